From an optimization exercise on the open Yosys and OpenROAD flow, aimed at small area and a short achievable clock period; shortcuts taken in it are not production practice. Function was checked by simulation only, so behaviour that the tests miss may differ from the original. Order is by start time. A run may have started before the one above it ended, and the first run may already hold edits. Some runs may be left out. An edit can pass the tests and still lose a function that they never use. Power and IR drop assume default switching activity.

File: constraint.sdc
create_clock -name core_clock -period 15.0 [get_ports {clk}]
set_input_delay 3.0000 -clock core_clock [delete_from_list [all_inputs] [get_ports {clk}]]
set_output_delay 3.0000 -clock core_clock [all_outputs]
set_load 0.01 [all_outputs]
File: config.mk
export PLATFORM = sky130hd
export DESIGN_NAME = rv64_core
export DESIGN_NICKNAME = rv64_core
export VERILOG_FILES = /design/flow/design.v
export SDC_FILE = /design/flow/constraint.sdc
export NUM_CORES = 4
export LEC_CHECK = 0
export CAP_MARGIN = 20
export CORE_MARGIN = 2
export CORE_UTILIZATION = 40
export SLEW_MARGIN = 20
File: run.sh
#!/bin/bash
# synth_recipe.tcl (not shown) runs the flow's synth.tcl, then flattens the netlist and writes it again
# the make line also repeats each setting of config.mk as NAME=value (left out here)
make -C /OpenROAD-flow-scripts/flow DESIGN_CONFIG=/design/flow/config.mk WORK_HOME=/design/flow/orfs CLKGATE_MAP_FILE= SYNTH_SCRIPT=/design/flow/synth_recipe.tcl finish
File: design.v
module alu(
    input  logic [63:0] a,
    input  logic [63:0] b,
    input  logic [3:0]  alu_op,
    output logic [63:0] result
);
    localparam ALU_ADD     = 4'b0000;
    localparam ALU_SUB     = 4'b0001;
    localparam ALU_SH1ADD  = 4'b0010;
    localparam ALU_SH2ADD  = 4'b0011;
    localparam ALU_SH3ADD  = 4'b0100;
    always_comb begin
        case(alu_op)
            ALU_ADD:     result = a + b;
            ALU_SUB:     result = a - b;
            ALU_SH1ADD:  result = a + (b << 1);
            ALU_SH2ADD:  result = a + (b << 2);
            ALU_SH3ADD:  result = a + (b << 3);
            default:     result = 0;
        endcase
    end
endmodule
module control(
    input  logic [6:0] opcode,
    input  logic [2:0] funct3,
    input  logic [6:0] funct7,
    output logic       mem_read,
    output logic       mem_write,
    output logic [3:0] alu_op
);
    localparam ALU_ADD     = 4'b0000;
    localparam ALU_SUB     = 4'b0001;
    localparam ALU_SH1ADD  = 4'b0010;
    localparam ALU_SH2ADD  = 4'b0011;
    localparam ALU_SH3ADD  = 4'b0100;
    always_comb begin
        mem_read  = 0;
        mem_write = 0;
        alu_op    = ALU_ADD;
        case (opcode)
            7'b0000011: mem_read = 1;         
            7'b0100011: mem_write = 1;        
            7'b0110011: begin                  
                case ({funct7, funct3})
                    10'b0000000000: alu_op = ALU_ADD;
                    10'b0100000000: alu_op = ALU_SUB;
                    10'b0010000010: alu_op = ALU_SH1ADD;
                    10'b0010000100: alu_op = ALU_SH2ADD;
                    10'b0010000110: alu_op = ALU_SH3ADD;
                    default: alu_op = ALU_ADD;
                endcase
            end
        endcase
    end
endmodule
module regfile(
    input  logic        clk,
    input  logic        we,
    input  logic [4:0]  ra1, ra2, wa,
    input  logic [63:0] wd,
    output logic [63:0] rd1, rd2
);
    logic [63:0] regs[31:0];
    assign rd1 = (ra1 == 5'd0) ? 64'd0 : regs[ra1];
    assign rd2 = (ra2 == 5'd0) ? 64'd0 : regs[ra2];
    always_ff @(posedge clk) begin
        if (we && wa != 0)
            regs[wa] <= wd;
    end
endmodule
module rv64_core (
    input  logic        clk,
    input  logic        reset,
    output logic [63:0] imem_addr,
    input  logic [31:0] imem_rdata,
    output logic        dmem_we,
    output logic [63:0] dmem_addr,
    output logic [63:0] dmem_wdata,
    input  logic [63:0] dmem_rdata
);
    logic [63:0] pc;
    always_ff @(posedge clk or posedge reset) begin
        if (reset) begin
            pc <= 64'h80000000;  
        end else begin
            pc <= pc + 4;  
        end
    end
    assign imem_addr = pc;
    logic [6:0] opcode;
    logic [2:0] funct3;
    logic [6:0] funct7;
    logic [4:0] rd_addr;
    logic [4:0] rs1_addr;
    logic [4:0] rs2_addr;
    assign opcode   = imem_rdata[6:0];
    assign funct3   = imem_rdata[14:12];
    assign funct7   = imem_rdata[31:25];
    assign rd_addr  = imem_rdata[11:7];
    assign rs1_addr = imem_rdata[19:15];
    assign rs2_addr = imem_rdata[24:20];
    logic       mem_read_ctrl;
    logic       mem_write_ctrl;
    logic [3:0] alu_op_ctrl;
    logic       reg_wr_en;
    assign reg_wr_en = (opcode == 7'b0110011) || mem_read_ctrl;
    control control_unit (
        .opcode(opcode),
        .funct3(funct3),
        .funct7(funct7),
        .mem_read(mem_read_ctrl),
        .mem_write(mem_write_ctrl),
        .alu_op(alu_op_ctrl)
    );
    logic [63:0] rs1_data;
    logic [63:0] rs2_data;
    logic [63:0] alu_result;
    logic [63:0] wb_data;
    assign wb_data = mem_read_ctrl ? dmem_rdata : alu_result;
    regfile reg_file (
        .clk(clk),
        .we(reg_wr_en),
        .ra1(rs1_addr),
        .ra2(rs2_addr),
        .wa(rd_addr),
        .wd(wb_data),     
        .rd1(rs1_data),
        .rd2(rs2_data)
    );
    alu alu_unit (
        .a(rs1_data),
        .b(rs2_data),
        .alu_op(alu_op_ctrl),
        .result(alu_result)
    );
    assign dmem_we    = mem_write_ctrl;
    assign dmem_addr  = alu_result;  
    assign dmem_wdata = rs2_data;    
endmodule
==> flow_summary_export.csv, run 1 <==
group,metric,value,unit
timing,finalSetupViolCount,0,
synthesis,yosys_register_bits,2107,
timing,rsz0062_at_grt,"no",
route,wl_met2,206,mm
global_route,grt-ovfl-total,0,
floorplanning,start_util,0.402,
power,powerDensity,138,nW/um^2
route,via_per_inst,6.69,
route,drtAntennaViolNets,0,
final_layout,synthToLayoutAreaGrowth,14.1,%
synthesis,synth-seq-area-share,0.545,
final_layout,final_cell_mix,"edfxtp_1 (2045), mux4_2 (1015), buf_4 (398)",
global_route,gr-usage-all-layers,0.299,
clock_tree,cts_buffer_depth,4,
global_route,grt_max_degree,100,
final_layout,final_common_cell,"edfxtp_1",
run_status,status,"finished clean",
timing,finalSetupTns,0,ns
final_layout,drive_gt1_frac,0.237,
global_route,grt_pass1_vias,78600,
hold_path,min_to,"pc[63]",
place,place.detailed.hpwl,303,mm
synthesis,async_flop_share,0.0294,
global_route,grt_pass1_wl,618,mm
hold_path,hold_depth,1,
floorplanning,rows,197,
final_layout,final_nets,8447,
clock_tree,cts_tree,"done",
timing,fin_crit,14.59,ns
clock_tree,cts_buffers,215,
timing,period_share,0.972,
critical_path,critPathKind,"in -> out",
hold_path,hp-class,"reg -> reg",
power,power,18.1,mW
route,wire_per_inst,37.2,um
hold_path,hp-start,"pc[63]",
critical_path,required,12.00,ns
critical_path,crit_arrival,11.59,ns
route,dr.max_layer_used,"met5",
floorplanning,dieWidth,541,um
timing,hold_viol_final,0,
critical_path,r2r_slack,6.66,ns
floorplanning,io_pins,291,
clock_tree,ctsHtreeMaxLevel,4,
place,portBuffers,288,
clock_tree,cts_resized,0,
critical_path,crit_path_max_fanout,67,
synthesis,synth-edff-count,2045,
timing,report.final.slew_viol_count,0,
route,drt_pass1_iterations,6,
synthesis,ys.flop_type,"edfxtp_1",
route,drt-total-wl,449,mm
critical_path,rr_worst_depth,28,
synthesis,syn_inst,7598,
timing,skew,0.0730,ns
route,drc,0,
synthesis,synth.distinct_cells,113,
clock_tree,post_cts_buffers,0,
critical_path,startpoint,"imem_rdata[15]",
timing,tightestPinTransition,1.18,ns
timing,max_freq,0.0686,GHz
clock_tree,clkSlewWorstSetupHoldPaths,0.06,ns
synthesis,synth_area_per_cell,15.2,sq um
timing,maxSlewHeadroom,0.206,
critical_path,worstSetupEndpointType,"output pin",
clock_tree,clock_latency,0.92,ns
power,ir_worst_vdd,0.115,mV
place,gp_congestion,1.01,
power,p_leak,44.8,nW
critical_path,setup.worst_path.start_class,"input port",
floorplanning,fp.dieH,541,um
critical_path,reg2reg_from,"reg_file.regs[25][8]",
job,drv_cap,0,
clock_tree,cts_root_buffer,"clkbuf_16",
global_route,antenna_found_initial,30,
route,met3_length,54.0,mm
place,placed_cells,11700,
clock_tree,cts_hold_buf,0,
floorplanning,die_area,293000,sq um
critical_path,r2r-end,"reg_file.regs[15][60]",
clock_tree,cts.sinks,2107,
final_layout,instances_no_fill,12100,
synthesis,syn-cell-area,116000,sq um
synthesis,yosysWarnings,4,
route,drt_iter0_markers,12200,
floorplanning,core_region_area,288000,sq um
route,vias,80700,
route,wl_met1,169,mm
through the flow:
stage          setup slack, ns  hold WS, ns   util  area [sq um]
6_report                 0.415        0.464  0.458        132000
5_1_grt                0.00242        0.480  0.458        132000
3_5_place_dp             0.568        0.459  0.434        125000
2_1_floorplan             2.10        0.504      -        116000
3_3_place_gp             0.586        0.460  0.434        125000
4_1_cts                  0.561        0.469  0.458        132000
how the worst max path moves through the flow:
stage,endpoint,cells past startpoint
after floorplan,dmem_addr[62],27
after global placement,dmem_addr[62],30
after detailed placement,dmem_addr[62],31
after CTS,dmem_addr[62],31
after global routing,dmem_addr[62],31
final,dmem_addr[55],20
sequential cells by signal (all words and copies together) (netlist names):
name / count
reg_file.regs: 2045
pc: 62
per-layer routing:
metal	track usage	vias to the layer above
li1	-	32200
met1	0.399	42100
met2	0.471	5579
met3	0.0725	896
met4	0.119	4
met5	0	-
synthesized netlist by cell type (all sizes together) (36+ instances only):
master | number | share of area
mux2 | 44 | 0.0043
a21oi | 387 | 0.017
o21a | 36 | 0.0023
xnor2 | 230 | 0.018
clkbuf | 220 | 0.0071
nor3 | 65 | 0.0029
nand4 | 91 | 0.0050
and3 | 59 | 0.0032
nand2b | 47 | 0.0025
a22oi | 157 | 0.010
a31oi | 48 | 0.0028
a211oi | 49 | 0.0032
o21ai | 239 | 0.010
mux2i | 349 | 0.030
o21bai | 37 | 0.0024
inv | 123 | 0.0040
nor2 | 446 | 0.015
ha | 234 | 0.025
edfxtp | 2045 | 0.53
a21o | 144 | 0.0094
nor2b | 46 | 0.0025
mux4 | 1015 | 0.20
nand2 | 374 | 0.012
xor2 | 116 | 0.0088
dfrtp | 61 | 0.013
and2 | 48 | 0.0026
o22ai | 58 | 0.0031
buf | 255 | 0.015
nand3 | 121 | 0.0053
final cells by class:
type / instances / area [sq um]
diodes: 5 / 12.5
flip-flops and latches: 2107 / 63000
well taps: 3781 / 4730
clock inverters: 123 / 1260
fillers: 24800 / 156000
clock buffers: 263 / 5670
repair buffers: 709 / 6360
inverters: 124 / 467
multi-input cells: 4954 / 50400
kinds of logic (layout without fill, tap and decap cells):
| group | count (synthesis) | count (layout) | synth area share |
|---|---|---|---|
| flops | 2107 | 2107 | 0.545 |
| compound gates | 1455 | 1455 | 0.0836 |
| simple gates | 1432 | 1432 | 0.0597 |
| mux | 1408 | 1408 | 0.232 |
| buf+inv | 599 | 1219 | 0.0257 |
| xor+xnor | 346 | 346 | 0.0263 |
| fa+ha+maj | 250 | 250 | 0.0271 |
| other cells | 1 | 68 | 0.0000325 |
where the power goes:
group	total [mW]	switching, mW	internal, mW
sequential	7.53	0.0276	7.50
combinational	5.19	3.55	1.64
clock	5.41	2.33	3.09
critical path, stage by stage:
cell and delay (ns):
buf_8 0.59, buf_12 0.41, mux4_2 0.61, mux4_2 0.49
mux2i_1 0.77, nor2_1 0.36, ha_1 0.49, and2_1 0.20
o21ai_0 0.39, a311oi_1 0.41, a32o_1 0.41, a31oi_1 0.13
a2111o_1 0.51, a211oi_1 0.47, o21ai_1 0.42, mux2i_1 0.44
o22ai_1 0.12, nor3_1 0.37, nand2_1 0.19, clkdlybuf4s50_1 0.53
==> inputs of run 2 (changes only) <==
==> design.v (replaced) <==
module alu(
    input  logic [63:0] a,
    input  logic [63:0] b,
    input  logic        sub,
    input  logic [1:0]  sh,
    output logic [63:0] result
);
    logic [63:0] bop;
    logic [64:0] sum;
    always_comb begin
        case (sh)
            2'd0:    bop = b;
            2'd1:    bop = {b[62:0], 1'b0};
            2'd2:    bop = {b[61:0], 2'b0};
            default: bop = {b[60:0], 3'b0};
        endcase
        if (sub)
            bop = ~b;
    end
    assign sum    = {a, 1'b1} + {bop, sub};
    assign result = sum[64:1];
endmodule
module control(
    input  logic [6:0] opcode,
    input  logic [2:0] funct3,
    input  logic [6:0] funct7,
    output logic       mem_read,
    output logic       mem_write,
    output logic       reg_write,
    output logic       sub,
    output logic [1:0] sh
);
    logic rtype;
    always_comb begin
        rtype     = (opcode == 7'b0110011);
        mem_read  = (opcode == 7'b0000011);
        mem_write = (opcode == 7'b0100011);
        reg_write = rtype | mem_read;
        sub       = rtype && ({funct7, funct3} == 10'b0100000_000);
        sh        = 2'd0;
        if (rtype && funct7 == 7'b0010000 && funct3[0] == 1'b0 && funct3 != 3'b000)
            sh = funct3[2:1] == 2'b01 ? 2'd1 : (funct3[2:1] == 2'b10 ? 2'd2 : 2'd3);
    end
endmodule
module regfile(
    input  logic        clk,
    input  logic        we,
    input  logic [4:0]  ra1, ra2, wa,
    input  logic [63:0] wd,
    output logic [63:0] rd1, rd2
);
    logic [31:1][63:0] regs;
    logic [31:1]       sel1, sel2, wsel;
    always_comb begin
        for (int r = 1; r < 32; r++) begin
            sel1[r] = (ra1 == r[4:0]);
            sel2[r] = (ra2 == r[4:0]);
            wsel[r] = we && (wa == r[4:0]);
        end
    end
    always_comb begin
        rd1 = '0;
        rd2 = '0;
        for (int r = 1; r < 32; r++) begin
            rd1 = rd1 | ({64{sel1[r]}} & regs[r]);
            rd2 = rd2 | ({64{sel2[r]}} & regs[r]);
        end
    end
    genvar g;
    generate
        for (g = 1; g < 32; g++) begin : gen_reg
            always_ff @(posedge clk) begin
                if (wsel[g])
                    regs[g] <= wd;
            end
        end
    endgenerate
endmodule
module rv64_core (
    input  logic        clk,
    input  logic        reset,
    output logic [63:0] imem_addr,
    input  logic [31:0] imem_rdata,
    output logic        dmem_we,
    output logic [63:0] dmem_addr,
    output logic [63:0] dmem_wdata,
    input  logic [63:0] dmem_rdata
);
    logic [63:0] pc;
    always_ff @(posedge clk or posedge reset) begin
        if (reset)
            pc <= 64'h80000000;
        else
            pc <= pc + 4;
    end
    assign imem_addr = pc;
    logic       mem_read, mem_write, reg_write, sub;
    logic [1:0] sh;
    control control_unit (
        .opcode(imem_rdata[6:0]),
        .funct3(imem_rdata[14:12]),
        .funct7(imem_rdata[31:25]),
        .mem_read(mem_read),
        .mem_write(mem_write),
        .reg_write(reg_write),
        .sub(sub),
        .sh(sh)
    );
    logic [63:0] rs1_data, rs2_data, alu_result, wb_data;
    assign wb_data = mem_read ? dmem_rdata : alu_result;
    regfile reg_file (
        .clk(clk),
        .we(reg_write),
        .ra1(imem_rdata[19:15]),
        .ra2(imem_rdata[24:20]),
        .wa(imem_rdata[11:7]),
        .wd(wb_data),
        .rd1(rs1_data),
        .rd2(rs2_data)
    );
    alu alu_unit (
        .a(rs1_data),
        .b(rs2_data),
        .sub(sub),
        .sh(sh),
        .result(alu_result)
    );
    assign dmem_we    = mem_write;
    assign dmem_addr  = alu_result;
    assign dmem_wdata = rs2_data;
endmodule
==> run 2 against run 1 <==
Effect of this change:
- now fails the layout checks on setup timing
- critical path depth up 3
- sequential power down 2%
- die area down 21%
- cell count down 15%
- sequential cell count down 61
- critical path type unchanged
- largest power group unchanged
==> flow_summary_export.csv, run 2 <==
group,metric,value,unit
run_status,status,"failed layout checks",
run_status,failed_checks,"setup timing",
synthesis,ys.flop_type,"edfxtp_1",
synthesis,synth.distinct_cells,77,
timing,hold_viol_final,0,
critical_path,crit_path_cell_trace,"clkdlybuf4s50_1 > nand3b_1 > nor2_4 > buf_4 > a22oi_1 > nand4_1 > nor3_1 > nand2_1 > mux2i_1 > a221oi_1 > a21o_1 > ha_1 > nand4_1 > nor2_1 > nand4_1 > a21oi_1 > o2111ai_1 > a21oi_1 > o21ai_0 > buf_4 > a31o_2 > xnor2_1 > clkdlybuf4s50_1",
power,pwr-share-comb,0.203,
critical_path,crit_path_max_fanout,25,
synthesis,synth-edff-count,1984,
floorplanning,core_region_area,227000,sq um
power,p_switching,4.88,mW
route,drc,0,
floorplanning,dieWidth,482,um
critical_path,required,12.00,ns
route,drtAntennaViolNets,0,
floorplanning,fp.dieH,482,um
synthesis,synth_most_common_cell,"edfxtp_1",
critical_path,r2r-end,"reg_file.regs[1975]",
power,p_leak,35.4,nW
place,place_area,100000,sq um
route,drt_pass1_iterations,13,
route,vias,82400,
job,drv_cap,0,
clock_tree,clkSlewWorstSetupHoldPaths,0.06,ns
final_layout,nFillCells,19700,
timing,rsz0062_at_grt,"no",
timing,skew,0.0511,ns
synthesis,synth-seq-area-share,0.668,
timing,tightestPinTransition,1.34,ns
global_route,grt-ovfl-total,0,
hold_path,hold_depth,1,
clock_tree,cts_buffers,208,
power,swShare,0.305,
place,placed_cells,9856,
final_layout,drive_gt1_frac,0.116,
global_route,gr-usage-all-layers,0.436,
timing,period_share,1.00,
final_layout,multi_input_area,29000,sq um
critical_path,setup.worst_path.start_class,"input port",
final_layout,final_cell_mix,"edfxtp_1 (1984), a22oi_1 (1378), nand2_1 (408)",
critical_path,critPathSlowestCell,"nor2_4",
power,powerDensity,149,nW/um^2
route,wire_per_inst,51.1,um
timing,fin_crit,15.03,ns
critical_path,critPathKind,"in -> out",
clock_tree,cts_buffer_depth,3,
power,intPower,11.1,mW
clock_tree,cts_resized,0,
clock_tree,cts.sinks,2046,
timing,maxSlewHeadroom,0.104,
power,pwr-share-clk,0.337,
timing,worst_slack,-0.0328,ns
place,gp_congestion,1.02,
global_route,grt_pass1_vias,74800,
final_layout,instances_no_fill,10300,
critical_path,rr_worst_depth,20,
route,via_per_inst,8.01,
synthesis,yosys_register_bits,2046,
critical_path,crit_arrival,12.03,ns
place,place.detailed.hpwl,305,mm
hold_path,hp-class,"reg -> reg",
power,ir_worst_vdd,0.105,mV
floorplanning,die_area,233000,sq um
clock_tree,clock_latency,0.92,ns
clock_tree,cts_tree,"done",
critical_path,r2r_slack,7.26,ns
synthesis,ys_top_cells_by_count,"edfxtp_1 (1984), a22oi_1 (1378), nand2_1 (410)",
synthesis,synthTopCellsByArea,"edfxtp_1 (65%), a22oi_1 (11%), a221oi_1 (1.9%)",
final_layout,largest_register,"reg_file.regs",
final_layout,ff_latch_area,61100,sq um
synthesis,async_flop_share,0.0303,
synthesis,synth_area_per_cell,13.6,sq um
hold_path,min_to,"pc[63]",
critical_path,worstSetupEndpointType,"output pin",
synthesis,synth_top_area_frac,0.651,
hold_path,hp-start,"pc[63]",
global_route,grt_max_degree,65,
critical_path,cp_slowest_stage_delay,0.94,ns
global_route,grt_pass1_wl,682,mm
final_layout,final_nets,7223,
final_layout,top_regs,"reg_file.regs (1984), pc (62)",
clock_tree,ctsHtreeMaxLevel,4,
floorplanning,start_util,0.402,
synthesis,syn_inst,6736,
timing,max_freq,0.0665,GHz
global_route,antenna_found_initial,47,
critical_path,reg2reg_from,"reg_file.regs[142]",
final_layout,synthToLayoutAreaGrowth,17.2,%
final_layout,final_cell_area,107000,sq um
route,drt-total-wl,526,mm
synthesis,syn-cell-area,91500,sq um
timing,report.final.slew_viol_count,0,
timing,finalSetupViolCount,1,
final_layout,largest_reg_flops,1984,
synthesis,yosysWarnings,4,
power,seq_power_share,0.460,
floorplanning,io_pins,291,
final_layout,final_common_cell,"edfxtp_1",
synthesis,synth_top_area_cell,"edfxtp_1",
clock_tree,cts_root_buffer,"clkbuf_16",
floorplanning,rows,175,
place,portBuffers,288,
route,drt_iter0_markers,22500,
clock_tree,cts_hold_buf,0,
critical_path,cp_common_cell,"nand4_1",
clock_tree,post_cts_buffers,0,
[run 2: layer usage]
layer | vias up | wire length, um | global-route usage
li1 | 28900 | - | -
met1 | 39800 | 167000 | 0.524
met2 | 10500 | 206000 | 0.595
met3 | 3112 | 97900 | 0.211
met4 | 48 | 54200 | 0.342
met5 | - | 430 | 0.00225
[run 2: cell type report]
type,count,area share
diodes,38,0.000887
clock buffers,249,0.0514
clock inverters,143,0.0131
inverters,29,0.00105
multi-input cells,4146,0.271
flip-flops and latches,2046,0.570
well taps,3009,0.0351
repair buffers,629,0.0577
[run 2: kinds of logic after synthesis]
family / Yosys count / share of synthesized area
fa+ha+maj: 65 / 0.00897
mux: 55 / 0.00648
xor+xnor: 124 / 0.0120
simple gates: 1515 / 0.0832
buf+inv: 545 / 0.0234
flops: 2046 / 0.668
other cells: 1 / 0.0000410
compound gates: 2385 / 0.198
[run 2: metrics by stage]
stage               utilization  hold slack [ns]  total power [mW]  setup TNS (ns)  setup slack, ns
global route              0.471            0.496              16.2               0           0.0821
detailed placement        0.440            0.467              10.5               0            0.380
CTS                       0.471            0.476              15.7               0            0.314
finish                    0.471            0.473              16.0         -0.0328          -0.0328
global placement          0.440            0.463              10.5               0            0.436
floorplan                     -            0.498              8.86               0             4.05
[run 2: worst max-delay path by stage]
stage | start | slack, ns | depth (start not counted) | end
detailed placement | imem_rdata[21] | 0.38 | 25 | dmem_addr[63]
CTS | imem_rdata[21] | 0.31 | 25 | dmem_addr[63]
global placement | imem_rdata[21] | 0.44 | 25 | dmem_addr[63]
floorplan | imem_rdata[23] | 4.05 | 23 | dmem_addr[49]
global route | imem_rdata[21] | 0.08 | 25 | dmem_addr[63]
finish | imem_rdata[22] | -0.03 | 23 | dmem_addr[63]
[run 2: critical path, delay by kind of cell]
kind | cells | cell delay [ns]
AOI/OAI and AO/OA | 8 | 2.63
buffers and inverters | 4 | 2.47
xor gates and xnor gates | 1 | 0.41
adders and majority gates | 1 | 0.31
and+or+nand+nor | 8 | 2.94
muxes | 1 | 0.16
[run 2: power by group through the flow]
stage                     registers (mW)  logic (mW)  clock network [mW]
after floorplan                     7.46        1.40                   0
after global placement              7.48        2.99                   0
after detailed placement            7.48        3.02                   0
after CTS                           7.36        3.02                5.35
after global routing                7.36        3.28                5.56
final                               7.36        3.25                5.39
==> run 3: too many edits to list; what changed since run 2 <==
design.v: 131 -> 3828 lines; modules unchanged: 0
  alu: edited, 22 -> 1689 lines, not shown
  h_a22oi: new, 3 lines
  h_nand2: new, 3 lines
  h_xor2: new, 3 lines
  h_xnor2: new, 3 lines
  h_nor2: new, 3 lines
  h_inv: new, 3 lines
  h_aoi21: new, 3 lines
  h_oai21: new, 3 lines
  h_buf: new, 3 lines
  control: edited, 22 -> 24 lines
  regfile: edited, 34 -> 2016 lines, shown in part
  g_a222oi: new, 3 lines
  g_nand2: new, 3 lines
  g_nand4: new, 3 lines
  g_nand3: new, 3 lines
  g_nor3: new, 3 lines
  g_or3: new, 3 lines
  rv64_core: edited, 53 -> 54 lines
==> module h_a22oi as of run 3 <==
module h_a22oi(input logic a1, b1, a2, b2, output logic y);
    assign y = ~((a1 & b1) | (a2 & b2));
endmodule
==> module h_nand2 as of run 3 <==
module h_nand2(input logic a, b, output logic y);
    assign y = ~(a & b);
endmodule
==> module h_xor2 as of run 3 <==
module h_xor2(input logic a, b, output logic y);
    assign y = a ^ b;
endmodule
==> module h_xnor2 as of run 3 <==
module h_xnor2(input logic a, b, output logic y);
    assign y = ~(a ^ b);
endmodule
==> module h_nor2 as of run 3 <==
module h_nor2(input logic a, b, output logic y);
    assign y = ~(a | b);
endmodule
==> module h_inv as of run 3 <==
module h_inv(input logic a, output logic y);
    assign y = ~a;
endmodule
==> module h_aoi21 as of run 3 <==
module h_aoi21(input logic a, b, c, output logic y);
    assign y = ~(a | (b & c));
endmodule
==> module h_oai21 as of run 3 <==
module h_oai21(input logic a, b, c, output logic y);
    assign y = ~(a & (b | c));
endmodule
==> module h_buf as of run 3 <==
module h_buf(input logic a, output logic y);
    assign y = a;
endmodule
==> module control as of run 3 <==
module control(
    input  logic [6:0] opcode,
    input  logic [2:0] funct3,
    input  logic [6:0] funct7,
    output logic       mem_read,
    output logic       mem_write,
    output logic       reg_write,
    output logic       sub,
    output logic [3:0] s
);
    logic rtype, zba;
    always_comb begin
        rtype     = (opcode == 7'b0110011);
        mem_read  = (opcode == 7'b0000011);
        mem_write = (opcode == 7'b0100011);
        reg_write = rtype | mem_read;
        sub       = rtype && funct7 == 7'b0100000 && funct3 == 3'b000;
        zba       = rtype && funct7 == 7'b0010000;
        s[1]      = zba && funct3 == 3'b010;
        s[2]      = zba && funct3 == 3'b100;
        s[3]      = zba && funct3 == 3'b110;
        s[0]      = !(s[1] | s[2] | s[3]);
    end
endmodule
==> module regfile, changes in run 3, first 43 of 2024 lines <==
@@ -3,10 +3,12 @@
     input  logic        we,
     input  logic [4:0]  ra1, ra2, wa,
     input  logic [63:0] wd,
-    output logic [63:0] rd1, rd2
+    output logic [63:0] rd1_n,
+    output logic [63:0] rd2,
+    output logic [63:0] rd2_n
 );
-    logic [31:1][63:0] regs;
-    logic [31:1]       sel1, sel2, wsel;
+    logic [63:0] regs [1:31];
+    logic [31:1] sel1, sel2, wsel;
     always_comb begin
         for (int r = 1; r < 32; r++) begin
             sel1[r] = (ra1 == r[4:0]);
@@ -14,14 +16,6 @@
             wsel[r] = we && (wa == r[4:0]);
         end
     end
-    always_comb begin
-        rd1 = '0;
-        rd2 = '0;
-        for (int r = 1; r < 32; r++) begin
-            rd1 = rd1 | ({64{sel1[r]}} & regs[r]);
-            rd2 = rd2 | ({64{sel2[r]}} & regs[r]);
-        end
-    end
     genvar g;
     generate
         for (g = 1; g < 32; g++) begin : gen_reg
@@ -31,4 +25,1992 @@
             end
         end
     endgenerate
+    logic [63:0] t1 [0:10];
+    logic [63:0] n1 [0:2];
+    g_a222oi u0 (.a1(sel1[1]), .b1(regs[1][0]), .a2(sel1[2]), .b2(regs[2][0]), .a3(sel1[3]), .b3(regs[3][0]), .y(t1[0][0]));
+    g_a222oi u1 (.a1(sel1[4]), .b1(regs[4][0]), .a2(sel1[5]), .b2(regs[5][0]), .a3(sel1[6]), .b3(regs[6][0]), .y(t1[1][0]));
+    g_a222oi u2 (.a1(sel1[7]), .b1(regs[7][0]), .a2(sel1[8]), .b2(regs[8][0]), .a3(sel1[9]), .b3(regs[9][0]), .y(t1[2][0]));
+    g_a222oi u3 (.a1(sel1[10]), .b1(regs[10][0]), .a2(sel1[11]), .b2(regs[11][0]), .a3(sel1[12]), .b3(regs[12][0]), .y(t1[3][0]));
+    g_a222oi u4 (.a1(sel1[13]), .b1(regs[13][0]), .a2(sel1[14]), .b2(regs[14][0]), .a3(sel1[15]), .b3(regs[15][0]), .y(t1[4][0]));
+    g_a222oi u5 (.a1(sel1[16]), .b1(regs[16][0]), .a2(sel1[17]), .b2(regs[17][0]), .a3(sel1[18]), .b3(regs[18][0]), .y(t1[5][0]));
==> module g_a222oi as of run 3 <==
module g_a222oi(input logic a1, b1, a2, b2, a3, b3, output logic y);
    assign y = ~((a1 & b1) | (a2 & b2) | (a3 & b3));
endmodule
==> module g_nand2 as of run 3 <==
module g_nand2(input logic a, b, output logic y);
    assign y = ~(a & b);
endmodule
==> module g_nand4 as of run 3 <==
module g_nand4(input logic a, b, c, d, output logic y);
    assign y = ~(a & b & c & d);
endmodule
==> module g_nand3 as of run 3 <==
module g_nand3(input logic a, b, c, output logic y);
    assign y = ~(a & b & c);
endmodule
==> module g_nor3 as of run 3 <==
module g_nor3(input logic a, b, c, output logic y);
    assign y = ~(a | b | c);
endmodule
==> module g_or3 as of run 3 <==
module g_or3(input logic a, b, c, output logic y);
    assign y = a | b | c;
endmodule
==> module rv64_core as of run 3 <==
module rv64_core (
    input  logic        clk,
    input  logic        reset,
    output logic [63:0] imem_addr,
    input  logic [31:0] imem_rdata,
    output logic        dmem_we,
    output logic [63:0] dmem_addr,
    output logic [63:0] dmem_wdata,
    input  logic [63:0] dmem_rdata
);
    logic [63:0] pc;
    always_ff @(posedge clk or posedge reset) begin
        if (reset)
            pc <= 64'h80000000;
        else
            pc <= pc + 4;
    end
    assign imem_addr = pc;
    logic       mem_read, mem_write, reg_write, sub;
    logic [3:0] s;
    control control_unit (
        .opcode(imem_rdata[6:0]),
        .funct3(imem_rdata[14:12]),
        .funct7(imem_rdata[31:25]),
        .mem_read(mem_read),
        .mem_write(mem_write),
        .reg_write(reg_write),
        .sub(sub),
        .s(s)
    );
    logic [63:0] rs1_data_n, rs2_data, rs2_data_n, alu_result, wb_data;
    assign wb_data = mem_read ? dmem_rdata : alu_result;
    regfile reg_file (
        .clk(clk),
        .we(reg_write),
        .ra1(imem_rdata[19:15]),
        .ra2(imem_rdata[24:20]),
        .wa(imem_rdata[11:7]),
        .wd(wb_data),
        .rd1_n(rs1_data_n),
        .rd2(rs2_data),
        .rd2_n(rs2_data_n)
    );
    alu alu_unit (
        .a_n(rs1_data_n),
        .b_n(rs2_data_n),
        .s(s),
        .sub(sub),
        .result(alu_result)
    );
    assign dmem_we    = mem_write;
    assign dmem_addr  = alu_result;
    assign dmem_wdata = rs2_data;
endmodule
removed: run.sh
==> flow/run.sh (new file) <==
#!/bin/bash
set -euo pipefail
export BUFFER_PORTS_ARGS="-buffer_cell sky130_fd_sc_hd__buf_2"
bash standard.sh > standard_flow.log 2>&1
==> standard.sh (new file) <==
#!/bin/bash
# synth_recipe.tcl (not shown) runs the flow's synth.tcl, then flattens the netlist and writes it again
# the make line also repeats each setting of config.mk as NAME=value (left out here)
make -C /OpenROAD-flow-scripts/flow DESIGN_CONFIG=/design/flow/config.mk WORK_HOME=/design/flow/orfs CLKGATE_MAP_FILE= SYNTH_SCRIPT=/design/flow/synth_recipe.tcl "${@:-finish}"
--- a/config.mk
+++ b/config.mk
@@ -8,4 +8,7 @@
 export CAP_MARGIN = 20
 export CORE_MARGIN = 2
 export CORE_UTILIZATION = 40
+export SETUP_SLACK_MARGIN = 5
 export SLEW_MARGIN = 20
+export SYNTH_HIERARCHICAL = 1
+export TNS_END_PERCENT = 10
==> run 3 against run 2 <==
Effect of this change:
- the run now finishes clean
- die area decreased by 2.9%
- maximum frequency increased by 44%
- clock skew increased by 0.030 ns
- first-iteration DRC count decreased by 2.9%
- critical path type unchanged
- largest cell class unchanged
==> flow_summary_export.csv, run 3 <==
group,metric,value,unit
final_layout,ff_latch_area,61100,sq um
route,via_per_inst,7.53,
clock_tree,cts_root_buffer,"clkbuf_16",
power,ir_worst_vdd,0.151,mV
synthesis,ys.flop_type,"edfxtp_1",
timing,period_share,0.694,
route,drtAntennaViolNets,0,
final_layout,multi_input_area,33400,sq um
final_layout,nFillCells,17800,
final_layout,instances_no_fill,9951,
place,portBuffers,288,
floorplanning,dieWidth,475,um
global_route,grt_pass1_vias,69300,
synthesis,synth_top_area_cell,"edfxtp_1",
final_layout,drive_gt1_frac,0.354,
final_layout,top_regs,"reg_file.regs (1984), pc (62)",
place,pre_cts_ws,2.58,ns
floorplanning,core_region_area,220000,sq um
timing,fin_crit,10.41,ns
clock_tree,ctsHtreeMaxLevel,4,
floorplanning,start_util,0.403,
clock_tree,cts_buffers,208,
place,gp_congestion,1.05,
critical_path,crit_path_max_fanout,9,
route,dr.max_layer_used,"met5",
hold_path,hp-class,"reg -> reg",
place,placed_cells,9019,
route,drt_pass1_iterations,15,
clock_tree,clkSlewWorstSetupHoldPaths,0.06,ns
timing,finalSetupViolCount,0,
route,wl_met2,178,mm
critical_path,setup.worst_path.start_class,"input port",
synthesis,synth_area_per_cell,16.0,sq um
synthesis,ys_top_cells_by_count,"edfxtp_1 (1984), a222oi_1 (1280), nand2_1 (370)",
synthesis,yosysWarnings,15,
synthesis,synth-seq-area-share,0.688,
final_layout,largest_register,"reg_file.regs",
power,powerDensity,146,nW/um^2
global_route,grt_max_degree,77,
route,drt_iter0_markers,21900,
global_route,grt-ovfl-total,0,
critical_path,required,12.00,ns
final_layout,final_cell_mix,"edfxtp_1 (1984), a222oi_1 (1280), buf_4 (505)",
timing,worst_slack,4.59,ns
timing,maxSlewHeadroom,0.153,
synthesis,syn-cell-area,88800,sq um
final_layout,final_nets,6898,
power,p_leak,37.1,nW
clock_tree,clock_latency,0.93,ns
timing,hold_viol_final,0,
route,wl_met1,142,mm
timing,report.final.slew_viol_count,0,
synthesis,synth_most_common_cell,"edfxtp_1",
timing,skew,0.0816,ns
critical_path,crit_arrival,7.41,ns
route,drc,0,
global_route,grt_pass1_wl,559,mm
route,vias,75000,
route,met3_length,72.4,mm
critical_path,worstSetupEndpointType,"output pin",
clock_tree,cts.sinks,2046,
timing,max_freq,0.0961,GHz
global_route,gr-usage-all-layers,0.358,
clock_tree,cts_buffer_depth,3,
synthesis,synth-edff-count,1984,
clock_tree,cts_tree,"done",
synthesis,yosys_register_bits,2046,
route,wire_per_inst,42.7,um
critical_path,r2r_slack,10.08,ns
timing,rsz0062_at_grt,"yes",
place,place.detailed.hpwl,249,mm
final_layout,largest_reg_flops,1984,
route,drt-total-wl,425,mm
global_route,antenna_found_initial,44,
timing,tightestPinTransition,1.27,ns
synthesis,synthTopCellsByArea,"edfxtp_1 (67%), a222oi_1 (14%), xor2_1 (2.5%)",
final_layout,synthToLayoutAreaGrowth,29.4,%
synthesis,synth.distinct_cells,48,
floorplanning,io_pins,291,
critical_path,critPathKind,"in -> out",
synthesis,syn_inst,5562,
floorplanning,fp.dieH,475,um
run_status,status,"finished clean",
synthesis,async_flop_share,0.0303,
floorplanning,rows,172,
timing,finalSetupTns,0,ns
floorplanning,die_area,226000,sq um
job,drv_cap,0,
synthesis,synth_top_area_frac,0.671,
final_layout,final_common_cell,"edfxtp_1",
==> run 3: cell types whose count changed after synthesis, sizes merged, moves of 119 or more <==
cell | previous run | this run
a222oi | 117 | 1280
buf | 126 | 4
a22oi | 1378 | 128
nand3 | 272 | 153
a22o | 193 | 0
a221oi | 201 | 0
clkbuf | 390 | 17
xor2 | 45 | 258
==> run 3: layer usage <==
metal,track usage,up-vias
met5,0,-
met4,0.223,26
met3,0.126,1660
met2,0.517,8009
met1,0.460,37100
li1,-,28100
==> run 3: cell type report <==
type | instances | area share
Antenna cell | 20 | 0.000436
Multi-Input combinational cell | 3483 | 0.291
Inverter | 26 | 0.000882
Clock inverter | 125 | 0.0116
Tap cell | 2958 | 0.0322
Clock buffer | 259 | 0.0473
Sequential cell | 2046 | 0.532
Timing Repair Buffer | 1034 | 0.0848
==> run 3: per-module statistics from Yosys (local to each module, per instance), excerpt <==
module   flops+latches  cells inside  area (sq um)  copies in the design
regfile           1984          2122         60200                     1
h_xnor2              0             1          8.76                    21
g_or3                0             1          6.26                    64
h_oai21              0             1          5.00                   147
g_nand2              0             1          3.75                   128
h_nand2              0             1          3.75                   211
==> run 3: cells by family (layout without fill, tap and decap cells) <==
logic type	after synthesis	count (layout)	share of synthesized area
buf+inv	47	1444	0.00213
other cells	2	28	0.0000846
compound gates	1724	1724	0.187
mux	64	64	0.00812
simple gates	1362	1370	0.0827
xor+xnor	316	316	0.0312
fa+ha+maj	1	1	0.000141
flops	2046	2046	0.688
==> run 3: worst max-delay path: stages <==
cell	delay, ns
buf_4	0.14
or3b_4	0.30
buf_4	0.14
nor2_4	0.07
buf_12	0.16
buf_6	0.16
a222oi_1	0.43
nand4_1	0.16
buf_4	0.19
nor3_4	0.19
buf_12	0.16
a22oi_2	0.08
nand2_2	0.16
xor2_2	0.27
nand2_2	0.20
nor2_4	0.20
nand2_2	0.12
o21ai_4	0.31
buf_4	0.18
a21oi_4	0.06
o21ai_4	0.20
xor2_4	0.18
buf_12	0.14
buf_2	0.13
==> run 3: final timing paths <==
path	depth (start not counted)	from	endpoint
worst min register to register	1	pc[63]	pc[63]
worst min-delay path	1	pc[63]	pc[63]
worst max-delay path	24	imem_rdata[23]	dmem_addr[61]
worst max register to register	14	reg_file.regs[22][5]	reg_file.regs[18][50]
max in group asynchronous	3	reset	pc[44]
min in group asynchronous	3	reset	pc[7]
==> run 3: through the flow <==
step           total power, mW   util  hold WS [ns]  area [sq um]
2_1_floorplan             8.90      -         0.497         89000
3_3_place_gp              10.4  0.439         0.461         96700
3_5_place_dp              10.4  0.439         0.470         96700
4_1_cts                   16.4  0.512         0.478        113000
5_1_grt                   17.0  0.522         0.491        115000
6_report                  16.7  0.522         0.468        115000
==> run 3: where the power goes <==
part / internal (mW) / total [mW] / switching (mW)
sequential: 7.30 / 7.30 / 0.00177
combinational: 1.22 / 4.22 / 3.00
clock: 2.89 / 5.22 / 2.33
total: 11.4 / 16.7 / 5.33
==> run 3: repair_timing <==
| item | in CTS | in global routing |
|---|---|---|
| setup buffers | 410 | 88 |
| pin swaps | 453 | 222 |
| gates cloned | 17 | 13 |
| setup endpoints to repair | 64 | 58 |
| resized for setup | 889 | 210 |
| endpoints found under the hold margin | 0 | 0 |
| hold buffers | 0 | 0 |
==> inputs of run 4 (changes only) <==
==> run.sh (new file) <==
#!/bin/bash
# synth_recipe.tcl (not shown) runs the flow's synth.tcl, then flattens the netlist and writes it again
# the make line also repeats each setting of config.mk as NAME=value (left out here)
make -C /OpenROAD-flow-scripts/flow DESIGN_CONFIG=/design/flow/config.mk WORK_HOME=/design/flow/orfs CLKGATE_MAP_FILE= SYNTH_SCRIPT=/design/flow/synth_recipe.tcl finish
removed: flow/run.sh
removed: standard.sh
==> run 4 against run 3 <==
Effect of this change:
- core utilization rose by 2.0 points
- cell area increased by 3.8%
- synthesized area unchanged
- still clean
- synthesized cell count unchanged
- combinational power grew 5.7%
- critical path type unchanged
- sequential share of layout area is 2.0 points lower
- sequential power about the same
- critical path depth shrank 3
- non-clock buffer count is 138 higher
- largest cell class unchanged
- cell count rose by 1.4%
- worst setup slack improved by 0.026 ns
- power rose by 2.8%
==> flow_summary_export.csv, run 4 <==
group,metric,value,unit
synthesis,async_flop_share,0.0303,
clock_tree,cts_root_buffer,"clkbuf_16",
final_layout,largest_reg_flops,1984,
power,pwr-share-clk,0.317,
power,power,17.2,mW
hold_path,hp-class,"reg -> reg",
final_layout,final_common_cell,"edfxtp_1",
clock_tree,ctsHtreeMaxLevel,4,
clock_tree,cts.sinks,2046,
route,drt-total-wl,425,mm
global_route,grt_pass1_wl,566,mm
synthesis,synth_area_per_cell,16.0,sq um
critical_path,cp_slowest_stage_delay,0.54,ns
clock_tree,cts_buffer_depth,3,
timing,report.final.slew_viol_count,0,
synthesis,yosys.area_share.xor_xnor,0.0312,
critical_path,setup.worst_path.start_class,"input port",
synthesis,ys.flop_type,"edfxtp_1",
floorplanning,io_pins,291,
synthesis,synthMuxAreaShare,0.00812,
global_route,antenna_found_initial,23,
power,powerDensity,144,nW/um^2
final_layout,top_regs,"reg_file.regs (1984), pc (62)",
synthesis,ys_top_cells_by_count,"edfxtp_1 (1984), a222oi_1 (1280), nand2_1 (370)",
critical_path,required,12.00,ns
synthesis,synthAdderAreaFrac,0.000141,
power,swShare,0.311,
route,drt_iter0_markers,20500,
global_route,grt_pass1_vias,72000,
critical_path,crit_arrival,7.38,ns
power,p_leak,38.6,nW
place,portBuffers,288,
timing,fin_crit,10.38,ns
power,p_switching,5.35,mW
final_layout,final_cell_mix,"edfxtp_1 (1984), a222oi_1 (1280), buf_4 (563)",
power,pwr-share-comb,0.259,
synthesis,synth_top_area_frac,0.671,
timing,finalSetupViolCount,0,
route,via_per_inst,7.46,
synthesis,synth-edff-count,1984,
route,drc,0,
global_route,grt_max_degree,65,
final_layout,ff_latch_area,61100,sq um
floorplanning,dieWidth,475,um
critical_path,crit_path_max_fanout,39,
route,drtAntennaViolNets,0,
floorplanning,core_region_area,220000,sq um
critical_path,critPathSlowestCell,"buf_6",
route,drt_pass1_iterations,14,
synthesis,syn-cell-area,88800,sq um
clock_tree,clkSlewWorstSetupHoldPaths,0.06,ns
synthesis,synthTopCellsByArea,"edfxtp_1 (67%), a222oi_1 (14%), xor2_1 (2.5%)",
synthesis,yosysWarnings,15,
timing,whs,0.467,ns
clock_tree,cts_tree,"done",
floorplanning,rows,172,
synthesis,synth.distinct_cells,48,
floorplanning,fp.dieH,475,um
timing,finalSetupTns,0,ns
final_layout,largest_register,"reg_file.regs",
synthesis,synth-seq-area-share,0.688,
power,intPower,11.9,mW
final_layout,synthToLayoutAreaGrowth,34.3,%
synthesis,syn_inst,5562,
final_layout,multi_input_area,34200,sq um
final_layout,drive_gt1_frac,0.341,
synthesis,synth_most_common_cell,"edfxtp_1",
run_status,status,"finished clean",
synthesis,synth_top_family_by_area,"compound AO/OA/AOI/OAI gates",
floorplanning,die_area,226000,sq um
clock_tree,clock_latency,0.93,ns
place,gp_congestion,1.05,
timing,hold_viol_final,0,
job,drv_cap,0,
floorplanning,start_util,0.403,
route,vias,75300,
final_layout,final_util,0.542,
global_route,grt-ovfl-total,0,
timing,rsz0062_at_grt,"yes",
power,seq_power_share,0.424,
global_route,gr-usage-all-layers,0.360,
final_layout,nFillCells,17200,
timing,skew,0.0807,ns
critical_path,critPathTopFamily,"buffers and inverters",
timing,period_share,0.692,
route,wire_per_inst,42.1,um
timing,tightestPinTransition,1.15,ns
synthesis,yosys.area_share.simple,0.0827,
place,place.detailed.hpwl,245,mm
timing,maxSlewHeadroom,0.230,
synthesis,synth_top_area_cell,"edfxtp_1",
timing,max_freq,0.0963,GHz
critical_path,worstSetupEndpointType,"output pin",
power,ir_worst_vdd,0.152,mV
final_layout,final_nets,7036,
clock_tree,cts_buffers,209,
critical_path,critPathKind,"in -> out",
critical_path,critPathBufInv,9,
synthesis,yosys_register_bits,2046,
critical_path,cp_common_cell,"buf_4",
synthesis,synth-compound-area-share,0.187,
critical_path,crit_path_cell_trace,"buf_6 > nand3b_1 > buf_4 > buf_4 > nor2_4 > buf_6 > a222oi_1 > nand3_1 > nor3_4 > xor2_2 > buf_4 > xor2_4 > buf_4 > a21oi_4 > o21ai_4 > a21oi_4 > inv_1 > a21oi_4 > xnor2_4 > buf_12 > dlygate4sd2_1",
run 4: cell counts after synthesis:
Identical to the previous run, type by type.
run 4: stage by stage:
stage | instances | cell area (sq um) | worst slack (ns)
4_1_cts | 10000 | 118000 | 4.90
5_1_grt | 10100 | 119000 | 4.55
2_1_floorplan | 5568 | 89000 | 1.12
3_3_place_gp | 9019 | 98100 | 0.871
3_5_place_dp | 9019 | 98100 | 1.25
6_report | 10100 | 119000 | 4.62
run 4: final timing paths:
path | slack (ns) | end | startpoint | cells after the start
min | 0.47 | pc[63] | pc[63] | 1
max | 4.62 | dmem_addr[23] | imem_rdata[16] | 21
min reg2reg | 0.47 | pc[63] | pc[63] | 1
max in group asynchronous | 11.82 | pc[47] | reset | 3
max reg2reg | 10.15 | reg_file.regs[16][25] | reg_file.regs[19][5] | 16
min in group asynchronous | 2.65 | pc[5] | reset | 3
run 4: final cells by class:
class | instances | share of cell area
Inverter | 26 | 0.000871
Clock buffer | 250 | 0.0455
Sequential cell | 2046 | 0.513
Clock inverter | 141 | 0.0141
Tap cell | 2958 | 0.0310
Antenna cell | 20 | 0.000420
Timing Repair Buffer | 1172 | 0.108
Multi-Input combinational cell | 3482 | 0.287
run 4: Yosys stat by module, one instance, submodules excluded, a selection:
module	times used	area, sq um	flops+latches
alu	1	3.75	0
g_nand2	128	3.75	0
g_nand4	256	6.26	0
g_nor3	128	10.0	0
g_or3	64	6.26	0
h_a22oi	128	12.5	0
h_buf	1	7.51	0
h_inv	16	3.75	0
h_nand2	211	3.75	0
h_nor2	169	3.75	0
h_xnor2	21	8.76	0
h_xor2	234	8.76	0
run 4: logic make-up (layout without fill, tap and decap cells):
kind of cell | count (synthesis) | in the layout
AOI/OAI and AO/OA | 1724 | 1725
xor gates and xnor gates | 316 | 316
adders and majority gates | 1 | 1
buffers and inverters | 47 | 1589
DFF | 2046 | 2046
muxes | 64 | 64
other | 2 | 28
and+or+nand+nor | 1362 | 1368
run 4: metal layers:
layer / global-route usage / up-vias / share of wire
met5: 0 / - / 0.00019
met4: 0.263 / 12 / 0.090
met3: 0.127 / 1698 / 0.16
met2: 0.527 / 7738 / 0.42
met1: 0.441 / 37400 / 0.33
li1: - / 28400 / -
run 4: what timing repair did:
action                                  4_1_cts  5_1_grt
buffers inserted                            577       52
hold buffers                                  0        0
hold endpoints to repair                      0        0
resized for setup                          1480       83
cloned                                       30        6
pin swaps                                   624      113
endpoints found under the setup margin      132       63
run 4: power groups by stage:
stage / sequential (mW) / combinational, mW / clock [mW]
floorplan: 7.40 / 1.50 / 0
global placement: 7.41 / 2.99 / 0
detailed placement: 7.41 / 3.04 / 0
CTS: 7.29 / 4.20 / 5.44
global route: 7.29 / 4.56 / 5.67
finish: 7.30 / 4.46 / 5.45
==> inputs of run 5 (changes only) <==
==> flow/run.sh (new file) <==
#!/bin/bash
set -euo pipefail
export BUFFER_PORTS_ARGS="-buffer_cell sky130_fd_sc_hd__buf_2"
bash standard.sh > standard_flow.log 2>&1
==> standard.sh (new file) <==
#!/bin/bash
# synth_recipe.tcl (not shown) runs the flow's synth.tcl, then flattens the netlist and writes it again
# the make line also repeats each setting of config.mk as NAME=value (left out here)
make -C /OpenROAD-flow-scripts/flow DESIGN_CONFIG=/design/flow/config.mk WORK_HOME=/design/flow/orfs CLKGATE_MAP_FILE= SYNTH_SCRIPT=/design/flow/synth_recipe.tcl "${@:-finish}"
--- a/config.mk
+++ b/config.mk
@@ -8,6 +8,8 @@
 export CAP_MARGIN = 20
 export CORE_MARGIN = 2
 export CORE_UTILIZATION = 40
+export CTS_CLUSTER_DIAMETER = 100
+export CTS_CLUSTER_SIZE = 30
 export SETUP_SLACK_MARGIN = 5
 export SLEW_MARGIN = 20
 export SYNTH_HIERARCHICAL = 1
removed: run.sh
==> run 5 against run 4 <==
Effect of this change:
- die area is the same
- via count is 2.8% lower
- combinational power down 5.6%
- cell count fell by 4.2%
- non-clock buffer count shrank 144
- register-to-register slack got worse by 0.09 ns
- maximum frequency decreased by 0.54%
- clock-buffer cell count is 160 lower
- critical path depth down 2
- synthesized area stayed put
- power is 16% lower
- clock skew is 0.019 ns lower
- critical endpoint is now dmem_addr[21]
- highest routed layer unchanged
==> flow_summary_export.csv, run 5 <==
group,metric,value,unit
floorplanning,fp.dieH,475,um
hold_path,hold_depth,1,
timing,maxSlewHeadroom,0.172,
timing,finalSetupTns,0,ns
synthesis,syn-cell-area,88800,sq um
timing,worst_slack,4.56,ns
route,drtAntennaViolNets,0,
power,pwr-share-clk,0.208,
synthesis,synth_most_common_cell,"edfxtp_1",
synthesis,ys_top_cells_by_count,"edfxtp_1 (1984), a222oi_1 (1280), nand2_1 (370)",
route,drt_iter0_markers,21400,
timing,skew,0.0619,ns
floorplanning,start_util,0.403,
power,p_switching,4.84,mW
global_route,grt_pass1_vias,68100,
timing,fin_crit,10.44,ns
synthesis,async_flop_share,0.0303,
final_layout,final_common_cell,"edfxtp_1",
power,powerDensity,132,nW/um^2
synthesis,synth_top_area_cell,"edfxtp_1",
power,swShare,0.333,
floorplanning,dieWidth,475,um
synthesis,yosysWarnings,15,
timing,hold_viol_final,0,
global_route,grt-ovfl-total,0,
place,pre_cts_ws,2.58,ns
timing,report.final.slew_viol_count,0,
final_layout,nFillCells,18200,
final_layout,multi_input_area,33500,sq um
synthesis,synth-edff-count,1984,
synthesis,synthTopCellsByArea,"edfxtp_1 (67%), a222oi_1 (14%), xor2_1 (2.5%)",
synthesis,ys.flop_type,"edfxtp_1",
route,wire_per_inst,42.9,um
critical_path,crit_path_max_fanout,17,
place,place.detailed.hpwl,249,mm
timing,finalSetupViolCount,0,
final_layout,final_nets,6768,
clock_tree,cts_root_buffer,"clkbuf_16",
final_layout,largest_register,"reg_file.regs",
hold_path,hp-class,"reg -> reg",
place,portBuffers,288,
floorplanning,rows,172,
global_route,grt_max_degree,77,
critical_path,crit_arrival,7.44,ns
final_layout,final_util,0.501,
job,drv_cap,0,
critical_path,rr_worst_depth,15,
clock_tree,clock_latency,0.82,ns
route,drt-total-wl,415,mm
power,p_leak,35.1,nW
timing,period_share,0.696,
clock_tree,cts_buffers,85,
critical_path,required,12.00,ns
clock_tree,ctsHtreeMaxLevel,3,
synthesis,synth-seq-area-share,0.688,
run_status,status,"finished clean",
synthesis,syn_inst,5562,
route,drc,0,
clock_tree,clkSlewWorstSetupHoldPaths,0.10,ns
route,drt_pass1_iterations,15,
place,gp_congestion,1.05,
timing,max_freq,0.0958,GHz
critical_path,critPathKind,"in -> out",
final_layout,ff_latch_area,61100,sq um
power,ir_worst_vdd,0.151,mV
timing,whs,0.474,ns
floorplanning,io_pins,291,
power,intPower,9.68,mW
critical_path,worstSetupEndpointType,"output pin",
synthesis,yosys_register_bits,2046,
power,seq_power_share,0.502,
global_route,gr-usage-all-layers,0.354,
power,pwr-share-comb,0.290,
final_layout,synthToLayoutAreaGrowth,24.3,%
timing,rsz0062_at_grt,"yes",
clock_tree,cts_buffer_depth,3,
floorplanning,core_region_area,220000,sq um
global_route,antenna_found_initial,53,
clock_tree,cts.sinks,2046,
final_layout,largest_reg_flops,1984,
synthesis,synth_area_per_cell,16.0,sq um
clock_tree,cts_tree,"done",
critical_path,setup.worst_path.start_class,"input port",
synthesis,synth.distinct_cells,48,
global_route,grt_pass1_wl,552,mm
floorplanning,die_area,226000,sq um
final_layout,final_cell_mix,"edfxtp_1 (1984), a222oi_1 (1280), buf_4 (533)",
synthesis,synth_top_area_frac,0.671,
timing,tightestPinTransition,1.24,ns
final_layout,top_regs,"reg_file.regs (1984), pc (62)",
route,vias,73300,
route,via_per_inst,7.57,
final_layout,drive_gt1_frac,0.340,
## run 5: cell counts after synthesis
Identical to the previous run, type by type.
## run 5: worst max-delay path: stages
cell	delay (ns)
clkbuf_4	0.17
or3b_4	0.34
nor2_4	0.11
buf_12	0.18
buf_16	0.19
a222oi_1	0.42
nand4_1	0.34
nor3_4	0.49
xor2_4	0.26
xor2_4	0.23
buf_4	0.16
nand2_4	0.08
nor2_4	0.18
nand2_4	0.11
o21ai_4	0.30
a21oi_4	0.10
buf_12	0.16
xnor2_4	0.35
buf_2	0.21
## run 5: logic make-up (layout without fill, tap and decap cells)
logic type	count (synthesis)	in the layout	synth area share
AO/OA/AOI/OAI	1724	1724	0.187
AND/OR/NAND/NOR	1362	1369	0.0827
buffers and inverters	47	1172	0.00213
other	2	24	0.0000846
flip-flops	2046	2046	0.688
XOR/XNOR	316	316	0.0312
adder cells (fa/ha/maj)	1	1	0.000141
multiplexers	64	64	0.00812
## run 5: layout make-up
type                            count  area share
Antenna cell                       16    0.000363
Clock buffer                       90      0.0196
Clock inverter                     28     0.00435
Inverter                           26    0.000918
Multi-Input combinational cell   3482       0.303
Sequential cell                  2046       0.554
Tap cell                         2958      0.0335
Timing Repair Buffer             1028      0.0839
## run 5: through the flow
step	area (sq um)	power, mW	instances
finish	110000	14.5	9674
global route	110000	14.8	9662
CTS	109000	14.3	9584
detailed placement	96700	10.4	9019
global placement	96700	10.4	9018
floorplan	89000	8.90	5568
## run 5: modules after synthesis (local to each module, per instance), a selection
module | cells | flip-flops and latches | times used | area [sq um]
g_nor3 | 1 | 0 | 128 | 10.0
g_a222oi | 1 | 0 | 1280 | 10.0
h_a22oi | 1 | 0 | 128 | 12.5
h_oai21 | 1 | 0 | 147 | 5.00
h_inv | 1 | 0 | 16 | 3.75
h_xor2 | 1 | 0 | 234 | 8.76
h_aoi21 | 1 | 0 | 168 | 8.76
## run 5: metal layers
| layer | part of all wire | routed length, um | global-route usage | vias to the layer above |
|---|---|---|---|---|
| li1 | - | - | - | 27700 |
| met2 | 0.42 | 174000 | 0.516 | 7573 |
| met3 | 0.17 | 69000 | 0.122 | 1510 |
| met5 | 0.00078 | 325 | 0 | - |
| met4 | 0.077 | 31800 | 0.218 | 40 |
| met1 | 0.34 | 139000 | 0.452 | 36400 |
## run 5: path summary, 6_finish.rpt
path                                       start  slack (ns)                    end
min in group asynchronous                  reset        2.43                  pc[7]
max reg2reg                reg_file.regs[22][34]       10.06  reg_file.regs[18][50]
max in group asynchronous                  reset       12.06                 pc[55]
min reg2reg                               pc[63]        0.47                 pc[63]
max                               imem_rdata[15]        4.56          dmem_addr[21]
min                                       pc[63]        0.47                 pc[63]
## run 5: what timing repair did
action	4_1_cts	5_1_grt
setup endpoints to repair	64	59
resized for setup	977	105
hold endpoints to repair	0	0
hold buffers	0	0
cloned	16	1
setup buffers	431	73
pin swaps	499	137
## run 5: power groups by stage
stage	combinational, mW	clock [mW]	sequential [mW]
after floorplan	1.50	0	7.40
after global placement	2.96	0	7.41
after detailed placement	3.01	0	7.42
after CTS	3.96	3.02	7.29
after global routing	4.30	3.20	7.29
final	4.21	3.03	7.29
## Run 6: large edit since run 5, in outline
design.v: 3828 -> 3997 lines; modules unchanged: 18
  regfile: edited, 2016 -> 2179 lines, shown in part
  g_inv: new, 3 lines
  g_nor2: new, 3 lines
==> module regfile, changes in run 6, first 46 of 4159 lines <==
@@ -8,13 +8,18 @@
     output logic [63:0] rd2_n
 );
     logic [63:0] regs [1:31];
-    logic [31:1] sel1, sel2, wsel;
+    logic [31:1] wsel;
+    logic [4:0] ra1_n;
+    logic [7:0] lo1_n;
+    logic [3:0] hi1_n;
+    logic [31:1] sel1 [0:1];
+    logic [4:0] ra2_n;
+    logic [7:0] lo2_n;
+    logic [3:0] hi2_n;
+    logic [31:1] sel2 [0:1];
     always_comb begin
-        for (int r = 1; r < 32; r++) begin
-            sel1[r] = (ra1 == r[4:0]);
-            sel2[r] = (ra2 == r[4:0]);
+        for (int r = 1; r < 32; r++)
             wsel[r] = we && (wa == r[4:0]);
-        end
     end
     genvar g;
     generate
@@ -25,1992 +30,2150 @@
             end
         end
     endgenerate
+    g_inv u0 (.a(ra1[0]), .y(ra1_n[0]));
+    g_inv u1 (.a(ra1[1]), .y(ra1_n[1]));
+    g_inv u2 (.a(ra1[2]), .y(ra1_n[2]));
+    g_inv u3 (.a(ra1[3]), .y(ra1_n[3]));
+    g_inv u4 (.a(ra1[4]), .y(ra1_n[4]));
+    g_nand3 u5 (.a(ra1_n[0]), .b(ra1_n[1]), .c(ra1_n[2]), .y(lo1_n[0]));
+    g_nand3 u6 (.a(ra1[0]), .b(ra1_n[1]), .c(ra1_n[2]), .y(lo1_n[1]));
+    g_nand3 u7 (.a(ra1_n[0]), .b(ra1[1]), .c(ra1_n[2]), .y(lo1_n[2]));
+    g_nand3 u8 (.a(ra1[0]), .b(ra1[1]), .c(ra1_n[2]), .y(lo1_n[3]));
+    g_nand3 u9 (.a(ra1_n[0]), .b(ra1_n[1]), .c(ra1[2]), .y(lo1_n[4]));
+    g_nand3 u10 (.a(ra1[0]), .b(ra1_n[1]), .c(ra1[2]), .y(lo1_n[5]));
+    g_nand3 u11 (.a(ra1_n[0]), .b(ra1[1]), .c(ra1[2]), .y(lo1_n[6]));
+    g_nand3 u12 (.a(ra1[0]), .b(ra1[1]), .c(ra1[2]), .y(lo1_n[7]));
+    g_nand2 u13 (.a(ra1_n[3]), .b(ra1_n[4]), .y(hi1_n[0]));
+    g_nand2 u14 (.a(ra1[3]), .b(ra1_n[4]), .y(hi1_n[1]));
+    g_nand2 u15 (.a(ra1_n[3]), .b(ra1[4]), .y(hi1_n[2]));
+    g_nand2 u16 (.a(ra1[3]), .b(ra1[4]), .y(hi1_n[3]));
+    g_nor2 u17 (.a(lo1_n[1]), .b(hi1_n[0]), .y(sel1[0][1]));
==> module g_inv as of run 6 <==
module g_inv(input logic a, output logic y);
    assign y = ~a;
endmodule
==> module g_nor2 as of run 6 <==
module g_nor2(input logic a, b, output logic y);
    assign y = ~(a | b);
endmodule
--- a/config.mk
+++ b/config.mk
@@ -8,8 +8,6 @@
 export CAP_MARGIN = 20
 export CORE_MARGIN = 2
 export CORE_UTILIZATION = 40
-export CTS_CLUSTER_DIAMETER = 100
-export CTS_CLUSTER_SIZE = 30
 export SETUP_SLACK_MARGIN = 5
 export SLEW_MARGIN = 20
 export SYNTH_HIERARCHICAL = 1
==> run 6 against run 5 <==
Effect of this change:
- still clean
- worst setup slack worse by 0.037 ns
- sequential share of layout area is 2.6 points lower
- sequential power hardly changed
- register-to-register slack better by 0.24 ns
- clock-buffer cell count is 162 higher
- non-clock buffer count is 3 higher
- hold slack worse by 0.0010 ns
- die area is 0.25% higher
- core utilization is 2.1 points higher
- maximum frequency is 0.36% lower
- cell count is 3.8% higher
- largest power group unchanged
- highest routed layer unchanged
==> flow_summary_export.csv, run 6 <==
group,metric,value,unit
floorplanning,rows,173,
final_layout,drive_gt1_frac,0.365,
power,seq_power_share,0.440,
timing,max_freq,0.0955,GHz
route,drt_iter0_markers,21100,
global_route,gr-usage-all-layers,0.351,
route,wire_per_inst,41.8,um
timing,finalSetupViolCount,0,
clock_tree,cts_tree,"done",
hold_path,hp-class,"reg -> reg",
job,drv_cap,0,
power,p_switching,5.20,mW
critical_path,worstSetupEndpointType,"output pin",
clock_tree,cts.sinks,2046,
synthesis,synth_top_area_frac,0.669,
power,swShare,0.313,
synthesis,async_flop_share,0.0303,
power,ir_worst_vdd,0.200,mV
timing,finalSetupTns,0,ns
critical_path,crit_path_max_fanout,32,
power,intPower,11.4,mW
timing,tightestPinTransition,1.11,ns
critical_path,crit_path_cell_trace,"buf_12 > clkinvlp_4 > buf_4 > nand3_4 > buf_4 > nor2_4 > buf_12 > a222oi_1 > nand4_1 > buf_4 > nor3_4 > buf_4 > a22oi_2 > nand2_2 > xor2_4 > buf_4 > a21oi_2 > o21ai_1 > a21oi_2 > o21ai_2 > a21oi_2 > o21ai_4 > xor2_4 > buf_6",
place,place.detailed.hpwl,244,mm
critical_path,critPathKind,"in -> out",
timing,rsz0062_at_grt,"yes",
final_layout,synthToLayoutAreaGrowth,30.0,%
route,drc,0,
synthesis,yosysWarnings,17,
synthesis,ys.flop_type,"edfxtp_1",
final_layout,ff_latch_area,61100,sq um
global_route,antenna_found_initial,28,
route,drt-total-wl,419,mm
route,drtAntennaViolNets,0,
timing,hold_viol_final,0,
timing,report.final.slew_viol_count,0,
place,placed_cells,9094,
critical_path,critPathSlowestCell,"a222oi_1",
power,powerDensity,143,nW/um^2
global_route,grt-ovfl-total,0,
floorplanning,die_area,226000,sq um
final_layout,final_util,0.522,
floorplanning,start_util,0.402,
synthesis,syn_inst,5631,
floorplanning,core_region_area,222000,sq um
critical_path,cp_slowest_stage_delay,0.47,ns
final_layout,final_nets,6970,
floorplanning,io_pins,291,
global_route,grt_pass1_wl,553,mm
final_layout,nFillCells,18000,
synthesis,synth-seq-area-share,0.687,
synthesis,synth_area_per_cell,15.8,sq um
power,pwr-share-comb,0.242,
synthesis,synth_most_common_cell,"edfxtp_1",
final_layout,multi_input_area,34600,sq um
place,portBuffers,288,
route,vias,75700,
clock_tree,cts_buffers,206,
final_layout,final_cell_mix,"edfxtp_1 (1984), a222oi_1 (1280), buf_4 (524)",
timing,period_share,0.698,
clock_tree,clock_latency,0.90,ns
hold_path,hp-start,"pc[63]",
critical_path,setup.worst_path.start_class,"input port",
synthesis,syn-cell-area,89000,sq um
floorplanning,dieWidth,476,um
timing,maxSlewHeadroom,0.262,
synthesis,synthTopCellsByArea,"edfxtp_1 (67%), a222oi_1 (14%), xor2_1 (2.5%)",
clock_tree,clkSlewWorstSetupHoldPaths,0.06,ns
synthesis,ys_top_cells_by_count,"edfxtp_1 (1984), a222oi_1 (1280), nand2_1 (377)",
critical_path,required,12.00,ns
clock_tree,cts_root_buffer,"clkbuf_16",
final_layout,top_regs,"reg_file.regs (1984), pc (62)",
synthesis,synth.distinct_cells,45,
route,via_per_inst,7.54,
synthesis,synth_top_area_cell,"edfxtp_1",
power,p_leak,37.3,nW
synthesis,yosys_register_bits,2046,
place,gp_congestion,1.08,
synthesis,synth-edff-count,1984,
final_layout,largest_reg_flops,1984,
critical_path,reg2reg_from,"reg_file.regs[4][1]",
final_layout,instances_no_fill,10000,
critical_path,cp_common_cell,"buf_4",
run_status,status,"finished clean",
final_layout,final_common_cell,"edfxtp_1",
timing,fin_crit,10.47,ns
clock_tree,cts_buffer_depth,3,
clock_tree,ctsHtreeMaxLevel,4,
global_route,grt_pass1_vias,70900,
critical_path,crit_arrival,7.47,ns
floorplanning,fp.dieH,476,um
route,drt_pass1_iterations,14,
timing,skew,0.0423,ns
critical_path,startpoint,"imem_rdata[20]",
final_layout,largest_register,"reg_file.regs",
power,pwr-share-clk,0.318,
global_route,grt_max_degree,65,
==> run 6: power by group through the flow <==
stage | registers (mW) | clock network, mW | logic [mW]
2_1_floorplan | 7.40 | 0 | 1.50
3_3_place_gp | 7.41 | 0 | 2.82
3_5_place_dp | 7.41 | 0 | 2.88
4_1_cts | 7.29 | 5.27 | 3.56
5_1_grt | 7.29 | 5.50 | 4.10
6_report | 7.29 | 5.28 | 4.02
==> run 6: cells by family (layout without fill, tap and decap cells) <==
family,Yosys count,in the layout,share of synthesized area
AOI/OAI and AO/OA,1724,1724,0.187
other,2,31,0.0000844
adders and majority gates,1,1,0.000141
and+or+nand+nor,1426,1437,0.0847
DFF,2046,2046,0.687
buffers and inverters,52,1446,0.00235
xor gates and xnor gates,316,316,0.0311
muxes,64,64,0.00810
==> run 6: cell type report <==
type,count,area share
Timing Repair Buffer,1031,0.0803
Inverter,36,0.00136
Antenna cell,23,0.000497
Clock inverter,127,0.0115
Tap cell,2975,0.0322
Clock buffer,252,0.0470
Multi-Input combinational cell,3550,0.299
Sequential cell,2046,0.528
==> run 6: worst max-delay path, delay by kind of cell <==
kind,cells,cell delay (ns)
buf+inv,9,1.51
compound gates,8,1.39
xor+xnor,2,0.55
simple gates,5,0.83
==> run 6: path summary, 6_finish.rpt <==
check                                       to  cells past startpoint  slack [ns]
setup / recovery                 dmem_addr[61]                     24        4.53
hold / removal                          pc[63]                      1        0.47
setup reg to reg           reg_file.regs[4][4]                     10       10.30
hold reg to reg                         pc[63]                      1        0.47
max in group asynchronous               pc[37]                      3       12.14
min in group asynchronous               pc[16]                      3        2.34
==> run 6: through the flow <==
stage          cell area [sq um]  setup slack [ns]  hold slack (ns)  total power [mW]
2_1_floorplan              89200              1.12            0.497              8.90
3_3_place_gp               97100              2.37            0.461              10.2
3_5_place_dp               97100              2.72            0.464              10.3
4_1_cts                   112000              4.75            0.475              16.1
5_1_grt                   116000              4.48            0.487              16.9
6_report                  116000              4.53            0.473              16.6
==> run 6: metal layers <==
layer / vias up / track usage / wire, um
met3: 1768 / 0.133 / 69500
li1: 28400 / - / -
met1: 37500 / 0.430 / 138000
met2: 8018 / 0.502 / 174000
met5: - / 0 / 185
met4: 28 / 0.259 / 36600
==> run 6: timing repair <==
action	4_1_cts	5_1_grt
setup buffers	369	149
endpoints found under the hold margin	0	0
resized for setup	841	393
endpoints found under the setup margin	63	62
hold buffers	0	0
pin swaps	447	372
cloned	12	14
==> run 6: Yosys stat by module, one instance, submodules excluded, a selection <==
module,flip-flops and latches,times used
alu,0,1
g_nand3,0,144
h_a22oi,0,128
h_nand2,0,211
h_xnor2,0,21
rv64_core,62,1
==> inputs of run 7 (changes only) <==
==> design.v: back to that of run 3 <==
--- a/config.mk
+++ b/config.mk
@@ -8,6 +8,8 @@
 export CAP_MARGIN = 20
 export CORE_MARGIN = 2
 export CORE_UTILIZATION = 40
+export CTS_CLUSTER_DIAMETER = 80
+export CTS_CLUSTER_SIZE = 24
 export SETUP_SLACK_MARGIN = 5
 export SLEW_MARGIN = 20
 export SYNTH_HIERARCHICAL = 1
==> run 7 against run 6 <==
Effect of this change:
- still clean on timing, DRC and antenna
- critical path depth down 5
- routed wire length about the same
- core utilization down 1.7 points
- critical path type unchanged
- highest routed layer unchanged
==> flow_summary_export.csv, run 7 <==
group,metric,value,unit
route,via_per_inst,7.56,
synthesis,ys.flop_type,"edfxtp_1",
clock_tree,clock_latency,0.88,ns
timing,fin_crit,10.43,ns
final_layout,top_regs,"reg_file.regs (1984), pc (62)",
run_status,status,"finished clean",
timing,tightestPinTransition,1.23,ns
global_route,gr-usage-all-layers,0.354,
timing,worst_slack,4.57,ns
clock_tree,clkSlewWorstSetupHoldPaths,0.09,ns
job,drv_cap,0,
floorplanning,start_util,0.403,
final_layout,final_common_cell,"edfxtp_1",
clock_tree,cts_buffers,110,
timing,skew,0.0913,ns
floorplanning,die_area,226000,sq um
synthesis,syn_inst,5562,
place,portBuffers,288,
synthesis,ys_top_cells_by_count,"edfxtp_1 (1984), a222oi_1 (1280), nand2_1 (370)",
synthesis,yosys.area_share.simple,0.0827,
power,p_leak,35.5,nW
synthesis,synthMuxAreaShare,0.00812,
critical_path,critPathKind,"in -> out",
power,power,14.9,mW
route,drc,0,
synthesis,synth.distinct_cells,48,
final_layout,largest_register,"reg_file.regs",
critical_path,required,12.00,ns
critical_path,crit_path_max_fanout,32,
synthesis,synthTopCellsByArea,"edfxtp_1 (67%), a222oi_1 (14%), xor2_1 (2.5%)",
timing,hold_viol_final,0,
timing,finalSetupViolCount,0,
timing,finalSetupTns,0,ns
global_route,grt_pass1_vias,67900,
synthesis,synth-edff-count,1984,
synthesis,synth_top_area_cell,"edfxtp_1",
timing,period_share,0.696,
timing,max_freq,0.0958,GHz
clock_tree,cts_root_buffer,"clkbuf_16",
timing,report.final.slew_viol_count,0,
synthesis,synthAdderAreaFrac,0.000141,
synthesis,synth-compound-area-share,0.187,
power,ir_worst_vdd,0.153,mV
synthesis,synth_top_area_frac,0.671,
final_layout,final_cell_mix,"edfxtp_1 (1984), a222oi_1 (1280), buf_4 (516)",
floorplanning,dieWidth,475,um
critical_path,setup.worst_path.start_class,"input port",
final_layout,largest_reg_flops,1984,
floorplanning,fp.dieH,475,um
final_layout,nFillCells,18100,
clock_tree,ctsHtreeMaxLevel,3,
hold_path,hp-class,"reg -> reg",
clock_tree,cts.sinks,2046,
timing,maxSlewHeadroom,0.180,
synthesis,syn-cell-area,88800,sq um
final_layout,drive_gt1_frac,0.344,
synthesis,synth_area_per_cell,16.0,sq um
global_route,grt_max_degree,77,
place,pre_cts_ws,2.58,ns
synthesis,yosys.area_share.xor_xnor,0.0312,
global_route,grt_pass1_wl,553,mm
floorplanning,core_region_area,220000,sq um
critical_path,worstSetupEndpointType,"output pin",
power,powerDensity,134,nW/um^2
route,drt_pass1_iterations,15,
route,drtAntennaViolNets,0,
clock_tree,cts_buffer_depth,3,
place,gp_congestion,1.05,
floorplanning,rows,172,
route,drt-total-wl,419,mm
synthesis,yosys_register_bits,2046,
floorplanning,io_pins,291,
clock_tree,cts_tree,"done",
timing,rsz0062_at_grt,"yes",
route,vias,73500,
synthesis,yosysWarnings,15,
route,drt_iter0_markers,21200,
global_route,antenna_found_initial,41,
global_route,grt-ovfl-total,0,
critical_path,crit_arrival,7.43,ns
route,wire_per_inst,43.1,um
final_layout,final_cell_area,111000,sq um
place,place_area,96700,sq um
synthesis,synth_most_common_cell,"edfxtp_1",
synthesis,synth-seq-area-share,0.688,
final_layout,final_nets,6795,
synthesis,async_flop_share,0.0303,
place,place.detailed.hpwl,249,mm
synthesis,synth_top_family_by_area,"compound AO/OA/AOI/OAI gates",
final_layout,synthToLayoutAreaGrowth,25.4,%
[run 7: cell count changes in the layout (fill, tap and decap cells not counted), moves of 30 or more]
| cell | change |
|---|---|
| buf_6 | -30 |
| clkbuf_1 | -33 |
| clkbuf_16 | -103 |
| clkinv_1 | -34 |
| clkinv_2 | -37 |
| nor2_4 | -74 |
[run 7: report_power, final]
| group | switching [mW] | internal (mW) |
|---|---|---|
| registers | 0.00175 | 7.29 |
| logic | 3.00 | 1.22 |
| clock network | 1.98 | 1.44 |
| total | 4.98 | 9.95 |
[run 7: path summary, 6_finish.rpt]
path / from / end / slack, ns / depth (start not counted)
worst min-delay path: pc[63] / pc[63] / 0.47 / 1
min in group asynchronous: reset / pc[4] / 2.40 / 3
max in group asynchronous: reset / pc[63] / 12.10 / 3
worst min register to register: pc[63] / pc[63] / 0.47 / 1
worst max-delay path: imem_rdata[15] / dmem_addr[62] / 4.57 / 19
worst max register to register: reg_file.regs[22][15] / reg_file.regs[18][50] / 10.06 / 15
[run 7: what timing repair did]
action,in CTS,in global routing
cloned,16,8
resized for setup,949,146
buffers inserted,430,69
pin swaps,490,175
hold buffers,0,0
setup endpoints to repair,64,60
[run 7: area by class of cell]
| class | instances | area (sq um) | area share |
|---|---|---|---|
| Timing Repair Buffer | 1030 | 9530 | 0.0856 |
| Antenna cell | 18 | 45.0 | 0.000405 |
| Clock inverter | 45 | 579 | 0.00520 |
| Clock buffer | 121 | 2860 | 0.0257 |
| Multi-Input combinational cell | 3482 | 33400 | 0.300 |
| Inverter | 26 | 101 | 0.000910 |
| Tap cell | 2958 | 3700 | 0.0332 |
| Sequential cell | 2046 | 61100 | 0.549 |
[run 7: routing by layer]
metal / global-route usage / part of all wire / up-vias
met5: 0 / 0.0012 / -
met4: 0.220 / 0.081 / 26
met3: 0.123 / 0.17 / 1552
met2: 0.513 / 0.42 / 7625
met1: 0.453 / 0.33 / 36600
li1: - / - / 27800
[run 7: logic make-up (layout without fill, tap and decap cells)]
group / after synthesis / in the layout
flops: 2046 / 2046
buf+inv: 47 / 1222
other cells: 2 / 26
mux: 64 / 64
simple gates: 1362 / 1369
xor+xnor: 316 / 316
compound gates: 1724 / 1724
fa+ha+maj: 1 / 1
[run 7: modules after synthesis (local to each module, per instance), excerpt]
module / cell area [sq um] / flops+latches / cells / times used
regfile: 60200 / 1984 / 2122 / 1
rv64_core: 3650 / 62 / 340 / 1
control: 171 / 0 / 20 / 1
h_a22oi: 12.5 / 0 / 1 / 128
g_a222oi: 10.0 / 0 / 1 / 1280
h_aoi21: 8.76 / 0 / 1 / 168
h_xor2: 8.76 / 0 / 1 / 234
g_nand4: 6.26 / 0 / 1 / 256
g_nand3: 5.00 / 0 / 1 / 128
h_oai21: 5.00 / 0 / 1 / 147
g_nand2: 3.75 / 0 / 1 / 128
h_nor2: 3.75 / 0 / 1 / 169
alu: 3.75 / 0 / 1 / 1
h_inv: 3.75 / 0 / 1 / 16
[run 7: critical path, cell delays in order]
cell	delay, ns
clkbuf_4	0.16
or3b_4	0.49
nor2_4	0.48
buf_8	0.38
a222oi_1	0.19
nand3_1	0.22
nor3_2	0.10
xor2_1	0.51
xor2_4	0.19
buf_4	0.19
a21oi_2	0.19
o21ai_2	0.12
a21oi_2	0.26
o21ai_2	0.13
a21oi_2	0.18
o21ai_4	0.09
xor2_4	0.16
buf_12	0.17
buf_2	0.14
[run 7: stage by stage]
step                hold WS [ns]  utilization  instances
global route               0.496        0.506       9714
CTS                        0.482        0.499       9631
global placement           0.461        0.439       9018
finish                     0.472        0.506       9726
floorplan                  0.497            -       5568
detailed placement         0.470        0.439       9019
==> inputs of run 8 (changes only) <==
--- a/config.mk
+++ b/config.mk
@@ -8,9 +8,9 @@
 export CAP_MARGIN = 20
 export CORE_MARGIN = 2
 export CORE_UTILIZATION = 40
-export CTS_CLUSTER_DIAMETER = 80
-export CTS_CLUSTER_SIZE = 24
-export SETUP_SLACK_MARGIN = 5
+export CTS_CLUSTER_DIAMETER = 100
+export CTS_CLUSTER_SIZE = 30
+export SETUP_SLACK_MARGIN = 4.6
 export SLEW_MARGIN = 20
 export SYNTH_HIERARCHICAL = 1
-export TNS_END_PERCENT = 10
+export TNS_END_PERCENT = 5
==> run 8 against run 7 <==
Effect of this change:
- still clean on timing, DRC and antenna
- power fell by 8.0%
- cell area fell by 5.3%
- combinational power fell by 18%
- critical path depth fell by 1
- die area did not move
- register-to-register slack barely moved
- cell count fell by 3.1%
- clock skew fell by 0.0041 ns
- non-clock buffer count fell by 239
- clock-buffer cell count fell by 31
- clock power fell by 12%
- global-route usage fell by 1.3 points
- largest cell class unchanged
==> flow_summary_export.csv, run 8 <==
group,metric,value,unit
final_layout,final_nets,6524,
hold_path,min_to,"pc[63]",
place,gp_congestion,1.06,
clock_tree,clock_latency,0.85,ns
synthesis,synth_area_per_cell,16.0,sq um
hold_path,hold_depth,1,
clock_tree,cts_buffers,85,
critical_path,crit_arrival,7.69,ns
final_layout,drive_gt1_frac,0.283,
critical_path,rr_worst_depth,15,
global_route,grt_max_degree,65,
floorplanning,start_util,0.403,
clock_tree,cts_buffer_depth,3,
job,drv_cap,0,
clock_tree,cts_root_buffer,"clkbuf_16",
global_route,grt-ovfl-total,0,
power,intPower,9.30,mW
timing,max_freq,0.0935,GHz
critical_path,critPathKind,"in -> out",
hold_path,hp-start,"pc[63]",
power,p_leak,33.0,nW
final_layout,largest_reg_flops,1984,
critical_path,cp_common_cell,"nand2_1",
timing,finalSetupTns,0,ns
critical_path,setup.worst_path.start_class,"input port",
floorplanning,dieWidth,475,um
floorplanning,rows,172,
timing,skew,0.0872,ns
route,wire_per_inst,42.8,um
timing,report.final.slew_viol_count,0,
route,drtAntennaViolNets,0,
synthesis,synthTopCellsByArea,"edfxtp_1 (67%), a222oi_1 (14%), xor2_1 (2.5%)",
final_layout,synthToLayoutAreaGrowth,18.7,%
final_layout,final_util,0.479,
floorplanning,core_region_area,220000,sq um
hold_path,hp-class,"reg -> reg",
place,portBuffers,288,
critical_path,crit_path_max_fanout,17,
place,place.detailed.hpwl,251,mm
run_status,status,"finished clean",
synthesis,syn_inst,5562,
timing,rsz0062_at_grt,"yes",
timing,tightestPinTransition,1.00,ns
synthesis,synth-edff-count,1984,
clock_tree,cts.sinks,2046,
final_layout,largest_register,"reg_file.regs",
power,seq_power_share,0.530,
floorplanning,fp.dieH,475,um
synthesis,synth_top_area_cell,"edfxtp_1",
global_route,gr-usage-all-layers,0.341,
critical_path,critPathTopFamily,"simple AND/OR/NAND/NOR gates",
synthesis,yosys_register_bits,2046,
synthesis,synth-seq-area-share,0.688,
clock_tree,ctsHtreeMaxLevel,3,
synthesis,synth_top_area_frac,0.671,
synthesis,async_flop_share,0.0303,
critical_path,r2r-end,"reg_file.regs[28][27]",
floorplanning,die_area,226000,sq um
route,drt_iter0_markers,20800,
floorplanning,io_pins,291,
synthesis,yosysWarnings,15,
critical_path,required,12.00,ns
timing,maxSlewHeadroom,0.331,
route,drt-total-wl,403,mm
final_layout,top_regs,"reg_file.regs (1984), pc (62)",
power,ir_worst_vdd,0.274,mV
timing,finalSetupViolCount,0,
power,swShare,0.323,
timing,hold_viol_final,0,
synthesis,ys.flop_type,"edfxtp_1",
timing,period_share,0.713,
synthesis,ys_top_cells_by_count,"edfxtp_1 (1984), a222oi_1 (1280), nand2_1 (370)",
critical_path,critPathSlowestCell,"a222oi_1",
global_route,antenna_found_initial,27,
power,pwr-share-clk,0.218,
synthesis,syn-cell-area,88800,sq um
power,p_switching,4.44,mW
power,powerDensity,130,nW/um^2
critical_path,r2r_slack,10.05,ns
route,drt_pass1_iterations,15,
final_layout,final_cell_mix,"edfxtp_1 (1984), a222oi_1 (1280), buf_4 (363)",
critical_path,crit_path_cell_trace,"buf_2 > or3b_4 > nor2_4 > buf_4 > buf_4 > a222oi_1 > nand4_1 > nor3_2 > xor2_1 > xor2_2 > nand2_1 > nor2_2 > nand2_1 > nor2_2 > nand2_1 > o21ai_2 > xor2_2 > buf_2",
route,vias,71300,
critical_path,reg2reg_from,"reg_file.regs[16][4]",
critical_path,worstSetupEndpointType,"output pin",
synthesis,synth_most_common_cell,"edfxtp_1",
timing,fin_crit,10.69,ns
clock_tree,cts_tree,"done",
clock_tree,clkSlewWorstSetupHoldPaths,0.10,ns
route,via_per_inst,7.56,
route,drc,0,
place,place_area,97000,sq um
synthesis,synth.distinct_cells,48,
final_layout,final_cell_area,105000,sq um
global_route,grt_pass1_wl,534,mm
global_route,grt_pass1_vias,67600,
final_layout,final_common_cell,"edfxtp_1",
critical_path,critPathBufInv,4,
power,pwr-share-comb,0.252,
critical_path,cp_slowest_stage_delay,0.56,ns
-- run 8: power groups by stage --
stage          Combinational, mW  Clock (mW)  Sequential [mW]
6_report                    3.46        3.00             7.29
5_1_grt                     3.56        3.17             7.29
4_1_cts                     3.19        2.99             7.28
3_5_place_dp                2.85           0             7.41
3_3_place_gp                2.80           0             7.41
2_1_floorplan               1.50           0             7.40
-- run 8: worst max-delay path by stage --
stage                              start       endpoint  slack, ns  cells past startpoint
after floorplan           imem_rdata[26]  dmem_addr[49]       1.12                     12
after global placement    imem_rdata[21]  dmem_addr[41]       2.67                     18
after detailed placement  imem_rdata[21]  dmem_addr[41]       2.73                     18
after CTS                 imem_rdata[24]  dmem_addr[41]       4.44                     20
after global routing      imem_rdata[24]  dmem_addr[59]       4.31                     21
final                     imem_rdata[16]  dmem_addr[46]       4.31                     18
-- run 8: routing by layer --
layer	part of all wire	global-route usage	up-vias
met5	0.00088	0.00171	-
met4	0.072	0.209	24
met3	0.16	0.112	1382
met2	0.43	0.508	6960
met1	0.34	0.430	35700
li1	-	-	27200
-- run 8: timing repair --
| item | 4_1_cts | 5_1_grt |
|---|---|---|
| endpoints found under the setup margin | 63 | 57 |
| cloned | 0 | 2 |
| pin swaps | 134 | 134 |
| hold buffers | 0 | 0 |
| resized for setup | 364 | 171 |
| setup buffers | 173 | 78 |
-- run 8: stage by stage --
| stage | hold WS, ns | power [mW] | instances | worst slack [ns] |
|---|---|---|---|---|
| 3_3_place_gp | 0.456 | 10.2 | 9041 | 2.67 |
| 4_1_cts | 0.478 | 13.5 | 9336 | 4.44 |
| 5_1_grt | 0.497 | 14.0 | 9418 | 4.31 |
| 3_5_place_dp | 0.463 | 10.3 | 9043 | 2.73 |
| 6_report | 0.484 | 13.7 | 9429 | 4.31 |
| 2_1_floorplan | 0.497 | 8.89 | 5568 | 1.12 |
-- run 8: cell type report --
type	count	area [sq um]
Fill cell	18900	115000
Timing Repair Buffer	791	6730
Inverter	26	97.6
Antenna cell	13	32.5
Sequential cell	2046	61100
Tap cell	2958	3700
Clock inverter	30	418
Multi-Input combinational cell	3475	31100
Clock buffer	90	2190
-- run 8: logic make-up after synthesis --
family / Yosys count / synth area share
flip-flops: 2046 / 0.688
AO/OA/AOI/OAI: 1724 / 0.187
AND/OR/NAND/NOR: 1362 / 0.0827
XOR/XNOR: 316 / 0.0312
multiplexers: 64 / 0.00812
buffers and inverters: 47 / 0.00213
other: 2 / 0.0000846
adder cells (fa/ha/maj): 1 / 0.000141
-- run 8: modules after synthesis (local to each module, per instance), excerpt --
module     times used  flip-flops and latches  cell area, sq um  cells
regfile             1                    1984             60200   2122
rv64_core           1                      62              3650    340
control             1                       0               171     20
h_a22oi           128                       0              12.5      1
g_nor3            128                       0              10.0      1
g_a222oi         1280                       0              10.0      1
g_nand4           256                       0              6.26      1
h_oai21           147                       0              5.00      1
h_nor2            169                       0              3.75      1
h_inv              16                       0              3.75      1
g_nand2           128                       0              3.75      1

re-timing with driven ports:
Ports are ideal in the flow. The routed layouts listed here were re-timed in OpenROAD.
Step 1, drivers: a clkbuf_16 drives clk and a buf_2 each remaining input, both assumed.
Step 2 moves the port delays by t, midway between the first and last clock arrival at a register: inputs arrive t later, outputs are due t later. That takes back most of the time a late clock gives input paths.
a / b / c = ideal ports / drivers / drivers and shift; a / b = the first two.
run	t (ns)	setup WS [ns]	worst register clock-pin slew, ns
run 1	0.994	0.415 / 0.366 / 0.366	0.08 / 0.08
run 2	1.002	-0.033 / -0.056 / -0.056	0.07 / 0.07
run 3	0.984	4.594 / 4.509 / 4.509	0.07 / 0.07
run 4	0.990	4.620 / 4.564 / 4.564	0.08 / 0.08
run 5	0.883	4.563 / 4.503 / 4.503	0.12 / 0.12
run 6	0.976	4.526 / 4.409 / 4.409	0.07 / 0.07
run 7	0.924	4.566 / 4.479 / 4.479	0.10 / 0.10
run 8	0.898	4.308 / 4.277 / 4.277	0.12 / 0.12
The setup slack of run 6, which loses most, moves by -0.117 ns with the drivers and by -0.117 ns with both steps.
